This design comes from an exercise in tuning for small area on the open sky130 flow, not from production work.
At most, simulation tests tie the RTL to the original design; equivalence was not proved.
Order is by start time. A run may have started before the one above it ended, and the first run may already hold edits.
Some runs may be left out. An edit can pass the tests and still lose a function that they never use.
The RTL of run 3 was laid out without a check of its function.
The flow treats the clock pin as an ideal source, which a real chip does not have.
Power figures rest on the tool's default switching activity, not on a simulated workload.

$ cat design/flow/run.sh
#!/bin/bash
# synth_recipe.tcl (not shown) runs the flow's synth.tcl, then flattens the netlist and writes it again
# the make line also repeats each setting of config.mk as NAME=value (left out here)
make -C /OpenROAD-flow-scripts/flow DESIGN_CONFIG=/design/flow/config.mk WORK_HOME=/design/flow/orfs CLKGATE_MAP_FILE= SYNTH_SCRIPT=/design/flow/synth_recipe.tcl finish
$ cat design/flow/config.mk
export PLATFORM = sky130hd
export DESIGN_NAME = uart_top
export DESIGN_NICKNAME = uart_top
export VERILOG_FILES = /design/flow/design.v
export SDC_FILE = /design/flow/constraint.sdc
export NUM_CORES = 4
export LEC_CHECK = 0
export CAP_MARGIN = 20
export CORE_MARGIN = 2
export CORE_UTILIZATION = 40
export SLEW_MARGIN = 20
$ cat design/flow/constraint.sdc
create_clock -name core_clock -period 10.0 [get_ports {clk}]
set_input_delay 2.0000 -clock core_clock [delete_from_list [all_inputs] [get_ports {clk}]]
set_output_delay 2.0000 -clock core_clock [all_outputs]
set_load 0.01 [all_outputs]
$ cat design/flow/design.v
module baud_generate_tx(clock, reset, tx_sel, baud_tx_out);
input clock;
input reset;
input [1:0]tx_sel;
output reg baud_tx_out;
wire baud_tick_115200bps, baud_tick_38400bps, baud_tick_19200bps, baud_tick_9600bps;
integer count1;
integer count2;
integer count3;
integer count4;
always@(posedge clock, negedge reset)
if(!reset)
count1<=0;
else if(count1<86)
count1<=count1+1;
else
count1<=1;
assign baud_tick_115200bps=(count1<44)?1:0;
always@(posedge clock, negedge reset)
if(!reset)
count2<=0;
else if(count2<260)
count2<=count2+1;
else
count2<=1;
assign baud_tick_38400bps =(count2<131)?1:0;
always@(posedge clock, negedge reset)
if(!reset)
count3<=0;
else if(count3<520)
count3<=count3+1;
else
count3<=1;
assign baud_tick_19200bps =(count3<261)?1:0;
always@(posedge clock, negedge reset)
if(!reset)
count4<=0;
else if(count4<1042)
count4<=count4+1;
else
count4<=1;
assign baud_tick_9600bps =(count4<522)?1:0;
always@(tx_sel, baud_tick_115200bps, baud_tick_38400bps, baud_tick_19200bps, baud_tick_9600bps)
begin
case(tx_sel)
2'b00 : baud_tx_out = baud_tick_115200bps;
2'b01 : baud_tx_out = baud_tick_38400bps;
2'b10 : baud_tx_out = baud_tick_19200bps;
2'b11 : baud_tx_out = baud_tick_9600bps;
endcase
end
endmodule
module baud_generate_rx(clock, reset, rx_sel, baud_rx_out);
input clock;
input reset;
input [1:0]rx_sel;
output reg baud_rx_out;
wire baud_tick_115200bps, baud_tick_38400bps, baud_tick_19200bps, baud_tick_9600bps;
integer count1;
integer count2;
integer count3;
integer count4;
always@(posedge clock, negedge reset)
if(!reset)
count1<=0;
else if(count1<68)
count1<=count1+1;
else
count1<=1;
assign baud_tick_115200bps=(count1<35)?1:0;
always@(posedge clock, negedge reset)
if(!reset)
count2<=0;
else if(count2<208)
count2<=count2+1;
else
count2<=1;
assign baud_tick_38400bps =(count2<105)?1:0;
always@(posedge clock, negedge reset)
if(!reset)
count3<=0;
else if(count3<416)
count3<=count3+1;
else
count3<=1;
assign baud_tick_19200bps =(count3<209)?1:0;
always@(posedge clock, negedge reset)
if(!reset)
count4<=0;
else if(count4<832)
count4<=count4+1;
else
count4<=1;
assign baud_tick_9600bps =(count4<417)?1:0;
always@(rx_sel, baud_tick_115200bps, baud_tick_38400bps, baud_tick_19200bps, baud_tick_9600bps)
begin
case(rx_sel)
2'b00 : baud_rx_out = baud_tick_115200bps;
2'b01 : baud_rx_out = baud_tick_38400bps;
2'b10 : baud_rx_out = baud_tick_19200bps;
2'b11 : baud_rx_out = baud_tick_9600bps;
endcase
end
endmodule
module uart_transmitter(tx_start,clock_tx,reset_tx,tick_tx,data_out_tx,data_in_tx);
input [7:0]data_in_tx;
input clock_tx,reset_tx;
input tick_tx;
input tx_start;
output data_out_tx;
wire w_shift_tx,w_load_tx,w_data_bit_tx,w_parity_bit_tx;
wire [1:0] w_select_tx;
fsm_tx  f1(.clock_tx(clock_tx),.reset_tx(reset_tx),.tick_tx(tick_tx),.tx_start(tx_start),.shift_tx(w_shift_tx),
            .load_tx(w_load_tx),.select_tx(w_select_tx));
piso_tx  p1(.clock_tx(clock_tx),.reset_tx(reset_tx),.tick_tx(tick_tx),.data_in_tx(data_in_tx),.data_out_tx(w_data_bit_tx),
            .load_tx(w_load_tx),.shift_tx(w_shift_tx));
mux_tx  m1(.data_bit_tx(w_data_bit_tx),.parity_bit_tx(w_parity_bit_tx),.data_output_tx(data_out_tx),
            .select_tx(w_select_tx));
parity_generator_tx  pg1(.clock_tx(clock_tx),.reset_tx(reset_tx),.tick_tx(tick_tx),
            .parity_out_tx(w_parity_bit_tx),.data_in_tx(data_in_tx),.load_tx(w_load_tx));
endmodule
module piso_tx(clock_tx,reset_tx,tick_tx,data_in_tx,data_out_tx,load_tx,shift_tx);
input [7:0]data_in_tx;
input clock_tx,reset_tx,tick_tx;
input load_tx,shift_tx;
output data_out_tx;
reg [7:0]temp_tx;
always @(posedge clock_tx, negedge reset_tx)
begin
if(!reset_tx)
temp_tx <= 8'b0;
else if(tick_tx)
begin
if(load_tx)
temp_tx <= data_in_tx;
else if(shift_tx)
temp_tx <= {1'b0, temp_tx[7:1]};
end
end
assign data_out_tx = temp_tx[0];
endmodule
module mux_tx(data_bit_tx,parity_bit_tx,data_output_tx,select_tx);
input [1:0]select_tx;
input data_bit_tx,parity_bit_tx;
output reg data_output_tx;
always @(select_tx,data_bit_tx,parity_bit_tx)
begin
case(select_tx)
2'b00 : data_output_tx = 1'b0;
2'b01 : data_output_tx = data_bit_tx;
2'b10 : data_output_tx = parity_bit_tx;
2'b11 : data_output_tx = 1'b1;
default : data_output_tx = 1'b1;
endcase
end
endmodule
module parity_generator_tx(clock_tx,reset_tx,tick_tx,parity_out_tx,data_in_tx,load_tx);
input clock_tx,reset_tx,tick_tx;
input [7:0]data_in_tx;
input load_tx;
output parity_out_tx;
reg [7:0]temp_parity_tx;
always @(posedge clock_tx, negedge reset_tx)
begin
if(!reset_tx)
temp_parity_tx <= 8'b0;
else if(tick_tx && load_tx)
temp_parity_tx <= data_in_tx;
end
assign parity_out_tx = ^(temp_parity_tx);
endmodule
module fsm_tx(clock_tx,reset_tx,tick_tx,tx_start,shift_tx,load_tx,select_tx);
input clock_tx,reset_tx,tick_tx;
input tx_start;
output reg [1:0]select_tx;
output reg shift_tx,load_tx;
parameter  [2:0] IDLE_TX = 3'b000, START_BIT_TX = 3'b001, DATA_BIT_TX = 3'b010, PARITY_BIT_TX = 3'b011,
                     STOP_BIT_TX = 3'b100;
reg [2:0] state_tx,next_state_tx;
integer count_tx;
reg go_tx;
always @(posedge clock_tx, negedge reset_tx)
begin
if(!reset_tx)
count_tx <= 1;
else if(tick_tx)
begin
if(go_tx)
count_tx <= count_tx + 1;
else
count_tx <= 1;
end
end
always @(state_tx,tx_start,count_tx)
begin
go_tx = 0;
case(state_tx)
IDLE_TX : next_state_tx = tx_start ? START_BIT_TX : IDLE_TX;
START_BIT_TX : next_state_tx = DATA_BIT_TX;
DATA_BIT_TX : begin
    go_tx = (count_tx == 8) ? 0 : 1;
    next_state_tx = (count_tx == 8) ? PARITY_BIT_TX : DATA_BIT_TX;
end
PARITY_BIT_TX : next_state_tx = STOP_BIT_TX;
STOP_BIT_TX : next_state_tx = IDLE_TX;
default : next_state_tx = IDLE_TX;
endcase 
end
always @(posedge clock_tx, negedge reset_tx)
begin
    if(!reset_tx)
    state_tx <= IDLE_TX;
    else if(tick_tx)
    state_tx <= next_state_tx;
end
always @(state_tx)
begin
if(state_tx == IDLE_TX)
begin
    select_tx = 2'b11;
    shift_tx = 0;
    load_tx = 0;
end
else if(state_tx == START_BIT_TX)
begin
    select_tx = 2'b00;
    shift_tx = 0;
    load_tx = 1;
end
else if(state_tx == DATA_BIT_TX)
begin
    select_tx = 2'b01;
    shift_tx = 1;
    load_tx = 0;
end
else if(state_tx == PARITY_BIT_TX)
begin
    select_tx = 2'b10;
    shift_tx = 0;
    load_tx = 0;
end
else if(state_tx == STOP_BIT_TX)
begin
    select_tx = 2'b11;
    shift_tx = 0;
    load_tx = 0;
end
else
begin
    select_tx = 2'b11;
    shift_tx = 0;
    load_tx = 0;
end
end
endmodule
module uart_receiver(rx_in,rx_clock,rx_reset,rx_tick,rx_parity_bit_error,stop_bit_error,data_out_rx);
input rx_in,rx_clock,rx_reset,rx_tick;
output rx_parity_bit_error,stop_bit_error;
output [7:0]data_out_rx;
wire w_start_detect, w_parity_load, w_shift_rx, w_check_stop, w_parity_mismatch;
wire [7:0]w_data;
fsm_rx  f2(.start_detect_rx(w_start_detect),.parity_mismatch_rx(w_parity_mismatch),.rx_clock(rx_clock),.rx_tick(rx_tick),
    .rx_reset(rx_reset),.parity_load_rx(w_parity_load),.rx_shift(w_shift_rx),.check_stop_rx(w_check_stop));
sipo_rx  sp2(.rx_data_in(rx_in),.rx_clock(rx_clock),.rx_reset(rx_reset),.rx_tick(rx_tick),.rx_shift(w_shift_rx),.rx_out(w_data));
start_bit_detector  sbd2(.rx_data_in(rx_in),.start_detect_rx(w_start_detect));
stop_bit_detector  stopbd2(.rx_data_in(rx_in),.rx_clock(rx_clock),.rx_reset(rx_reset),.rx_tick(rx_tick),
    .check_stop_rx(w_check_stop),.stop_bit_error(stop_bit_error));
parity_checker  pc2(.rx_data_in(rx_in),.rx_clock(rx_clock),.rx_reset(rx_reset),.rx_tick(rx_tick),
    .parity_load_rx(w_parity_load),.data_in_sipo(w_data),.parity_mismatch_rx(w_parity_mismatch),
    .rx_parity_bit_error(rx_parity_bit_error));
assign data_out_rx = (stop_bit_error == 0) ? w_data : 8'b0;
endmodule
module sipo_rx(rx_data_in,rx_clock,rx_reset,rx_tick,rx_shift,rx_out);
input rx_clock,rx_reset,rx_tick;
input rx_shift;
input rx_data_in;
output [7:0]rx_out;
reg [7:0]temp_rx;
reg [7:0]hold_rx;
always @(posedge rx_clock, negedge rx_reset)
begin
if(!rx_reset)
temp_rx <= 8'b0;
else if(rx_tick && rx_shift)
temp_rx <= {rx_data_in,temp_rx[7:1]};
end
always @(posedge rx_clock, negedge rx_reset)
begin
if(!rx_reset)
hold_rx <= 8'b0;
else if(!rx_shift)
hold_rx <= temp_rx;
end
assign rx_out = (!rx_shift) ? temp_rx : hold_rx;
endmodule
module start_bit_detector(rx_data_in,start_detect_rx);
input rx_data_in;
output reg start_detect_rx;
always @(rx_data_in)
begin
if(rx_data_in == 0)
start_detect_rx = 1;
else 
start_detect_rx = 0;
end
endmodule
module stop_bit_detector(rx_data_in,rx_clock,rx_reset,rx_tick,check_stop_rx,stop_bit_error);
input rx_data_in, check_stop_rx;
input rx_clock,rx_reset,rx_tick;
output reg stop_bit_error;
always @(posedge rx_clock, negedge rx_reset)
begin
if(!rx_reset)
stop_bit_error <= 0;
else if(rx_tick && check_stop_rx)
begin
    if(rx_data_in==1)
    stop_bit_error <= 0;
    else
    stop_bit_error <= 1;
end
end
endmodule
module parity_checker(rx_data_in,rx_clock,rx_reset,rx_tick,parity_load_rx,data_in_sipo,parity_mismatch_rx,rx_parity_bit_error);
input rx_data_in,parity_load_rx;
input rx_clock,rx_reset,rx_tick;
input [7:0] data_in_sipo;
output parity_mismatch_rx;
output reg rx_parity_bit_error;
assign parity_mismatch_rx = (rx_data_in != ^data_in_sipo);
always @(posedge rx_clock, negedge rx_reset)
begin
if(!rx_reset)
rx_parity_bit_error <= 0;
else if(rx_tick && parity_load_rx == 1)
begin
    if(rx_data_in == ^data_in_sipo)
    rx_parity_bit_error <= 0;
    else
    rx_parity_bit_error <= 1;
end
end
endmodule
module fsm_rx(start_detect_rx,parity_mismatch_rx,rx_clock,rx_reset,rx_tick,parity_load_rx,rx_shift,check_stop_rx);
input rx_clock,rx_reset,rx_tick;
input start_detect_rx, parity_mismatch_rx;
output reg check_stop_rx, rx_shift, parity_load_rx;
parameter [1:0] IDLE_RX = 2'b00, DATA_RX = 2'b01, PARITY_BIT_RX = 2'b10, STOP_RX = 2'b11;
reg [1:0] state_rx, next_state_rx;
integer count_rx;
reg go_rx;
always @(posedge rx_clock, negedge rx_reset)  begin
if(!rx_reset)
count_rx <= 1;
else if(rx_tick)
begin
if(go_rx == 1)
count_rx <= count_rx + 1;
else
count_rx <= 1;
end
end
always @(state_rx, start_detect_rx, parity_mismatch_rx,count_rx)
begin
go_rx = 0;
case(state_rx)
IDLE_RX : next_state_rx = (start_detect_rx) ? DATA_RX : IDLE_RX;
DATA_RX : begin
    go_rx = (count_rx == 8) ? 0 : 1;
    next_state_rx = (count_rx == 8) ? PARITY_BIT_RX : DATA_RX;
end
PARITY_BIT_RX : next_state_rx = (parity_mismatch_rx == 1) ? IDLE_RX : STOP_RX;
STOP_RX : next_state_rx = IDLE_RX;
default :  next_state_rx = IDLE_RX;
endcase
end
always @(posedge rx_clock, negedge rx_reset)
begin
if(!rx_reset)
state_rx <= IDLE_RX;
else if(rx_tick)
state_rx <= next_state_rx;
end
always @(state_rx)
begin
if(state_rx == IDLE_RX)
begin
rx_shift = 0;
parity_load_rx = 0;
check_stop_rx = 0;
end
else if(state_rx == DATA_RX)
begin
rx_shift = 1;
parity_load_rx = 0;
check_stop_rx = 0;
end
else if(state_rx == PARITY_BIT_RX)
begin
rx_shift = 0;
parity_load_rx = 1;
check_stop_rx = 0;
end
else if(state_rx == STOP_RX)
begin
rx_shift = 0;
parity_load_rx = 0;
check_stop_rx = 1;
end
else
begin
rx_shift = 0;
parity_load_rx = 0;
check_stop_rx = 0;
end
end
endmodule
module uart_top(
    input        clk,
    input        rst_n,
    input  [1:0] tx_sel,
    input  [1:0] rx_sel,
    input        tx_start,
    input  [7:0] tx_data,
    output       tx_out,
    input        rx_in,
    output [7:0] rx_data,
    output       rx_parity_error,
    output       rx_stop_error
);
wire baud_tx, baud_rx;
reg  baud_tx_q, baud_rx_q;
baud_generate_tx bg_tx(.clock(clk), .reset(rst_n), .tx_sel(tx_sel), .baud_tx_out(baud_tx));
baud_generate_rx bg_rx(.clock(clk), .reset(rst_n), .rx_sel(rx_sel), .baud_rx_out(baud_rx));
always @(posedge clk, negedge rst_n)
begin
if(!rst_n)
begin
    baud_tx_q <= 1'b1;
    baud_rx_q <= 1'b1;
end
else
begin
    baud_tx_q <= baud_tx;
    baud_rx_q <= baud_rx;
end
end
wire tick_tx = baud_tx & ~baud_tx_q;
wire tick_rx = baud_rx & ~baud_rx_q;
uart_transmitter tx(.tx_start(tx_start), .clock_tx(clk), .reset_tx(rst_n), .tick_tx(tick_tx),
    .data_out_tx(tx_out), .data_in_tx(tx_data));
uart_receiver rx(.rx_in(rx_in), .rx_clock(clk), .rx_reset(rst_n), .rx_tick(tick_rx),
    .rx_parity_bit_error(rx_parity_error), .stop_bit_error(rx_stop_error), .data_out_rx(rx_data));
endmodule
==> notes.md, run 1 <==
Shortest period the worst path allows: 4.554 ns. Synthesis produced 1933 cells. After clock tree synthesis, the clock-pin slew on the worst setup and hold paths is 0.06 ns.

The clock passes through at most 3 buffers. The hold buffer count at cts was 0; the power per unit of standard cell area was 173.4 mW/mm^2. Net switching is 25.26% of the power. Synthesis inferred 361 register bits. The core region is 0.04528 sq mm. The post-layout worst setup margin was 5.446 ns. The area overhead of the layout relative to synthesis is 13.10%. The tools report the cell-internal power as 2686 uW.

For the post-route non-filler standard cell count, the log shows 2592. For the final routed database, the setup TNS stands at 0 ns. The area share of the largest cell type after synthesis is 48.77%. Cell with the most instances after synthesis: dfrtp_1. The predominant post-synthesis flop cell was dfrtp_1.

From left edge to right edge, the die measures 218.0 um. The antenna violation net count after detailed routing was 0; the cell area after technology mapping was 0.01832 sq mm. The element type at the critical path end is an output pin.

The leakage power summed over all cells came out at 0.008982 uW. Type of the worst min-delay path: reg2reg. The initial core utilization came out at 40.45%. The number of gates resized after CTS was 0. The residual DRC count came out at 0.

IR analysis of the VDD net gives a maximum drop of 0.0001430 V. In the global route stage, met1 resource usage came out at 21.57%. The post-placement cell count is 2516, and the number of inserted diodes is 0. Full die area: 0.04752 sq mm.

In this run the vertical extent of the chip is 218.0 um. The core utilization of the finished layout was 45.75%. Across all layers, the routed design uses 13750 vias.

The tools report the maximum level of the CTS H-tree as 2. Layer with the highest usage after global routing: met2. For the number of nets in the synthesized netlist, the log shows 1965. The number of rows in the core area was 78.

Required time at the worst-slack endpoint: 8.00 ns. Of the total power, registers draw 44.6%. For the half-perimeter wire length after placement, the log shows 23820 um.

The tools report the number of antenna violations at the first check in global routing as 0. Per report_power, the clock group accounts for 43.7% of the total. The total iterations of the first detailed-routing run came out at 5.

The worst setup path is launched from a flop. The analysis attributes to net switching a power of 907.5 uW. The design draws 3593 uW.

Number of top-level pins: 27. The count of buffers added on input and output ports is 26. OpenSTA, run right after detailed placement, puts the worst setup slack at 5.288 ns. The logs give 26.47% for the met2 capacity usage during global routing and 2.55 ns for the data arrival time at the worst-slack endpoint. The layout cell share with drive strength beyond 1 was 7.781%. Final cycle utilization of the critical path: 45.54%.

The root buffer cell chosen for the clock tree is clkbuf_16. The number of global-route vias before repair was 13650; the Yosys warning count was 12. TritonCTS created 42 clock buffers.

The final net count was 1992. In the post-synthesis netlist, the biggest area contributors are dfrtp_1, nor2_1, xor2_1, xnor2_1, nand3_1. Yosys mapped a number of flops with a built-in enable equal to 0.

After detailed routing, the number of vias per cell comes to 5.304. Entering global routing, the biggest net connects 180 pins. The global-route wire length before repair was 64710 um. Setup repair after global routing left no endpoint under its margin.

In the synthesized netlist, the cells that appear most often are dfrtp_1, nor2_1, xor2_1. For the worst-skew pair, the clock arrives at the later sink with an insertion delay of 0.57 ns. Of the total power, combinational logic draws 11.6%. The tree built by TritonCTS fans out to 361 sinks. Pin slew with the least headroom to its limit: 1.020 ns.

The logs give 0.02702 ns for the worst clock skew and 0 for the total count of max-transition violations in the final report. The weighted congestion at the end of routability-driven global placement is 0.7684, and the setup violation total in the final timing report is 0. The run gives 4332 as the filler cell count. The run gives 64 as the unique cell type count in the Yosys netlist. Path type of the worst setup path: reg2out. The tools report the total count of hold-check failures in the final report as 0. The tightest slew margin relative to the limit was 31.41%; the average footprint of a synthesized cell was 9.476 sq um. Setup fix buffers added after clock tree synthesis: 0.

The max-capacitance violation count is 0. Global routing finished with a remaining overflow of 0. Static timing analysis puts the maximum clock frequency at 0.2196 GHz. The final routed wire length divided by cell count came out at 14.19 um.

The maximum fanout along the worst path was 14. TritonCTS built the clock tree. The run finished with no timing, DRC or antenna violations. The cell taking the most area after synthesis was dfrtp_1.

The met3 capacity usage during global routing is 2.329%, and the total routing usage reported by global routing is 15.96%. After synthesis, flip-flops and latches occupy 49.34% of the total area. In the synthesized netlist the async set-or-reset flop fraction comes to 100.0%. The detailed router finished its first iteration with 841 violations. Wires add up to 36770 um.
## kinds of logic (layout without fill, tap and decap cells)
kind of cell	count (synthesis)	after routing	share of synthesized area [%]
AND/OR/NAND/NOR	896	896	24.17
multiplexers	40	40	2.432
AO/OA/AOI/OAI	275	275	9.447
flip-flops	361	361	49.34
adder cells (fa/ha/maj)	16	16	1.093
XOR/XNOR	233	233	11.14
buffers and inverters	112	171	2.370
## final cells by class
| class | instances | area (sq um) | area share (%) |
|---|---|---|---|
| Tap cell | 600 | 750.7 | 3.624 |
| Timing Repair Buffer | 44 | 412.9 | 1.993 |
| Multi-Input combinational cell | 1460 | 8901 | 42.96 |
| Sequential cell | 361 | 9039 | 43.63 |
| Clock inverter | 25 | 286.5 | 1.383 |
| Inverter | 51 | 191.4 | 0.9240 |
| Clock buffer | 51 | 1136 | 5.484 |
## critical path: stages (launching register included)
cell,delay [ns]
dfrtp_1,0.40
nand2b_1,0.55
mux2_2,0.42
and2_1,0.16
clkdlybuf4s50_1,0.48
## power by group through the flow
| stage | Combinational (uW) | Clock [uW] | Sequential [uW] |
|---|---|---|---|
| floorplan | 313 | 0 | 1600 |
| detailed placement | 426 | 0 | 1630 |
| global placement | 414 | 0 | 1630 |
| CTS | 428 | 1620 | 1600 |
| finish | 418 | 1570 | 1600 |
| global route | 471 | 1680 | 1620 |
## metrics by stage
step | cell area, sq um | hold WS [ns]
2_1_floorplan | 18320 | 0.4460
3_3_place_gp | 19280 | 0.4687
3_5_place_dp | 19290 | 0.4760
4_1_cts | 20710 | 0.4819
5_1_grt | 20720 | 0.5079
6_report | 20720 | 0.4803
## placed cells by master, fill, tap and decap left out, types with 11 or more instances in the layout
cell type and count:
o31ai_1 41, ha_1 16, and3_1 49, o21ai_0 101, nand3_1 119, and2_1 17, nand2_1 126, a21oi_1 48
clkinv_2 13, or3_1 23, nand4_1 71, buf_4 17, nor3_1 35, nand2b_1 17, inv_1 51, nor2_1 313
nor4_1 59, xnor2_1 100, nor2b_1 16, mux2_2 36, xor2_1 133, clkbuf_16 43, clkdlybuf4s50_1 25, and4_1 26
o41ai_1 11, dfrtp_1 357, a31oi_1 19
## layer usage
metal  vias up  share of wire, %  routed length, um
met1      6714                49              17920
met3        45               2.8               1016
li1       6859                 -                  -
met5         -                 0                  0
met2       130                47              17130
met4         0               1.9                703
## registers in the layout (all words and copies together), names as in the netlist
register / count
bg_rx.count1: 32
tx.pg1.temp_parity_tx: 8
rx.f2.count_rx: 32
tx.p1.temp_tx: 8
bg_tx.count2: 32
tx.f1.count_tx: 32
tx.f1.state_tx: 3
baud_rx_q: 1
bg_rx.count2: 32
bg_tx.count1: 32
bg_rx.count3: 32
rx.pc2.rx_parity_bit_error: 1
bg_tx.count4: 32
rx.stopbd2.stop_bit_error: 1
rx.sp2.temp_rx: 8
bg_tx.count3: 32
baud_tx_q: 1
bg_rx.count4: 32
rx.sp2.hold_rx: 8
rx.f2.state_rx: 2
## path summary, 6_finish.rpt
path                               startpoint                       end  slack (ns)  cells past startpoint
setup / recovery            rx.f2.state_rx[1]                rx_data[2]        5.45                      4
hold / removal             tx.f1.count_tx[31]        tx.f1.count_tx[31]        0.48                      1
setup reg to reg              bg_tx.count4[8]  tx.pg1.temp_parity_tx[3]        6.16                      7
hold reg to reg            tx.f1.count_tx[31]        tx.f1.count_tx[31]        0.48                      1
max in group asynchronous               rst_n          bg_rx.count1[23]        6.70                      3
min in group asynchronous               rst_n         tx.f1.count_tx[6]        1.41                      1
==> run 2: changes to the inputs <==
==> design/flow/design.v (replaced) <==
module baud_generate_tx(clock, reset, tx_sel, baud_tx_out);
input clock;
input reset;
input [1:0] tx_sel;
output baud_tx_out;
reg [5:0] a0; reg       b0;    
reg [7:0] a1; reg [1:0] b1;    
reg [9:0] a3; reg       b3;    
wire w0 = a0[5] & a0[3] & a0[1] & a0[0];
wire w1 = a1[7] & a1[1];
wire w3 = a3[9] & a3[3] & a3[0];
always @(posedge clock, negedge reset)
if (!reset) begin
    a0 <= 6'd0; b0 <= 1'b0;
    a1 <= 8'd0; b1 <= 2'd0;
    a3 <= 10'd0; b3 <= 1'b0;
end else begin
    a0 <= w0 ? 6'd1 : a0 + 6'd1;
    b0 <= b0 ^ w0;
    a1 <= w1 ? 8'd1 : a1 + 8'd1;
    b1 <= b1 + {1'b0, w1};
    a3 <= w3 ? 10'd1 : a3 + 10'd1;
    b3 <= b3 ^ w3;
end
reg lv;
always @(*)
case (tx_sel)
2'b00: lv = b0;
2'b01: lv = b1[0];
2'b10: lv = b1[1];
default: lv = b3;
endcase
assign baud_tx_out = ~lv;
endmodule
module baud_generate_rx(clock, reset, rx_sel, baud_rx_out);
input clock;
input reset;
input [1:0] rx_sel;
output baud_rx_out;
reg [5:0] a0; reg       b0;    
reg [6:0] a1; reg [2:0] b1;    
wire w0 = a0[5] & a0[1];
wire w1 = a1[6] & a1[5] & a1[3];
always @(posedge clock, negedge reset)
if (!reset) begin
    a0 <= 6'd0; b0 <= 1'b0;
    a1 <= 7'd0; b1 <= 3'd0;
end else begin
    a0 <= w0 ? 6'd1 : a0 + 6'd1;
    b0 <= b0 ^ w0;
    a1 <= w1 ? 7'd1 : a1 + 7'd1;
    b1 <= b1 + {2'b0, w1};
end
reg lv;
always @(*)
case (rx_sel)
2'b00: lv = b0;
2'b01: lv = b1[0];
2'b10: lv = b1[1];
default: lv = b1[2];
endcase
assign baud_rx_out = ~lv;
endmodule
module uart_transmitter(tx_start,clock_tx,reset_tx,tick_tx,data_out_tx,data_in_tx);
input [7:0] data_in_tx;
input clock_tx, reset_tx;
input tick_tx;
input tx_start;
output data_out_tx;
reg st;
reg [9:0] s;
wire empty = (s == 10'd0);
always @(posedge clock_tx, negedge reset_tx)
if (!reset_tx) begin
    st <= 1'b0;
    s <= 10'd0;
end else if (tick_tx) begin
    st <= ~st & empty & tx_start;
    s <= st ? {1'b1, ^data_in_tx, data_in_tx} : {1'b0, s[9:1]};
end
assign data_out_tx = ~st & (s[0] | empty);
endmodule
module uart_receiver(rx_in,rx_clock,rx_reset,rx_tick,rx_parity_bit_error,stop_bit_error,data_out_rx);
input rx_in, rx_clock, rx_reset, rx_tick;
output reg rx_parity_bit_error, stop_bit_error;
output [7:0] data_out_rx;
localparam IDLE = 2'd0, DATA = 2'd1, PARITY = 2'd2, STOP = 2'd3;
reg [1:0] state;
reg [7:0] x;
reg [7:0] w;
wire mismatch = rx_in ^ (^w);
always @(posedge rx_clock)
if (state == IDLE)
    x <= 8'h80;
else if (rx_tick)
    x <= {rx_in, x[7:1]};
always @(posedge rx_clock, negedge rx_reset)
if (!rx_reset) begin
    state <= IDLE;
    w <= 8'd0;
    rx_parity_bit_error <= 1'b0;
    stop_bit_error <= 1'b0;
end else if (rx_tick) begin
    case (state)
    IDLE: if (!rx_in) state <= DATA;
    DATA: if (x[0]) begin
        w <= {rx_in, x[7:1]};
        state <= PARITY;
    end
    PARITY: begin
        rx_parity_bit_error <= mismatch;
        state <= mismatch ? IDLE : STOP;
    end
    STOP: begin
        stop_bit_error <= ~rx_in;
        state <= IDLE;
    end
    endcase
end
assign data_out_rx = stop_bit_error ? 8'd0 : w;
endmodule
module uart_top(
    input        clk,
    input        rst_n,
    input  [1:0] tx_sel,
    input  [1:0] rx_sel,
    input        tx_start,
    input  [7:0] tx_data,
    output       tx_out,
    input        rx_in,
    output [7:0] rx_data,
    output       rx_parity_error,
    output       rx_stop_error
);
wire baud_tx, baud_rx;
reg  baud_tx_q, baud_rx_q;
baud_generate_tx bg_tx(.clock(clk), .reset(rst_n), .tx_sel(tx_sel), .baud_tx_out(baud_tx));
baud_generate_rx bg_rx(.clock(clk), .reset(rst_n), .rx_sel(rx_sel), .baud_rx_out(baud_rx));
always @(posedge clk, negedge rst_n)
if (!rst_n) begin
    baud_tx_q <= 1'b1;
    baud_rx_q <= 1'b1;
end else begin
    baud_tx_q <= baud_tx;
    baud_rx_q <= baud_rx;
end
wire tick_tx = baud_tx & ~baud_tx_q;
wire tick_rx = baud_rx & ~baud_rx_q;
uart_transmitter tx(.tx_start(tx_start), .clock_tx(clk), .reset_tx(rst_n), .tick_tx(tick_tx),
    .data_out_tx(tx_out), .data_in_tx(tx_data));
uart_receiver rx(.rx_in(rx_in), .rx_clock(clk), .rx_reset(rst_n), .rx_tick(tick_rx),
    .rx_parity_bit_error(rx_parity_error), .stop_bit_error(rx_stop_error), .data_out_rx(rx_data));
endmodule
==> run 2 against run 1 <==
Final area down 81%. Critical path depth up 1. Sequential cell count down 283. Clock power down 87%. Wire length down 85%. Worst hold slack worse by 0.010 ns. Maximum frequency up 6.2%. Global-route usage down 2.6 points. Combinational power down 84%. First-iteration DRC count down 90%. Critical endpoint is now tx_out. Largest power group unchanged.
==> notes.md, run 2 <==
The length in cells of the worst reg-to-reg path came out at 5 (-2). The cell sitting at the root of the clock tree is a clkbuf_8. The unique cell type count in the Yosys netlist is 40 (-38%), and the Yosys warning count is 5 (-7). The biggest cell delay along the critical path was 0.54 ns (about the same); the cell area after technology mapping was 0.003480 sq mm (-81%). The setup violation total in the final timing report is 0 (unchanged). The startpoint identified for the worst hold timing path is bg_rx.b0. The number of global-route vias before repair was 2242 (-84%); the share of the yosys chip area belonging to registers was 55.02% (+5.7 points). The flow ran to the end and the layout has no timing, DRC or antenna violations. For the final net count, the log shows 370 (-81%). Sorting the synthesized cells by area gives the leading types as dfrtp_1, dfxtp_1, xnor2_1, mux2i_1, nor2_1. The total vias in the final route came out at 2270 (-83%). For the full die area, the log shows 0.009461 sq mm (-80%). The core region area is 0.008593 sq mm (-81%).

For the post-placement setup slack, the log shows 5.340 ns (+0.05206 ns). The area growth from synthesis to layout is 15.32%. The number of top-level pins was 27 (unchanged); the maximum count of clock buffers along a single path was 2 (-1).

The post-placement cell count was 443 (-82%). The overall die width is 97.27 um (-55%). Upper clock frequency limit: 0.2333 GHz (+6.2%).

Among all stages on the critical path, the largest delay is contributed by clkdlybuf4s50_1. The category of the worst setup path launch point is a flop. The maximum level of the CTS H-tree is 3 (+1), and the register-to-register setup slack is 7.48 ns (+1.32 ns). The met2 capacity usage during global routing came out at 20.51% (-6.0 points). Setup repair after global routing left no endpoint under its margin. The logs give 4.101% (+1.8 points) for the met3 capacity usage during global routing and 0 ns (unchanged) for the sum of negative setup slack. The required time at the worst-slack endpoint is 8.00 ns (about the same), and the worst vdd rail ir drop is 0.00007661 V (-46%). The final routed wire length divided by cell count was 12.34 um (-13%); the half-perimeter wire length after placement was 3785 um (-84%). The tools report the worst clock skew as 0.01068 ns (-0.01634 ns). In this run the critical register-to-register path is captured at rx.w[6]. The layer flagged by global routing as most heavily used is met2.

The setup fix buffers added after clock tree synthesis is 0 (unchanged), and the number of buffers inserted by port buffering is 26 (unchanged). The logs give 42.53% (+11 points) for the tightest slew margin relative to the limit and 0.35 ns (-0.22 ns) for the clock latency reported for the late side of the worst-skew pair. The die span in y works out to 97.27 um (-55%). The logs give 0 (unchanged) for the sum of overflow across all layers after global routing and 0 (unchanged) for the residual DRC count. The antenna violation net count after detailed routing came out at 0 (unchanged). The most common library cell in the layout ignoring fill and taps was dfrtp_1. The CTS sink count was 78 (-78%). The worst register-to-register path begins at bg_rx.b1[2].

The path type of the worst setup path was reg2out. The leakage power summed over all cells is 0.001777 uW (-80%). The top cell types in the final layout, fill and taps aside, are dfrtp_1, nor2_1, clkdlybuf4s50_1, nand2_1, xnor2_1. The area share of the largest cell type after synthesis is 48.90% (+0.13 points), and the power per unit of standard cell area is 156.0 mW/mm^2 (-10%). The via count normalized by instance count is 4.946 (-6.8%), and the cell depth of the worst hold path is 1 (unchanged). The element type at the critical path end is an output pin. The final cycle utilization of the critical path came out at 42.87% (-2.7 points). The data arrival time at the worst-slack endpoint came out at 2.29 ns (-0.26 ns). The layout cell share with drive strength beyond 1 works out to 9.687% (+1.9 points). The shortest period the worst path allows came out at 4.287 ns (-0.2677 ns). The tightest min-delay check is of the reg2reg type.

The worst hold path endpoint is bg_rx.b0. The number of rows in the core area is 34 (-56%), and the global-route wire length before repair is 10190 um (-84%). The maximum number of pins on one net before global-route repair is 71 (-61%). The buffering stage count on the worst path with inverters included was 1 (unchanged).

In this design, the critical path's most frequently occurring cell is nor2_1. The post-place instance area is 0.003846 sq mm (-80%), and the max-capacitance violation count is 0 (unchanged). The maximum fanout along the worst path came out at 3 (-11).

The number of antenna violations at the first check in global routing was 0 (unchanged). The number of buffers inserted during clock tree synthesis came out at 9 (-79%). Walking the worst path, the cells encountered are or4_1 > nor4_1 > nor2_1 > nor2_1 > clkdlybuf4s50_1. The weighted congestion at the end of routability-driven global placement is 0.7706 (+0.29%).

The largest registers in the layout are bg_tx.a3: 10 flops, tx.s: 10 flops. For the met1 layer usage reported by global route, the log shows 17.38% (-4.2 points). The cell taking the most area after synthesis is dfrtp_1.

The most common cell in the synthesized netlist is dfrtp_1. The tools report the post-layout worst setup margin as 5.713 ns (+0.2677 ns). The predominant post-synthesis flop cell was dfrtp_1. Filler cell count: 833 (-81%).

The number of nets in the synthesized netlist was 340 (-83%). By count the netlist is led by dfrtp_1, nor2_1, nand2_1. The logs give 316 (-84%) for the number of instances in the synthesized netlist and 0 (unchanged) for the number of inserted diodes. The total routing usage reported by global routing was 13.34% (-2.6 points). The area of all placed cells without fillers was 0.004013 sq mm (-81%).

The run gives 0 (unchanged) as the hold buffer count at cts. The number of gates given a new drive strength after cts came out at 0 (unchanged). The post-route non-filler standard cell count was 459 (-82%); the total count of hold-check failures in the final report was 0 (unchanged). The clock transition at the registers of the reported paths came out at 0.08 ns (+0.02 ns).

The kind of cell with the highest combined delay along the critical path is simple AND/OR/NAND/NOR gates. The initial core utilization was 40.49% (+0.041 points); the final routed wirelength across all metal layers was 5662 um (-85%). TritonCTS built the clock tree. The flop and latch count out of synthesis was 78 (-78%); the number of DRC markers after the initial detailed-route iteration was 86 (-90%). The total iterations of the first detailed-routing run is 4 (-1). Average footprint of a synthesized cell: 11.01 sq um (+16%). The tools report the total count of max-transition violations in the final report as 0 (unchanged). Count of flip-flops with a built-in enable after synthesis: 0 (unchanged).

The pin slew with the least headroom to its limit is 0.8621 ns (-0.1574 ns). Fraction of registers with async set/reset: 89.74% (-10 points).
run 2: changes by cell type in the layout (fill, tap and decap cells not counted), moves of 44 or more:
cell,change
nor4_1,-58
nand2_1,-105
nor2_1,-276
nand4_1,-67
dfrtp_1,-289
o21ai_0,-85
inv_1,-44
xnor2_1,-82
and3_1,-46
xor2_1,-119
nand3_1,-106
run 2: power by group:
group	internal (uW)	switching (uW)
clock network	89.2	113
logic	33.6	32.5
registers	333	25.0
run 2: layer usage:
layer  share of wire [%]  vias up
met5                   0        -
met3                 4.5        9
met1                  49     1090
li1                    -     1138
met4                 2.0        0
met2                  44       33
run 2: worst max-delay path by stage:
stage,depth (start not counted),from,slack (ns),end
3_5_place_dp,6,rx_sel[1],5.34,rx.w[6]
2_1_floorplan,5,rx_sel[1],6.49,rx.w[7]
6_report,5,tx.s[5],5.71,tx_out
3_3_place_gp,6,rx_sel[1],5.41,rx.w[3]
5_1_grt,5,tx.s[5],5.56,tx_out
4_1_cts,5,tx.s[5],5.68,tx_out
run 2: worst reg2reg max path, stage by stage, from the launching register on:
cell	delay [ns]
dfrtp_1	0.40
mux4_2	0.52
nor2_2	0.53
inv_2	0.16
nor3_4	0.43
mux2_2	0.39
run 2: final cells by class:
class | count | area [sq um] | share of cell area (%)
sequential | 78 | 1914 | 47.71
multi-input combinational | 222 | 1504 | 37.48
timing repair buffer | 27 | 262.8 | 6.548
tap | 108 | 135.1 | 3.368
clock buffer | 10 | 127.6 | 3.181
clock inverter | 6 | 38.79 | 0.9666
inverter | 8 | 30.03 | 0.7484
run 2: logic make-up (layout without fill, tap and decap cells):
logic type | after synthesis | count (layout) | synth area share (%)
adder cells (fa/ha/maj) | 8 | 8 | 2.877
AO/OA/AOI/OAI | 44 | 44 | 7.264
buffers and inverters | 16 | 51 | 1.762
flip-flops | 78 | 78 | 55.02
XOR/XNOR | 33 | 33 | 8.702
multiplexers | 27 | 27 | 8.846
AND/OR/NAND/NOR | 110 | 110 | 15.53
run 2: through the flow:
stage	hold slack [ns]	power [uW]	utilization [%]
after floorplan	0.4330	397.6	-
after global placement	0.4582	429.8	44.76
after detailed placement	0.4618	431.4	44.76
after CTS	0.4755	637.1	46.69
after global routing	0.4797	660.0	46.69
final	0.4701	626.0	46.69
==> run 3: changes to the inputs <==
--- a/design/flow/design.v
+++ b/design/flow/design.v
@@ -4,22 +4,31 @@
 input [1:0] tx_sel;
 output baud_tx_out;
-reg [5:0] a0; reg       b0;    
-reg [7:0] a1; reg [1:0] b1;    
-reg [9:0] a3; reg       b3;    
-wire w0 = a0[5] & a0[3] & a0[1] & a0[0];
-wire w1 = a1[7] & a1[1];
-wire w3 = a3[9] & a3[3] & a3[0];
+reg [5:0] a0;
+wire a0_w = a0[5] & a0[2] & a0[1] & a0[0];
+wire a0_f = ~(a0[4] ^ a0[5]) ^ a0_w;
+reg [7:0] a1;
+wire a1_w = a1[7] & ~a1[4] & a1[3] & ~a1[2] & ~a1[0];
+wire a1_f = ~(a1[0] ^ a1[4] ^ a1[5] ^ a1[7]) ^ a1_w;
+reg [9:0] a3;
+wire a3_w = ~a3[9] & a3[6] & a3[5] & ~a3[4] & a3[2] & a3[1] & ~a3[0];
+wire a3_f = ~(a3[2] ^ a3[9]) ^ a3_w;
+reg b0;
+reg [1:0] b1;
+reg b3;
 always @(posedge clock, negedge reset)
 if (!reset) begin
-    a0 <= 6'd0; b0 <= 1'b0;
-    a1 <= 8'd0; b1 <= 2'd0;
-    a3 <= 10'd0; b3 <= 1'b0;
+    a0 <= 6'd23;
+    a1 <= 8'd40;
+    a3 <= 10'd750;
+    b0 <= 1'b0;
+    b1 <= 2'd0;
+    b3 <= 1'b0;
 end else begin
-    a0 <= w0 ? 6'd1 : a0 + 6'd1;
-    b0 <= b0 ^ w0;
-    a1 <= w1 ? 8'd1 : a1 + 8'd1;
-    b1 <= b1 + {1'b0, w1};
-    a3 <= w3 ? 10'd1 : a3 + 10'd1;
-    b3 <= b3 ^ w3;
+    a0 <= {a0[4:0], a0_f};
+    a1 <= {a1[6:0], a1_f};
+    a3 <= {a3[8:0], a3_f};
+    b0 <= b0 ^ a0_w;
+    b1 <= b1 + {1'b0, a1_w};
+    b3 <= b3 ^ a3_w;
 end
 reg lv;
@@ -38,17 +47,23 @@
 input [1:0] rx_sel;
 output baud_rx_out;
-reg [5:0] a0; reg       b0;    
-reg [6:0] a1; reg [2:0] b1;    
-wire w0 = a0[5] & a0[1];
-wire w1 = a1[6] & a1[5] & a1[3];
+reg [5:0] a0;
+wire a0_w = a0[5] & a0[1] & a0[0];
+wire a0_f = ~(a0[4] ^ a0[5]) ^ a0_w;
+reg [6:0] a1;
+wire a1_w = a1[6] & ~a1[4] & a1[3] & a1[2] & ~a1[1] & a1[0];
+wire a1_f = ~(a1[0] ^ a1[6]) ^ a1_w;
+reg b0;
+reg [2:0] b1;
 always @(posedge clock, negedge reset)
 if (!reset) begin
-    a0 <= 6'd0; b0 <= 1'b0;
-    a1 <= 7'd0; b1 <= 3'd0;
+    a0 <= 6'd27;
+    a1 <= 7'd13;
+    b0 <= 1'b0;
+    b1 <= 3'd0;
 end else begin
-    a0 <= w0 ? 6'd1 : a0 + 6'd1;
-    b0 <= b0 ^ w0;
-    a1 <= w1 ? 7'd1 : a1 + 7'd1;
-    b1 <= b1 + {2'b0, w1};
+    a0 <= {a0[4:0], a0_f};
+    a1 <= {a1[5:0], a1_f};
+    b0 <= b0 ^ a0_w;
+    b1 <= b1 + {2'b0, a1_w};
 end
 reg lv;
==> design/flow/flow/run.sh (new file) <==
#!/bin/bash
# Standard ORFS layout (standard.sh), with two knobs changed:
#  - the port buffers that buffer_ports inserts use the smallest buffer cell;
#  - clock tree synthesis uses small clock buffers and no dummy loads.
set -euo pipefail
CTS="-sink_clustering_enable -repair_clock_nets -dont_use_dummy_load -buf_list sky130_fd_sc_hd__clkbuf_4 -root_buf sky130_fd_sc_hd__clkbuf_4 -sink_clustering_size 30 -sink_clustering_max_diameter 100"
bash standard.sh synth > log_synth.txt 2>&1
bash standard.sh "BUFFER_PORTS_ARGS=-buffer_cell sky130_fd_sc_hd__buf_1" "CTS_ARGS=$CTS" finish > log_layout.txt 2>&1
==> design/flow/standard.sh (new file) <==
#!/bin/bash
# synth_recipe.tcl (not shown) runs the flow's synth.tcl, then flattens the netlist and writes it again
# the make line also repeats each setting of config.mk as NAME=value (left out here)
make -C /OpenROAD-flow-scripts/flow DESIGN_CONFIG=/design/flow/config.mk WORK_HOME=/design/flow/orfs CLKGATE_MAP_FILE= SYNTH_SCRIPT=/design/flow/synth_recipe.tcl "${@:-finish}"
removed: design/flow/run.sh
==> run 3 against run 2 <==
Sequential share of layout area up 11 points. Still clean. Synthesized cell count is 31% lower. Combinational power increased by 120%. Largest power group unchanged.
==> notes.md, run 3 <==
The flow ran to the end and the layout has no timing, DRC or antenna violations. The upper clock frequency limit was 0.2550 GHz (+9.3%). The via count normalized by instance count works out to 4.702 (-4.9%). The number of rows in the core area came out at 31 (-8.8%). For the share of the yosys chip area belonging to registers, the log shows 63.52% (+8.5 points). By count the netlist is led by dfrtp_1, dfstp_2, nor2_1.

For this design, the slowest cell found on the critical path is or4_1. The data arrival time at the worst-slack endpoint is 1.92 ns (-0.37 ns), and the final cycle utilization of the critical path is 39.22% (-3.7 points). The type of the worst min-delay path is reg2reg.

Final routed wirelength across all metal layers: 4548 um (-20%). Setup repair after global routing left no endpoint under its margin. Final routed wire length divided by cell count: 13.03 um (+5.6%). The cell sitting at the root of the clock tree is a clkbuf_4. The length in cells of the worst reg-to-reg path is 5 (unchanged), and the area share of the largest cell type after synthesis is 39.34% (-9.6 points). The layout cell share with drive strength beyond 1 was 20.40% (+11 points); the pin slew with the least headroom to its limit was 0.8486 ns (-0.01349 ns).

The run gives 1731 (-23%) as the number of global-route vias before repair. The total routing usage reported by global routing was 12.89% (-0.45 points). Category of the worst setup path launch point: a flop. Max-capacitance violation count: 0 (unchanged). The overall die width was 91.37 um (-6.1%).

The total count of max-transition violations in the final report is 0 (unchanged). The die span in y works out to 91.37 um (-6.1%). The shortest period the worst path allows is 3.922 ns (-0.3651 ns). For the worst vdd rail ir drop, the log shows 0.0001303 V (+70%).

Initial core utilization: 41.65% (+1.2 points). The tools report the required time at the worst-slack endpoint as 8.00 ns (about the same). The number of inserted diodes is 0 (unchanged), and the half-perimeter wire length after placement is 3095 um (-18%).

The XOR/XNOR share of the synthesized area is 7.623% (-1.1 points), and the final net count is 271 (-27%). The biggest area contributor in the post-synthesis netlist is dfrtp_1. Post-synthesis share of cell area spent on full adders, half adders and majority gates: 1.230% (-1.6 points). The tools report the core region area as 0.007331 sq mm (-15%). The run gives 0 (unchanged) as the antenna violation net count after detailed routing. For the clock latency reported for the late side of the worst-skew pair, the log shows 0.41 ns (+0.06 ns). STA classifies the critical path endpoint as an output pin. The run gives 45.25% (-1.4 points) as the core utilization of the finished layout.

The full die area came out at 0.008348 sq mm (-12%). The unique cell type count in the Yosys netlist came out at 40 (unchanged). The most used flip-flop cell after synthesis is dfrtp_1. TritonCTS built the clock tree.

The number of buffers inserted by port buffering was 26 (unchanged). Counting stages on the worst path, the most repeated cell is nor2_1. Maximum level of the CTS H-tree: 3 (unchanged). The biggest cell delay along the critical path works out to 0.54 ns (about the same). dfrtp_1 is the most common cell in the netlist.

The average footprint of a synthesized cell is 13.94 sq um (+27%), and the multiplexer share of the synthesized area is 12.42% (+3.6 points). The maximum count of clock buffers along a single path came out at 2 (unchanged). For the number of top-level pins, the log shows 27 (unchanged).

For the CTS sink count, the log shows 78 (unchanged). The fraction of registers with async set/reset is 89.74% (unchanged), and the total vias in the final route is 1641 (-28%). The power per unit of standard cell area was 200.7 mW/mm^2 (+29%); the worst clock skew was 0.04219 ns (+0.03151 ns). The simple-gate area share of the yosys netlist works out to 9.754% (-5.8 points). Total count of hold-check failures in the final report: 0 (unchanged).

Sum of overflow across all layers after global routing: 0 (unchanged). The largest registers in the layout are bg_tx.a3: 10 flops, tx.s: 10 flops. The maximum fanout along the worst path came out at 3 (unchanged). For the sum of negative setup slack, the log shows 0 ns (unchanged). By area, the combinational part of the netlist is dominated by multiplexers. The number of antenna violations at the first check in global routing came out at 0 (unchanged). Leaving out fill and tap cells, the most frequent cell in the layout is dfrtp_1. The logs give 0 (unchanged) for the hold buffer count at cts and 0 (unchanged) for the number of gates given a new drive strength after cts. The maximum number of pins on one net before global-route repair was 71 (unchanged). The tightest slew margin relative to the limit is 43.43% (+0.90 points), and the global-route wire length before repair is 8349 um (-18%). The run gives 0 (unchanged) as the setup fix buffers added after clock tree synthesis. The top cell types in the final layout, fill and taps aside, are dfrtp_1, buf_1, nor2_1, dfstp_2, mux2i_1. The tools report the leakage power summed over all cells as 0.001450 uW (-18%). The residual DRC count is 0 (unchanged). By area the synthesized netlist is led by dfrtp_1, dfstp_2, mux2i_1, dfxtp_1, xnor2_1.

The run gives 0.7393 (-4.1%) as the weighted congestion at the end of routability-driven global placement. The Yosys warning count is 5 (unchanged). By startpoint and endpoint, the worst setup path is classified as reg2out. The compound-cell area share of the yosys netlist was 3.852% (-3.4 points).

The critical path goes through or4_1 > nor4_2 > nor2_1 > nor2_1 > buf_1. Total iterations of the first detailed-routing run: 4 (unchanged). The run gives 219 (-31%) as the number of instances in the synthesized netlist. The setup violation total in the final timing report is 0 (unchanged).

The number of nets in the synthesized netlist is 238 (-30%). The area growth from synthesis to layout is 8.648%. The cell depth of the worst hold path is 0 (-1).

The count of flip-flops with a built-in enable after synthesis came out at 0 (unchanged). The flop and latch count out of synthesis was 78 (unchanged); the number of DRC markers after the initial detailed-route iteration was 32 (-63%). The cell area after technology mapping was 0.003053 sq mm (-12%); the clock transition at the registers of the reported paths was 0.12 ns (+0.04 ns).

The number of buffers inserted during clock tree synthesis is 9 (unchanged).
-- run 3: changes by cell type in the layout (fill, tap and decap cells not counted), sizes merged, moves of 16 or more --
cell / change
buf: +26
clkdlybuf4s50: -25
dfrtp: -20
dfstp: +20
nand2: -17
nor2: -16
-- run 3: cell type report --
| class | count | area, sq um |
|---|---|---|
| sequential | 78 | 1939 |
| timing repair buffer | 28 | 113.9 |
| tap | 99 | 123.9 |
| clock buffer | 9 | 67.56 |
| inverter | 2 | 7.507 |
| multi-input combinational | 133 | 1065 |
| fill | 664 | 4014 |
-- run 3: final timing paths --
path	startpoint	endpoint	slack [ns]
min in group asynchronous	rst_n	bg_tx.a0[5]	1.76
worst max register to register	baud_rx_q	rx.w[5]	7.96
worst min register to register	bg_tx.a1[6]	bg_tx.a1[7]	0.35
worst min-delay path	bg_tx.a1[6]	bg_tx.a1[7]	0.35
max in group asynchronous	rst_n	rx.w[2]	7.63
worst max-delay path	tx.s[5]	tx_out	6.08
-- run 3: cell families after synthesis --
group           count (synthesis)
flops                          78
simple gates                   53
mux                            32
xor+xnor                       25
compound gates                 20
buf+inv                         8
fa+ha+maj                       3
-- run 3: through the flow --
stage	setup WS, ns	total power [uW]	area (sq um)	hold slack, ns	instances
2_1_floorplan	6.640	499.6	3053	0.3312	219
3_3_place_gp	6.326	543.5	3249	0.3338	340
3_5_place_dp	6.279	545.3	3249	0.3379	340
4_1_cts	6.017	678.3	3317	0.3530	349
5_1_grt	5.887	714.6	3317	0.3559	349
6_report	6.078	665.8	3317	0.3481	349
-- run 3: layer usage --
metal  global-route usage, %  vias up  part of all wire, %
li1                        -      811                    -
met1                   16.76      799                   48
met2                   18.77       25                   46
met3                   6.307        6                  4.8
met4                   4.419        0                  1.3
met5                       0        -                    0
-- run 3: critical path: cells and delay by family (launching register included) --
kind / cells / cell delay (ns)
flip-flops: 1 / 0.40
AND/OR/NAND/NOR: 4 / 0.97
buffers and inverters: 1 / 0.17
-- run 3: power by group --
group / internal [uW] / switching (uW)
Combinational: 79.2 / 63.9
Clock: 41.9 / 86.2
Sequential: 354 / 40.0
Total: 476 / 190
==> run 4: changes to the inputs <==
--- a/design/flow/design.v
+++ b/design/flow/design.v
@@ -1,33 +1,26 @@
-module baud_generate_tx(clock, reset, tx_sel, baud_tx_out);
+module baud_generate_tx(clock, reset, tx_sel, baud_tx_out, l260, l520);
 input clock;
 input reset;
 input [1:0] tx_sel;
 output baud_tx_out;
+input l260, l520;
 reg [5:0] a0;
 wire a0_w = a0[5] & a0[2] & a0[1] & a0[0];
 wire a0_f = ~(a0[4] ^ a0[5]) ^ a0_w;
-reg [7:0] a1;
-wire a1_w = a1[7] & ~a1[4] & a1[3] & ~a1[2] & ~a1[0];
-wire a1_f = ~(a1[0] ^ a1[4] ^ a1[5] ^ a1[7]) ^ a1_w;
+reg b0;
 reg [9:0] a3;
 wire a3_w = ~a3[9] & a3[6] & a3[5] & ~a3[4] & a3[2] & a3[1] & ~a3[0];
 wire a3_f = ~(a3[2] ^ a3[9]) ^ a3_w;
-reg b0;
-reg [1:0] b1;
 reg b3;
 always @(posedge clock, negedge reset)
 if (!reset) begin
     a0 <= 6'd23;
-    a1 <= 8'd40;
+    b0 <= 1'b0;
     a3 <= 10'd750;
-    b0 <= 1'b0;
-    b1 <= 2'd0;
     b3 <= 1'b0;
 end else begin
     a0 <= {a0[4:0], a0_f};
-    a1 <= {a1[6:0], a1_f};
+    b0 <= b0 ^ a0_w;
     a3 <= {a3[8:0], a3_f};
-    b0 <= b0 ^ a0_w;
-    b1 <= b1 + {1'b0, a1_w};
     b3 <= b3 ^ a3_w;
 end
@@ -35,43 +28,66 @@
 always @(*)
 case (tx_sel)
-2'b00: lv = b0;
-2'b01: lv = b1[0];
-2'b10: lv = b1[1];
-default: lv = b3;
+2'b00: lv = ~b0;
+2'b01: lv = l260;
+2'b10: lv = l520;
+default: lv = ~b3;
 endcase
-assign baud_tx_out = ~lv;
+assign baud_tx_out = lv;
 endmodule
-module baud_generate_rx(clock, reset, rx_sel, baud_rx_out);
+module baud_generate_rx(clock, reset, rx_sel, baud_rx_out, l260, l520);
 input clock;
 input reset;
 input [1:0] rx_sel;
 output baud_rx_out;
+output reg l260, l520;
 reg [5:0] a0;
 wire a0_w = a0[5] & a0[1] & a0[0];
 wire a0_f = ~(a0[4] ^ a0[5]) ^ a0_w;
-reg [6:0] a1;
-wire a1_w = a1[6] & ~a1[4] & a1[3] & a1[2] & ~a1[1] & a1[0];
-wire a1_f = ~(a1[0] ^ a1[6]) ^ a1_w;
 reg b0;
-reg [2:0] b1;
+reg [4:0] s;
+wire s_w = ~s[4] & s[3] & s[2] & s[0];
+wire s_f = ~(s[1] ^ s[4]) ^ s_w;
+reg [4:0] qb;
+reg [2:0] q5;
 always @(posedge clock, negedge reset)
 if (!reset) begin
     a0 <= 6'd27;
-    a1 <= 7'd13;
     b0 <= 1'b0;
-    b1 <= 3'd0;
+    s <= 5'd29;
+    qb <= 5'd0;
+    q5 <= 3'd0;
 end else begin
     a0 <= {a0[4:0], a0_f};
-    a1 <= {a1[5:0], a1_f};
     b0 <= b0 ^ a0_w;
-    b1 <= b1 + {2'b0, a1_w};
+    s <= {s[3:0], s_f};
+    qb <= qb + {4'd0, s_w};
+    if (s_w) q5 <= (q5 == 3'd4) ? 3'd0 : q5 + 3'd1;
 end
+always @(*)
+case ({q5, qb[1:0]})
+{3'd0, 2'd0}: {l520, l260} = 2'b11;    
+{3'd1, 2'd1}: {l520, l260} = 2'b11;    
+{3'd2, 2'd2}: {l520, l260} = 2'b11;    
+{3'd3, 2'd3}: {l520, l260} = 2'b11;    
+{3'd4, 2'd0}: {l520, l260} = 2'b11;    
+{3'd0, 2'd1}: {l520, l260} = 2'b10;    
+{3'd1, 2'd2}: {l520, l260} = 2'b10;    
+{3'd2, 2'd3}: {l520, l260} = 2'b10;    
+{3'd3, 2'd0}: {l520, l260} = 2'b10;    
+{3'd4, 2'd1}: {l520, l260} = 2'b10;    
+{3'd0, 2'd2}: {l520, l260} = 2'b01;    
+{3'd1, 2'd3}: {l520, l260} = 2'b01;    
+{3'd2, 2'd0}: {l520, l260} = 2'b01;    
+{3'd3, 2'd1}: {l520, l260} = 2'b01;    
+{3'd4, 2'd2}: {l520, l260} = 2'b01;    
+default:      {l520, l260} = 2'b00;    
+endcase
 reg lv;
 always @(*)
 case (rx_sel)
 2'b00: lv = b0;
-2'b01: lv = b1[0];
-2'b10: lv = b1[1];
-default: lv = b1[2];
+2'b01: lv = qb[2];
+2'b10: lv = qb[3];
+default: lv = qb[4];
 endcase
 assign baud_rx_out = ~lv;
@@ -149,7 +165,10 @@
 );
 wire baud_tx, baud_rx;
+wire l260, l520;
 reg  baud_tx_q, baud_rx_q;
-baud_generate_tx bg_tx(.clock(clk), .reset(rst_n), .tx_sel(tx_sel), .baud_tx_out(baud_tx));
-baud_generate_rx bg_rx(.clock(clk), .reset(rst_n), .rx_sel(rx_sel), .baud_rx_out(baud_rx));
+baud_generate_tx bg_tx(.clock(clk), .reset(rst_n), .tx_sel(tx_sel), .baud_tx_out(baud_tx),
+    .l260(l260), .l520(l520));
+baud_generate_rx bg_rx(.clock(clk), .reset(rst_n), .rx_sel(rx_sel), .baud_rx_out(baud_rx),
+    .l260(l260), .l520(l520));
 always @(posedge clk, negedge rst_n)
 if (!rst_n) begin
==> design/flow/flow/run.sh (replaced) <==
#!/bin/bash
# Standard ORFS layout (standard.sh), with two knobs changed:
#  - the port buffers that buffer_ports inserts use the smallest buffer cell;
#  - clock tree synthesis uses one size of clock buffer and no dummy loads.
set -euo pipefail
CTS="-sink_clustering_enable -repair_clock_nets -dont_use_dummy_load -buf_list sky130_fd_sc_hd__clkbuf_8 -root_buf sky130_fd_sc_hd__clkbuf_8 -sink_clustering_size 50 -sink_clustering_max_diameter 200"
bash standard.sh synth > log_synth.txt 2>&1
bash standard.sh "BUFFER_PORTS_ARGS=-buffer_cell sky130_fd_sc_hd__buf_1" "CTS_ARGS=$CTS" finish > log_layout.txt 2>&1
==> run 4 against run 3 <==
Sequential share of layout area down 5.0 points. Global-route usage down 0.71 points. Clock skew down 0.013 ns. Cell count up 2.0%. Critical path type is now in2reg. Critical endpoint is now rx.w[5]. Largest cell class unchanged. Largest power group unchanged. Highest routed layer unchanged.
==> notes.md, run 4 <==
TritonCTS built the clock tree. The flop and latch count out of synthesis was 71 (-9.0%); the die span in y was 89.83 um (-1.7%). The number of nets in the synthesized netlist was 245 (+2.9%); the hold buffer count at cts was 0 (unchanged).

The weighted congestion at the end of routability-driven global placement was 0.7421 (+0.38%); the upper clock frequency limit was 0.2737 GHz (+7.3%). Via count normalized by instance count: 4.809 (+2.3%). The run finished with no timing, DRC or antenna violations.

dfrtp_1 is the most common cell in the netlist. Hold path startpoint: bg_tx.a3[1]. The worst register-to-register path begins at bg_rx.qb[2]. For the number of antenna violations at the first check in global routing, the log shows 0 (unchanged). Setup repair after global routing left no endpoint under its margin.

Walking the worst path, the cells encountered are buf_1 > mux4_2 > nor2_4 > inv_2 > nor3_4 > mux2_2. The post-placement setup slack is 6.004 ns (-0.2747 ns), and the setup fix buffers added after clock tree synthesis is 0 (unchanged). The required time at the worst-slack endpoint came out at 10.21 ns (+2.21 ns).

The tools report the antenna violation net count after detailed routing as 0 (unchanged). Initial core utilization: 41.06% (-0.58 points). The tightest slew margin relative to the limit came out at 49.11% (+5.7 points).

Worst vdd rail ir drop: 0.00006675 V (-49%). The worst clock skew came out at 0.02890 ns (-0.01329 ns). The tools report the unique cell type count in the Yosys netlist as 36 (-10%). The clock transition at the registers of the reported paths is 0.08 ns (-0.04 ns), and the Yosys warning count is 5 (unchanged).

The library cell contributing the largest single delay on the critical path was mux4_2. The run gives 7.72 ns (-0.24 ns) as the register-to-register setup slack. Total iterations of the first detailed-routing run: 4 (unchanged).

The largest registers in the layout are bg_tx.a3: 10 flops, tx.s: 10 flops. The critical path is of the in2reg type. Final cycle utilization of the critical path: 36.54% (-2.7 points). The count of flip-flops with a built-in enable after synthesis came out at 0 (unchanged).

The commonest cells after synthesis are dfrtp_1, mux2_2, dfstp_2. The logs give 0 (unchanged) for the number of inserted diodes and 0 (unchanged) for the setup violation total in the final timing report. The tools report the number of instances in the synthesized netlist as 224 (+2.3%).

The predominant post-synthesis flop cell was dfrtp_1. The global-route wire length before repair is 7872 um (-5.7%). Area overhead of the layout relative to synthesis: 11.93%.

The final routed wire length divided by cell count came out at 12.24 um (-6.1%). The number of gates given a new drive strength after cts is 0 (unchanged). The tools report the number of top-level pins as 27 (unchanged). The run gives 0.34 ns (-0.07 ns) as the clock latency reported for the late side of the worst-skew pair. The total vias in the final route was 1712 (+4.3%); the final net count was 280 (+3.3%). The element type at the critical path end was a flop.

For the share of the yosys chip area belonging to registers, the log shows 59.83% (-3.7 points). The CTS sink count was 71 (-9.0%); the overall die width was 89.83 um (-1.7%). The tools report the sum of overflow across all layers after global routing as 0 (unchanged). After synthesis, the cell types taking the most area are dfrtp_1, dfstp_2, mux2_2, dfxtp_1, xnor2_1.

Layout cell share with drive strength beyond 1: 26.46% (+6.1 points). The tools report the data arrival time at the worst-slack endpoint as 3.86 ns (+1.94 ns). For the max-capacitance violation count, the log shows 0 (unchanged). The run gives 2 (unchanged) as the maximum count of clock buffers along a single path. The shortest period the worst path allows was 3.654 ns (-0.2673 ns).

Tracing the worst setup path back leads to its startpoint at rx_sel[1]. The tightest min-delay check is of the reg2reg type. Pin slew with the least headroom to its limit: 0.7634 ns (-0.08519 ns).

The worst setup path is launched from an input pin. The total count of hold-check failures in the final report is 0 (unchanged), and the power per unit of standard cell area is 180.5 mW/mm^2 (-10%). The post-layout worst setup margin is 6.346 ns (+0.2673 ns).

Of all cell types, the one taking the most synthesized area is dfrtp_1. The cell area after technology mapping was 0.002947 sq mm (-3.5%). The logs give 12.18% (-0.71 points) for the total routing usage reported by global routing and 0 (unchanged) for the total count of max-transition violations in the final report. Leaving out fill and tap cells, the most frequent cell in the layout is dfrtp_1. The run gives 0.003174 sq mm (-2.3%) as the post-place instance area. The sum of negative setup slack is 0 ns (unchanged), and the full die area is 0.008069 sq mm (-3.3%). The run gives 31 (unchanged) as the number of rows in the core area. In the layout the commonest cells are dfrtp_1, mux2_2, buf_1, dfstp_2, xnor2_1. The number of buffers inserted by port buffering is 26 (unchanged).

The tools report the half-perimeter wire length after placement as 2927 um (-5.4%). CTS placed an instance of clkbuf_8 at the clock tree root. The number of DRC markers after the initial detailed-route iteration is 48 (+50%). The area share of the largest cell type after synthesis was 35.67% (-3.7 points).

The maximum level of the CTS H-tree was 3 (unchanged); the fraction of registers with async set/reset was 88.73% (-1.0 points). The average footprint of a synthesized cell is 13.15 sq um (-5.6%), and the area of all placed cells without fillers is 0.003298 sq mm (-0.57%). The maximum fanout along the worst path is 13 (+10).

Biggest cell delay along the critical path: 0.55 ns (about the same). For the residual DRC count, the log shows 0 (unchanged). The number of buffers inserted during clock tree synthesis came out at 9 (unchanged). The logs give 1712 (-1.1%) for the number of global-route vias before repair and 64 (-9.9%) for the maximum number of pins on one net before global-route repair. The final routed wirelength across all metal layers is 4356 um (-4.2%), and the leakage power summed over all cells is 0.001390 uW (-4.1%). The core region area came out at 0.007176 sq mm (-2.1%).
run 4: cell count changes after synthesis, moves of 3 or more:
cell,before,now
nand3_1,3,8
mux2_2,4,30
o21ai_0,1,9
nor4_1,1,5
o21ai_1,5,0
a21oi_1,9,2
nand2_1,4,11
dfrtp_1,48,42
inv_1,2,5
mux2i_1,18,8
mux2_4,8,0
nor2_1,22,14
run 4: cell type report:
cell class              count  area [sq um]
inverters                   6         22.52
clock buffers               9         123.9
repair buffers             28         113.9
fillers                   666          3877
well taps                  99         123.9
flip-flops and latches     71          1763
multi-input cells         143          1151
run 4: critical path: cells and delay by family:
kind / cells / cell delay [ns]
buf+inv: 2 / 0.19
mux: 2 / 0.93
simple gates: 2 / 0.74
run 4: metal layers:
layer	GRT usage [%]	vias up	part of all wire (%)
met2	19.13	28	47
met5	0	-	0
met1	15.71	834	48
met4	3.077	0	0.78
li1	-	846	-
met3	5.113	4	4.3
run 4: path summary, 6_finish.rpt:
path | endpoint | cells past startpoint
max in group asynchronous | bg_tx.a3[0] | 2
min in group asynchronous | bg_tx.a0[3] | 2
worst min-delay path | bg_tx.a3[2] | 0
worst max register to register | rx.w[5] | 5
worst min register to register | bg_tx.a3[2] | 0
worst max-delay path | rx.w[5] | 6
run 4: power breakdown:
group | internal [uW] | switching, uW | leakage, uW
registers | 313 | 26.9 | 0.000816
clock network | 80.1 | 86.5 | 0.0000647
logic | 49.8 | 39.1 | 0.000510
run 4: logic make-up (layout without fill, tap and decap cells):
family	after synthesis	in the layout	share of synthesized area (%)
xor gates and xnor gates	24	24	7.601
muxes	39	39	14.95
and+or+nand+nor	57	57	10.36
adders and majority gates	5	5	2.123
AOI/OAI and AO/OA	18	18	3.779
buffers and inverters	10	43	1.359
DFF	71	71	59.83
run 4: metrics by stage:
| stage | instances | util, % | hold slack (ns) | power [uW] |
|---|---|---|---|---|
| 3_5_place_dp | 347 | 44.24 | 0.3418 | 434.6 |
| 4_1_cts | 356 | 45.96 | 0.3534 | 606.4 |
| 2_1_floorplan | 224 | - | 0.3330 | 406.5 |
| 5_1_grt | 356 | 45.96 | 0.3553 | 634.9 |
| 6_report | 356 | 45.96 | 0.3528 | 595.3 |
| 3_3_place_gp | 347 | 44.24 | 0.3369 | 433.6 |
==> run 5: changes to the inputs <==
==> design/flow/flow/run.sh (replaced) <==
#!/bin/bash
# Standard ORFS layout (standard.sh), with two knobs changed:
#  - the port buffers that buffer_ports inserts use the smallest buffer cell;
#  - clock tree synthesis uses one size of clock buffer and no dummy loads.
set -euo pipefail
CTS="-sink_clustering_enable -repair_clock_nets -dont_use_dummy_load -buf_list sky130_fd_sc_hd__clkbuf_16 -root_buf sky130_fd_sc_hd__clkbuf_16 -sink_clustering_size 100 -sink_clustering_max_diameter 500"
bash standard.sh synth > log_synth.txt 2>&1
bash standard.sh "BUFFER_PORTS_ARGS=-buffer_cell sky130_fd_sc_hd__buf_1" "CTS_ARGS=$CTS" finish > log_layout.txt 2>&1
==> run 5 against run 4 <==
Cell count stayed put. Global-route usage is 0.33 points higher. Worst hold slack about the same. Largest power group unchanged. Clock skew is 0.010 ns lower. Count of clock-buffer cells in the layout unchanged. Critical path type unchanged. Non-clock buffer count is the same. Final area increased by 3.1%. Clock power is 53% higher. Still clean on timing, DRC and antenna. Utilization increased by 1.4 points. First-iteration DRC count up 4.2%. Via count fell by 0.47%. Maximum frequency fell by 0.75%.
==> notes.md, run 5 <==
The worst register-to-register path ends at rx.w[0]. The full die area is 0.008069 sq mm (unchanged), and the shortest period the worst path allows is 3.682 ns (+0.02760 ns). For the number of antenna violations at the first check in global routing, the log shows 0 (unchanged). The final cycle utilization of the critical path came out at 36.82% (+0.28 points). For the register-to-register setup slack, the log shows 7.71 ns (about the same). The number of inserted diodes was 0 (unchanged). In the post-synthesis netlist, the biggest area contributors are dfrtp_1, dfstp_2, mux2_2, dfxtp_1, xnor2_1.

The count of flip-flops with a built-in enable after synthesis came out at 0 (unchanged). The run gives 1733 (+1.2%) as the number of global-route vias before repair. Length in cells of the worst reg-to-reg path: 5 (unchanged). The power per unit of standard cell area is 201.3 mW/mm^2 (+12%).

The tools report the max-capacitance violation count as 0 (unchanged). The layout cell share with drive strength beyond 1 is 26.46% (unchanged), and the core region area is 0.007176 sq mm (unchanged). The library cell used most frequently in the layout, excluding fill and tap cells, is dfrtp_1. The number of top-level pins was 27 (unchanged). Among all flip-flop cells after synthesis, the most frequent one is dfrtp_1. The setup fix buffers added after clock tree synthesis was 0 (unchanged); the maximum level of the CTS H-tree was 3 (unchanged). The run gives 4401 um (+1.0%) as the final routed wirelength across all metal layers.

The logs give 2927 um (unchanged) for the half-perimeter wire length after placement and 10.20 ns (about the same) for the required time at the worst-slack endpoint. The number of nets in the synthesized netlist is 245 (unchanged). The path with the worst hold slack has its endpoint at bg_rx.a0[3]. The hold buffer count at cts is 0 (unchanged), and the data arrival time at the worst-slack endpoint is 3.88 ns (+0.02 ns).

The global-route wire length before repair is 7962 um (+1.1%). Antenna violation net count after detailed routing: 0 (unchanged). The upper clock frequency limit was 0.2716 GHz (-0.75%).

The post-place instance area was 0.003174 sq mm (unchanged). The total vias in the final route was 1704 (-0.47%). The worst clock skew was 0.01862 ns (-0.01028 ns); the leakage power summed over all cells was 0.001437 uW (+3.3%). The clock transition at the registers of the reported paths was 0.05 ns (-0.03 ns). The largest registers in the layout are bg_tx.a3: 10 flops, tx.s: 10 flops. The flop and latch count out of synthesis came out at 71 (unchanged).

Category of the worst setup path launch point: an input pin. Fraction of registers with async set/reset: 88.73% (unchanged). The initial core utilization came out at 41.06% (unchanged).

The run finished with no timing, DRC or antenna violations. The total count of max-transition violations in the final report was 0 (unchanged); the worst hold-check slack was 0.3531 ns (+0.0002370 ns). The tools report the total count of hold-check failures in the final report as 0 (unchanged).

Area overhead of the layout relative to synthesis: 15.37%. For the post-route non-filler standard cell count, the log shows 356 (unchanged). In the layout the commonest cells are dfrtp_1, mux2_2, buf_1, dfstp_2, xnor2_1. The total power of the final layout is 684.3 uW (+15%), and the clock latency reported for the late side of the worst-skew pair is 0.32 ns (-0.02 ns). The number of buffers inserted by port buffering works out to 26 (unchanged). For the unique cell type count in the Yosys netlist, the log shows 36 (unchanged). TritonCTS built the clock tree. Summed over all instances, the cell type with the most area after synthesis is dfrtp_1.

The area share of the largest cell type after synthesis is 35.67% (unchanged), and the maximum fanout along the worst path is 13 (unchanged). The worst setup path is captured at a flop. The run gives 48.64% (-0.46 points) as the tightest slew margin relative to the limit. The tools report the total routing usage reported by global routing as 12.50% (+0.33 points). Cell area after technology mapping: 0.002947 sq mm (unchanged). The number of DRC markers after the initial detailed-route iteration is 50 (+4.2%). For the area of all placed cells without fillers, the log shows 0.003400 sq mm (+3.1%). The logs give 0.7421 (unchanged) for the weighted congestion at the end of routability-driven global placement and 0 (unchanged) for the number of gates given a new drive strength after cts. The run gives 31 (unchanged) as the number of rows in the core area.

The share of the yosys chip area belonging to registers is 59.83% (unchanged), and the number of instances in the synthesized netlist is 224 (unchanged). The reg-to-reg critical path startpoint is bg_rx.qb[2]. The worst setup path is of the in2reg kind.

In the post-synthesis netlist, the cell with the most instances is dfrtp_1. The die span in y is 89.83 um (unchanged). Via count normalized by instance count: 4.787 (-0.47%). The number of buffers inserted during clock tree synthesis was 9 (unchanged). The filler cell count was 651 (-2.3%); the post-placement cell count was 347 (unchanged). Setup violation total in the final timing report: 0 (unchanged).

The logs give 71 (unchanged) for the CTS sink count and 0.00008138 V (+22%) for the worst vdd rail ir drop. The cell depth of the worst hold path came out at 0 (unchanged). The type of the worst min-delay path is reg2reg. The tools report the maximum number of pins on one net before global-route repair as 64 (unchanged). The sum of negative setup slack was 0 ns (unchanged); the Yosys warning count was 5 (unchanged).

The sum of overflow across all layers after global routing was 0 (unchanged). In this run the worst setup path begins at rx_sel[1]. The final routed wire length divided by cell count was 12.36 um (+1.0%).

The residual DRC count was 0 (unchanged). The average footprint of a synthesized cell was 13.15 sq um (unchanged). The pin slew with the least headroom to its limit is 0.7703 ns (+0.006919 ns), and the maximum count of clock buffers along a single path is 2 (unchanged). The overall die width was 89.83 um (unchanged). The root buffer cell chosen for the clock tree is clkbuf_16.

The hold path startpoint is bg_rx.a0[2]. After synthesis, the most frequently instantiated cells are dfrtp_1, mux2_2, dfstp_2. The tools report the total iterations of the first detailed-routing run as 4 (unchanged).

Final net count: 280 (unchanged). Setup repair after global routing left no endpoint under its margin.
[run 5: cell families after synthesis]
kind of cell | synth area share (%)
adders and majority gates | 2.123
and+or+nand+nor | 10.36
AOI/OAI and AO/OA | 3.779
xor gates and xnor gates | 7.601
buffers and inverters | 1.359
DFF | 59.83
muxes | 14.95
[run 5: final cells by class]
class	count	area (sq um)	area share, %
flip-flops and latches	71	1763	51.86
multi-input cells	143	1151	33.86
clock buffers	9	225.2	6.625
well taps	99	123.9	3.644
repair buffers	28	113.9	3.349
inverters	6	22.52	0.6625
[run 5: routing by layer]
metal  part of all wire, %  global-route usage (%)  wire length (um)
met3                   3.6                   5.113               160
met2                    47                   19.57              2050
met1                    49                   15.83              2143
met4                   1.0                   4.231                45
met5                     0                       0                 0
[run 5: critical path, stage by stage]
cell,delay [ns]
buf_1,0.09
mux4_2,0.55
nor2_4,0.34
inv_2,0.10
nor3_4,0.40
mux2_2,0.39
[run 5: worst max-delay path by stage]
stage	endpoint	slack [ns]	cells after the start
2_1_floorplan	rx.w[7]	6.50	5
3_3_place_gp	rx.w[7]	6.01	6
3_5_place_dp	rx.w[3]	6.00	6
4_1_cts	rx.w[0]	6.32	6
5_1_grt	rx.w[0]	6.23	6
6_report	rx.w[0]	6.32	6
[run 5: through the flow]
step	setup slack, ns	utilization (%)
2_1_floorplan	6.498	-
6_report	6.318	47.38
4_1_cts	6.317	47.38
3_3_place_gp	6.007	44.24
3_5_place_dp	6.004	44.24
5_1_grt	6.235	47.38
[run 5: where the power goes]
| group | internal, uW | switching [uW] |
|---|---|---|
| logic | 49.8 | 38.8 |
| registers | 313 | 27.3 |
| clock network | 157 | 98.0 |
| total | 520 | 164 |
==> run 6: changes to the inputs <==
==> design/flow/flow/run.sh (replaced) <==
#!/bin/bash
# The standard ORFS layout (standard.sh), with three changes:
#  - synthesis: the standard script (synth_recipe.tcl) with only the ABC script
#    replaced by an area-oriented one (flow/area.abc); registers are mapped
#    before ABC, so they are the standard synthesis's, by name and cell;
#  - the port buffers that buffer_ports inserts use the smallest buffer cell;
#  - before clock tree synthesis, flow/clock_buffers.tcl drives the registers'
#    clock pins through four clkbuf_8 buffers, one per quarter of the
#    registers by placement, all fed by the clock port; CTS then leaves it.
# Each make run's full output goes to a log_*.txt file here.
set -euo pipefail
W=$PWD
cat > $W/flow_synth.tcl <<EOT
proc abc {args} {
  set i [lsearch \$args -script]
  if {\$i >= 0} { lset args [expr {\$i + 1}] $W/flow/area.abc }
  yosys abc {*}\$args
}
source $W/synth_recipe.tcl
EOT
export NBUF=4 BUFCELL=sky130_fd_sc_hd__clkbuf_8
bash standard.sh SYNTH_SCRIPT=$W/flow_synth.tcl synth > log_synth.txt 2>&1
bash standard.sh SYNTH_SCRIPT=$W/flow_synth.tcl "BUFFER_PORTS_ARGS=-buffer_cell sky130_fd_sc_hd__buf_1" \
  "PRE_CTS_TCL=$W/flow/clock_buffers.tcl" finish > log_layout.txt 2>&1
==> design/flow/flow/area.abc (new file) <==
strash
balance; rewrite; refactor; balance; rewrite; rewrite -z; balance; refactor -z; rewrite -z; balance
dch -f
map -a
mfs2
strash
dch -f
map -a
topo
==> design/flow/flow/clock_buffers.tcl (new file) <==
# Drive the registers' clock pins through NBUF clock buffers of type BUFCELL,
# each serving the pins of one group of registers, grouped by placement.
set nbuf $::env(NBUF)
set cell $::env(BUFCELL)
set pins {}
foreach p [get_pins -of_objects [get_nets clk]] {
  set inst [$p instance]
  if {$inst eq ""} continue
  set db [sta::sta_to_db_inst $inst]
  set loc [$db getLocation]
  lappend pins [list [get_full_name $p] [lindex $loc 0] [lindex $loc 1]]
}
set n [llength $pins]
# split into columns by x, then each column by y
set ncol [expr {$nbuf >= 2 ? 2 : 1}]
if {$nbuf == 1} {set ncol 1}
set nrow [expr {$nbuf / $ncol}]
set byx [lsort -integer -index 1 $pins]
set per [expr {($n + $ncol - 1) / $ncol}]
set k 0
for {set c 0} {$c < $ncol} {incr c} {
  set col [lrange $byx [expr {$c*$per}] [expr {($c+1)*$per-1}]]
  set col [lsort -integer -index 2 $col]
  set m [llength $col]
  set per2 [expr {($m + $nrow - 1) / $nrow}]
  for {set r 0} {$r < $nrow} {incr r} {
    set g [lrange $col [expr {$r*$per2}] [expr {($r+1)*$per2-1}]]
    if {[llength $g] == 0} continue
    set sx 0; set sy 0; set names {}
    foreach e $g { lappend names [lindex $e 0]; incr sx [lindex $e 1]; incr sy [lindex $e 2] }
    set dbu [[ord::get_db_block] getDbUnitsPerMicron]
    set x [expr {double($sx) / [llength $g] / $dbu}]
    set y [expr {double($sy) / [llength $g] / $dbu}]
    insert_buffer -buffer_cell $cell -net clk -load_pins [get_pins $names] -location [list $x $y] -buffer_name clkbuf_g$k -net_name clknet_g$k
    incr k
  }
}
==> run 6 against run 5 <==
Combinational power rose by 110%. Sequential power rose by 12%. Cell count rose by 13%. Wire length rose by 4.8%. Clock power fell by 58%. Final area fell by 8.4%. Worst hold slack improved by 0.0082 ns. Highest routed layer unchanged. Register-to-register slack got worse by 0.08 ns. First-iteration DRC count fell by 6.0%. Via count rose by 10%. Critical path type unchanged. Synthesized cell count rose by 23%. Sequential share of layout area rose by 4.8 points.
==> notes.md, run 6 <==
The worst clock skew was 0.005460 ns (-0.01316 ns). The required time at the worst-slack endpoint was 10.02 ns (-0.18 ns). The pin slew with the least headroom to its limit is 0.7461 ns (-0.02424 ns). The antenna violation net count after detailed routing was 0 (unchanged). The setup fix buffers added after clock tree synthesis was 0 (unchanged); the clock latency reported for the late side of the worst-skew pair was 0.16 ns (-0.16 ns). Startpoint of the worst setup timing path: rx_sel[1].

The signal on the critical path passes through buf_1 > clkinv_1 > o21ai_0 > o32a_2 > nand2_1 > clkinv_1 > o311ai_0 > nor3_2 > o21ai_0. The tightest slew margin relative to the limit is 50.26% (+1.6 points). The hold path startpoint is bg_rx.a0[3]. The element type at the critical path end is a flop.

The setup violation total in the final timing report was 0 (unchanged); the data arrival time at the worst-slack endpoint was 3.96 ns (+0.08 ns). The logs give 0 (unchanged) for the number of antenna violations at the first check in global routing and 0.002828 sq mm (-4.0%) for the cell area after technology mapping. Met1 layer usage reported by global route: 18.32% (+2.5 points). The run finished with no timing, DRC or antenna violations.

The upper clock frequency limit came out at 0.2542 GHz (-6.4%). Sorting the synthesized cells by how often they occur yields nor2_1, dfrtp_1, o21ai_0. The largest registers in the layout are bg_tx.a3: 10 flops, tx.s: 10 flops.

The via count normalized by instance count is 4.667 (-2.5%). The total count of max-transition violations in the final report came out at 0 (unchanged). Setup repair after global routing left no endpoint under its margin. The critical path is of the in2reg type.

The area share of the largest cell type after synthesis came out at 37.17% (+1.5 points). In this run the critical register-to-register path is launched from bg_rx.q5[0]. The layer flagged by global routing as most heavily used is met2. From synthesis to final layout, the design area changed by 10.13%.

The logs give 30 (-3.2%) for the number of rows in the core area and 4611 um (+4.8%) for the final routed wirelength across all metal layers. The global-route wire length before repair was 7900 um (-0.78%); the number of buffers inserted by port buffering was 26 (unchanged). For this run, the leading register cell type out of synthesis is dfrtp_1. The final routed wire length divided by cell count is 11.47 um (-7.2%), and the Yosys warning count is 5 (unchanged). The full die area is 0.007758 sq mm (-3.8%). The fraction of registers with async set/reset was 88.73% (unchanged). The total count of hold-check failures in the final report was 0 (unchanged).

The min-delay analysis places its worst path in the category reg2reg. The total vias in the final route is 1876 (+10%), and the leakage power summed over all cells is 0.001281 uW (-11%). The number of nets in the synthesized netlist was 296 (+21%).

Switching share of total power: 32.96% (+9.0 points). The final cycle utilization of the critical path is 39.34% (+2.5 points). The post-route non-filler standard cell count is 402 (+13%), and the die span in y is 88.08 um (-1.9%). On the critical path, the stage with the largest delay is an instance of nor3_2. The max-capacitance violation count was 0 (unchanged). The number of DRC markers after the initial detailed-route iteration is 47 (-6.0%), and the share of the yosys chip area belonging to registers is 62.35% (+2.5 points). The post-placement cell count is 398 (+15%).

For the unique cell type count in the Yosys netlist, the log shows 25 (-31%). Number of top-level pins: 27 (unchanged). The initial core utilization is 41.39% (+0.33 points), and the overall die width is 88.08 um (-1.9%). The sum of overflow across all layers after global routing was 0 (unchanged); the total iterations of the first detailed-routing run was 4 (unchanged).

Hold buffer count at cts: 0 (unchanged). The switching power is 222.7 uW (+36%). The power share of the sequential group is 56.5% (+6.7 points). The count of flip-flops with a built-in enable after synthesis was 0 (unchanged); the maximum fanout along the worst path was 16 (+3). The part of the power in the clock network is 15.8% (-22 points), and the number of instances in the synthesized netlist is 275 (+23%). Core utilization of the finished layout: 45.59% (-1.8 points).

The cell taking the most area after synthesis is dfrtp_1. The run gives 0.7954 (+7.2%) as the weighted congestion at the end of routability-driven global placement. The met3 capacity usage during global routing is 0.9425% (-4.2 points). Biggest cell delay along the critical path: 0.60 ns (+0.05 ns).

The number of gates given a new drive strength after cts came out at 0 (unchanged). The half-perimeter wire length after placement was 3261 um (+11%); the core region area was 0.006832 sq mm (-4.8%). The tools report the part of the power in combinational logic as 27.8% (+15 points). The cell-internal power was 453.1 uW (-13%). Yosys attributes the largest share of cell area to dfrtp_1, dfstp_2, o21ai_0, nor2_1, dfxtp_1. The sum of negative setup slack is 0 ns (unchanged), and the total routing usage reported by global routing is 12.28% (-0.22 points). Maximum number of pins on one net before global-route repair: 64 (unchanged).

Cell with the most instances after synthesis: nor2_1. The flop and latch count out of synthesis was 71 (unchanged); the layout cell share with drive strength beyond 1 was 9.804% (-17 points). The power per unit of standard cell area came out at 217.0 mW/mm^2 (+7.8%).

The library cell used most frequently in the layout, excluding fill and tap cells, is nor2_1. The number of inserted diodes came out at 0 (unchanged). The tools report the number of global-route vias before repair as 1760 (+1.6%). The shortest period the worst path allows is 3.934 ns (+0.2518 ns). Residual DRC count: 0 (unchanged).

The met2 capacity usage during global routing was 20.45% (+0.88 points); the clock transition at the registers of the reported paths was 0.11 ns (+0.06 ns). The tools report the worst vdd rail ir drop as 0.0001433 V (+76%). The average footprint of a synthesized cell is 10.28 sq um (-22%). In the layout the commonest cells are nor2_1, dfrtp_1, o21ai_0, clkinv_1, nand2_1. Category of the worst setup path launch point: an input pin.

Final net count: 329 (+18%).
-- run 6: cell type report, without the clock buffers --
type / count / area, sq um
fill: 656 / 3717
tap: 96 / 120.1
inverter: 30 / 112.6
sequential: 71 / 1763
multi-input combinational: 174 / 957.2
timing repair buffer: 27 / 106.4
-- run 6: worst max-delay path: cells and delay by family --
kind | cells | cell delay (ns)
and+or+nand+nor | 2 | 0.75
buffers and inverters | 3 | 0.43
AOI/OAI and AO/OA | 4 | 0.77
-- run 6: routing by layer --
layer,share of wire (%),wire length (um)
met5,0,0
met4,1.4,63
met3,3.4,155
met2,43,1973
met1,52,2418
-- run 6: path summary, 6_finish.rpt --
kind                               end  slack [ns]  cells past startpoint
min                        bg_rx.a0[4]        0.36                      0
max                            rx.w[0]        6.07                      9
min reg2reg                bg_rx.a0[4]        0.36                      0
min in group asynchronous  bg_tx.a0[3]        1.98                      2
max in group asynchronous   bg_rx.s[1]        7.54                      2
max reg2reg                    tx.s[2]        7.63                     11
-- run 6: power by group through the flow --
stage / clock network [uW] / logic, uW / registers [uW]
after floorplan: 0 / 139 / 377
after global placement: 0 / 189 / 386
after detailed placement: 0 / 190 / 386
after CTS: 79.6 / 191 / 387
after global routing: 123 / 217 / 389
final: 107 / 188 / 382
-- run 6: stage by stage --
step	hold slack, ns	setup WS, ns	cell area (sq um)	total power (uW)
floorplan	0.3330	6.101	2828	516.1
global placement	0.3389	5.604	3054	575.4
detailed placement	0.3399	5.867	3059	575.8
CTS	0.3382	5.862	3114	658.2
global route	0.3712	5.693	3114	728.4
finish	0.3613	6.066	3114	675.8
-- run 6: cells by family (layout without fill, tap and decap cells) --
kind of cell	Yosys count	count (layout)	share of synthesized area (%)
adders and majority gates	5	5	2.212
AOI/OAI and AO/OA	55	55	10.71
buffers and inverters	30	61	3.982
and+or+nand+nor	89	89	13.01
xor gates and xnor gates	25	25	7.743
DFF	71	71	62.35
==> run 7: changes to the inputs <==
--- a/design/flow/design.v
+++ b/design/flow/design.v
@@ -6,16 +6,16 @@
 input l260, l520;
 reg [5:0] a0;
-wire a0_w = a0[5] & a0[2] & a0[1] & a0[0];
-wire a0_f = ~(a0[4] ^ a0[5]) ^ a0_w;
+wire a0_w = ~a0[5] & ~a0[2] & ~a0[1] & ~a0[0];
+wire a0_f = (a0[4] ^ a0[5]) ^ a0_w;
 reg b0;
 reg [9:0] a3;
-wire a3_w = ~a3[9] & a3[6] & a3[5] & ~a3[4] & a3[2] & a3[1] & ~a3[0];
-wire a3_f = ~(a3[2] ^ a3[9]) ^ a3_w;
+wire a3_w = a3[9] & ~a3[6] & ~a3[5] & a3[4] & ~a3[2] & ~a3[1] & a3[0];
+wire a3_f = (a3[2] ^ a3[9]) ^ a3_w;
 reg b3;
 always @(posedge clock, negedge reset)
 if (!reset) begin
-    a0 <= 6'd23;
+    a0 <= 6'd40;
     b0 <= 1'b0;
-    a3 <= 10'd750;
+    a3 <= 10'd273;
     b3 <= 1'b0;
 end else begin
@@ -42,17 +42,17 @@
 output reg l260, l520;
 reg [5:0] a0;
-wire a0_w = a0[5] & a0[1] & a0[0];
-wire a0_f = ~(a0[4] ^ a0[5]) ^ a0_w;
+wire a0_w = ~a0[5] & ~a0[1] & ~a0[0];
+wire a0_f = (a0[4] ^ a0[5]) ^ a0_w;
 reg b0;
 reg [4:0] s;
-wire s_w = ~s[4] & s[3] & s[2] & s[0];
-wire s_f = ~(s[1] ^ s[4]) ^ s_w;
+wire s_w = s[4] & ~s[3] & ~s[2] & ~s[0];
+wire s_f = (s[1] ^ s[4]) ^ s_w;
 reg [4:0] qb;
 reg [2:0] q5;
 always @(posedge clock, negedge reset)
 if (!reset) begin
-    a0 <= 6'd27;
+    a0 <= 6'd36;
     b0 <= 1'b0;
-    s <= 5'd29;
+    s <= 5'd2;
     qb <= 5'd0;
     q5 <= 3'd0;
@@ -99,16 +99,19 @@
 input tx_start;
 output data_out_tx;
-reg st;
+reg f;
 reg [9:0] s;
-wire empty = (s == 10'd0);
+wire top0 = (s[9:2] == 8'd0);
+wire empty = top0 & ~s[1] & ~s[0];
+wire stop = top0 & ~s[1] & s[0];
+wire st = f & empty;
 always @(posedge clock_tx, negedge reset_tx)
 if (!reset_tx) begin
-    st <= 1'b0;
+    f <= 1'b0;
     s <= 10'd0;
 end else if (tick_tx) begin
-    st <= ~st & empty & tx_start;
-    s <= st ? {1'b1, ^data_in_tx, data_in_tx} : {1'b0, s[9:1]};
+    f <= empty ? (~f & tx_start) : (~stop & (f ^ s[0]));
+    s <= {st, s[9:1]} | ({10{st}} & {2'b0, data_in_tx});   
 end
-assign data_out_tx = ~st & (s[0] | empty);
+assign data_out_tx = ~st & (s[0] | (top0 & (~s[1] | f)));
 endmodule
 module uart_receiver(rx_in,rx_clock,rx_reset,rx_tick,rx_parity_bit_error,stop_bit_error,data_out_rx);
@@ -120,5 +123,6 @@
 reg [7:0] x;
 reg [7:0] w;
-wire mismatch = rx_in ^ (^w);
+reg p;    
+wire mismatch = rx_in ^ p;
 always @(posedge rx_clock)
 if (state == IDLE)
@@ -126,4 +130,7 @@
 else if (rx_tick)
     x <= {rx_in, x[7:1]};
+always @(posedge rx_clock)
+if (rx_tick)
+    p <= (state != IDLE) & (p ^ rx_in);
 always @(posedge rx_clock, negedge rx_reset)
 if (!rx_reset) begin
@@ -166,5 +173,5 @@
 wire baud_tx, baud_rx;
 wire l260, l520;
-reg  baud_tx_q, baud_rx_q;
+reg  baud_tx_n, baud_rx_n;
 baud_generate_tx bg_tx(.clock(clk), .reset(rst_n), .tx_sel(tx_sel), .baud_tx_out(baud_tx),
     .l260(l260), .l520(l520));
@@ -173,12 +180,12 @@
 always @(posedge clk, negedge rst_n)
 if (!rst_n) begin
-    baud_tx_q <= 1'b1;
-    baud_rx_q <= 1'b1;
+    baud_tx_n <= 1'b0;
+    baud_rx_n <= 1'b0;
 end else begin
-    baud_tx_q <= baud_tx;
-    baud_rx_q <= baud_rx;
+    baud_tx_n <= ~baud_tx;
+    baud_rx_n <= ~baud_rx;
 end
-wire tick_tx = baud_tx & ~baud_tx_q;
-wire tick_rx = baud_rx & ~baud_rx_q;
+wire tick_tx = baud_tx & baud_tx_n;
+wire tick_rx = baud_rx & baud_rx_n;
 uart_transmitter tx(.tx_start(tx_start), .clock_tx(clk), .reset_tx(rst_n), .tick_tx(tick_tx),
     .data_out_tx(tx_out), .data_in_tx(tx_data));
==> design/flow/flow/area.abc (replaced) <==
strash
balance; rewrite; refactor; balance; rewrite; rewrite -z; balance; refactor -z; rewrite -z; balance
balance; rewrite; refactor; balance; rewrite; rewrite -z; balance; refactor -z; rewrite -z; balance
dch -f
map -a
mfs2
strash
dch -f
map -a
topo
==> run 7 against run 6 <==
Still clean on timing, DRC and antenna. Cell count shrank 8.0%. Critical path depth down 2. Final area down 4.3%. Wire length decreased by 4.5%. Die area fell by 3.6%. Total power shrank 13%. Worst setup slack lost 0.24 ns. First-iteration DRC count is 110% higher. Sequential cell count grew 1. Critical path type is now reg2out.
==> notes.md, run 7 <==
Filler cell count: 655 (-0.15%). For the residual DRC count, the log shows 0 (unchanged). The worst setup path is captured at an output pin. The tools report the post-placement cell count as 366 (-8.0%). The run gives 0 (unchanged) as the hold buffer count at cts. The run gives 27 (unchanged) as the number of top-level pins. Number of global-route vias before repair: 1824 (+3.6%). The clock transition at the registers of the reported paths is 0.10 ns (about the same), and the number of buffers inserted by port buffering is 26 (unchanged).

The max-capacitance violation count was 0 (unchanged). Setup repair after global routing left no endpoint under its margin. The library cells used most frequently in the layout, excluding fill and tap cells, are dfrtp_1, nand2_1, a21oi_1, nor2_1, clkinv_1.

For the cell-internal power, the log shows 409.6 uW (-9.6%). For the upper clock frequency limit, the log shows 0.2398 GHz (-5.7%). The met2 capacity usage during global routing was 21.40% (+0.94 points); the power per unit of standard cell area was 196.7 mW/mm^2 (-9.4%).

Maximum fanout along the worst path: 10 (-6). The leakage power summed over all cells is 0.001264 uW (-1.3%), and the register-to-register setup slack is 7.53 ns (-0.10 ns). The tools report the number of nets in the synthesized netlist as 280 (-5.4%). The tools report the post-place instance area as 0.002927 sq mm (-4.3%). The average footprint of a synthesized cell was 10.50 sq um (+2.1%); the number of rows in the core area was 30 (unchanged). The met3 capacity usage during global routing came out at 1.333% (+0.39 points).

The sum of negative setup slack is 0 ns (unchanged), and the final routed wire length divided by cell count is 11.90 um (+3.7%). The area share of the largest cell type after synthesis is 50.60% (+13 points), and the full die area is 0.007476 sq mm (-3.6%). The layout cell share with drive strength beyond 1 is 6.207% (-3.6 points), and the unique cell type count in the Yosys netlist is 24 (-4.0%). The predominant post-synthesis flop cell was dfrtp_1. In the final layout, the registers with the most flip-flops are bg_tx.a3: 10 flops, tx.s: 10 flops. The sum of overflow across all layers after global routing was 0 (unchanged); the clock latency reported for the late side of the worst-skew pair was 0.16 ns (about the same). The category of the worst setup path launch point is a flop. The via count normalized by instance count was 4.803 (+2.9%).

The core region area is 0.006681 sq mm (-2.2%). dfrtp_1 is the most common cell in the netlist. The overall die width is 86.47 um (-1.8%), and the total iterations of the first detailed-routing run is 4 (unchanged). The number of antenna violations at the first check in global routing is 0 (unchanged).

The library cell used most frequently in the layout, excluding fill and tap cells, is dfrtp_1. The final net count was 313 (-4.9%); the flop and latch count out of synthesis was 72 (+1.4%). The flow ran to the end and the layout has no timing, DRC or antenna violations. The maximum number of pins on one net before global-route repair is 64 (unchanged). The path type of the worst setup path was reg2out.

Layer with the highest usage after global routing: met2. The number of gates given a new drive strength after cts was 0 (unchanged). The global-route wire length before repair is 7921 um (+0.27%), and the total vias in the final route is 1777 (-5.3%). The share of the yosys chip area belonging to registers is 65.32% (+3.0 points). The tools report the weighted congestion at the end of routability-driven global placement as 0.7967 (+0.16%).

Sorting the synthesized cells by how often they occur yields dfrtp_1, nand2_1, a21oi_1. The shortest period the worst path allows is 4.170 ns (+0.2367 ns), and the final routed wirelength across all metal layers is 4402 um (-4.5%). The count of flip-flops with a built-in enable after synthesis is 1 (+1), and the worst clock skew is 0.004741 ns (-0.0007198 ns).

Data arrival time at the worst-slack endpoint: 2.17 ns (-1.79 ns). The die span in y was 86.47 um (-1.8%). By area the synthesized netlist is led by dfrtp_1, dfstp_2, a21oi_1, dfxtp_1, nand2_1. The fraction of registers with async set/reset is 87.50% (-1.2 points).

The required time at the worst-slack endpoint is 8.00 ns (-2.02 ns), and the setup fix buffers added after clock tree synthesis is 0 (unchanged). Number of instances in the synthesized netlist: 259 (-5.8%). The tools report the part of the power in combinational logic as 20.8% (-7.0 points).

The run gives 0 (unchanged) as the total count of max-transition violations in the final report. The cell taking the most area after synthesis was dfrtp_1. The worst hold-check slack is 0.3633 ns (+0.001990 ns). The tools report the part of the power in the clock network as 18.1% (+2.3 points). The worst hold path belongs to the class reg2reg. The worst vdd rail ir drop is 0.00009445 V (-34%), and the tightest slew margin relative to the limit is 34.77% (-15 points).

The logs give 101 (+110%) for the number of DRC markers after the initial detailed-route iteration and 12.50% (+0.22 points) for the total routing usage reported by global routing. The total count of hold-check failures in the final report was 0 (unchanged). The setup violation total in the final timing report is 0 (unchanged). The tools report the cell area after technology mapping as 0.002720 sq mm (-3.8%).

Switching power: 176.9 uW (-21%). The logs give 586.5 uW (-13%) for the total power of the final layout and 40.71% (-0.68 points) for the initial core utilization. The post-route non-filler standard cell count is 370 (-8.0%). The area of all placed cells without fillers came out at 0.002982 sq mm (-4.3%). The final cycle utilization of the critical path was 41.70% (+2.4 points).

The Yosys warning count came out at 5 (unchanged). The met1 layer usage reported by global route came out at 17.99% (-0.33 points). Switching share of total power: 30.17% (-2.8 points).

The pin slew with the least headroom to its limit was 0.9709 ns (+0.2248 ns); the area overhead of the layout relative to synthesis was 9.614%. The antenna violation net count after detailed routing was 0 (unchanged). The number of inserted diodes came out at 0 (unchanged). The logs give 3019 um (-7.4%) for the half-perimeter wire length after placement and 61.1% (+4.6 points) for the power share of the sequential group.
[run 7: cell types whose count changed in the layout (fill, tap and decap cells not counted), moves of 5 or more]
cell     delta
a21oi_1    +24
dfrtp_1    +13
dfstp_2    -13
nand2_1     +9
nor2_1     -14
nor3_1      +5
o21ai_0    -19
xor2_1     -11
[run 7: metal layers]
metal | wire [um] | share of wire (%) | vias to the layer above
met5 | 0 | 0 | -
met2 | 2013 | 46 | 17
met4 | 47 | 1.1 | 0
met1 | 2217 | 50 | 840
li1 | - | - | 917
met3 | 124 | 2.8 | 3
[run 7: kinds of logic after synthesis]
kind of cell | synth area share (%)
simple gates | 12.88
flops | 65.32
compound gates | 11.50
buf+inv | 3.726
xor+xnor | 3.864
fa+ha+maj | 2.300
mux | 0.4140
[run 7: metrics by stage]
step / utilization [%] / setup WS (ns)
2_1_floorplan: - / 6.415
3_3_place_gp: 43.80 / 5.970
3_5_place_dp: 43.80 / 5.948
4_1_cts: 44.63 / 5.973
5_1_grt: 44.63 / 5.499
6_report: 44.63 / 5.830
[run 7: final cells by class, without the clock buffers]
| type | instances | area [sq um] | area share [%] |
|---|---|---|---|
| tap | 80 | 100.1 | 3.357 |
| sequential | 72 | 1777 | 59.59 |
| multi-input combinational | 160 | 842.1 | 28.24 |
| timing repair buffer | 27 | 106.4 | 3.567 |
| inverter | 27 | 101.3 | 3.399 |
[run 7: power by group through the flow]
stage	combinational (uW)	sequential (uW)	clock (uW)
2_1_floorplan	82.8	358	0
3_5_place_dp	124	364	0
5_1_grt	144	364	121
3_3_place_gp	122	364	0
6_report	122	358	106
4_1_cts	124	364	80.2
[run 7: critical path, stage by stage, from the launching register on]
cell and delay, ns:
dfrtp_1 0.41, nor3_1 0.20, nand4_1 0.14, nor2_1 0.16, clkinv_1 0.10, nor3_1 0.75, nor2_1 0.08, buf_1 0.16
[run 7: path summary, 6_finish.rpt]
kind	startpoint	endpoint	cells past startpoint
min reg2reg	bg_tx.a3[7]	bg_tx.a3[8]	0
min	bg_tx.a3[7]	bg_tx.a3[8]	0
max reg2reg	bg_rx.q5[0]	tx.s[9]	9
min in group asynchronous	rst_n	rx.w[5]	2
max	tx.s[3]	tx_out	7
max in group asynchronous	rst_n	bg_rx.qb[1]	2
==> run 8: changes to the inputs <==
--- a/design/flow/design.v
+++ b/design/flow/design.v
@@ -121,13 +121,13 @@
 localparam IDLE = 2'd0, DATA = 2'd1, PARITY = 2'd2, STOP = 2'd3;
 reg [1:0] state;
-reg [7:0] x;
-reg [7:0] w;
-reg p;    
+reg [7:0] xn;
+reg [7:0] wn;
+reg p;
 wire mismatch = rx_in ^ p;
 always @(posedge rx_clock)
 if (state == IDLE)
-    x <= 8'h80;
+    xn <= 8'h7f;
 else if (rx_tick)
-    x <= {rx_in, x[7:1]};
+    xn <= {~rx_in, xn[7:1]};
 always @(posedge rx_clock)
 if (rx_tick)
@@ -136,5 +136,5 @@
 if (!rx_reset) begin
     state <= IDLE;
-    w <= 8'd0;
+    wn <= 8'hff;
     rx_parity_bit_error <= 1'b0;
     stop_bit_error <= 1'b0;
@@ -142,6 +142,6 @@
     case (state)
     IDLE: if (!rx_in) state <= DATA;
-    DATA: if (x[0]) begin
-        w <= {rx_in, x[7:1]};
+    DATA: if (!xn[0]) begin
+        wn <= {~rx_in, xn[7:1]};
         state <= PARITY;
     end
@@ -156,5 +156,5 @@
     endcase
 end
-assign data_out_rx = stop_bit_error ? 8'd0 : w;
+assign data_out_rx = ~(wn | {8{stop_bit_error}});
 endmodule
 module uart_top(
==> design/flow/flow/area.abc (replaced) <==
strash
balance; rewrite; refactor; balance; rewrite; rewrite -z; balance; refactor -z; rewrite -z; balance
dch -f
map -a
mfs2 -W 20 -M 5000
strash
dch -f
map -a
mfs2 -W 20 -M 5000
strash
dch -f
map -a
topo
==> run 8 against run 7 <==
Final area is 0.13% lower. Via count is 1.7% lower. Wire length is 1.3% lower. Clock skew is 0.0022 ns higher. Worst hold slack worse by 0.0014 ns. Sequential power is 8.4% higher. Cell count is 2.7% lower. Sequential cell count stayed put. Synthesized cell count is 3.5% lower. Sequential share of layout area is 0.41 points higher.
==> notes.md, run 8 <==
Final routed wirelength across all metal layers: 4344 um (-1.3%). The main combinational cell family by area after synthesis was compound AO/OA/AOI/OAI gates. The tools report the setup violation total in the final timing report as 0 (unchanged). Number of instances in the synthesized netlist: 250 (-3.5%). Ranked by instance count, the synthesized netlist is headed by dfrtp_1, nor2_1, a21oi_1. The die span in y was 86.20 um (-0.31%); the number of inserted diodes was 0 (unchanged).

The run gives 1746 (-1.7%) as the total vias in the final route. Setup repair after global routing left no endpoint under its margin. The overall die width was 86.20 um (-0.31%). The pin slew with the least headroom to its limit works out to 0.8402 ns (-0.1307 ns). The total power of the final layout came out at 624.7 uW (+6.5%). The cell taking the most area after synthesis is dfrtp_1. The count of flip-flops with a built-in enable after synthesis came out at 1 (unchanged).

In the layout the commonest cells are dfrtp_1, nor2_1, a21oi_1, clkinv_1, buf_1. For the initial core utilization, the log shows 41.84% (+1.1 points). The area of all placed cells without fillers was 0.002978 sq mm (-0.13%); the number of buffers inserted by port buffering was 26 (unchanged). The maximum number of pins on one net before global-route repair is 64 (unchanged), and the power per unit of standard cell area is 209.8 mW/mm^2 (+6.6%). The compound-cell area share of the yosys netlist is 13.15% (+1.6 points), and the via count normalized by instance count is 4.850 (+0.98%). The worst setup path is launched from an input pin.

The logs give 12.40% (-0.10 points) for the total routing usage reported by global routing and 5 (unchanged) for the Yosys warning count. The cell area after technology mapping is 0.002703 sq mm (-0.64%). The number of rows in the core area was 29 (-3.3%); the final routed wire length divided by cell count was 12.07 um (+1.4%). For the final net count, the log shows 306 (-2.2%).

The logs give 0 (unchanged) for the setup fix buffers added after clock tree synthesis and 0 (unchanged) for the number of antenna violations at the first check in global routing. In the post-synthesis netlist, the biggest area contributors are dfrtp_1, dfstp_2, a21oi_1, dfxtp_1, nor2_1. In this run the worst hold path is classified as reg2reg.

Final cycle utilization of the critical path: 42.92% (+1.2 points). The unique cell type count in the Yosys netlist was 28 (+17%); the required time at the worst-slack endpoint was 10.10 ns (+2.10 ns). For the sum of negative setup slack, the log shows 0 ns (unchanged). The largest registers in the layout are bg_tx.a3: 10 flops, tx.s: 10 flops. The flop and latch count out of synthesis came out at 72 (unchanged). The register-to-register setup slack is 7.25 ns (-0.28 ns), and the XOR/XNOR share of the synthesized area is 3.565% (-0.30 points). The logs give 0.2330 GHz (-2.8%) for the upper clock frequency limit and 7748 um (-2.2%) for the global-route wire length before repair. The sum of overflow across all layers after global routing was 0 (unchanged). Path type of the worst setup path: in2reg. The layout cell share with drive strength beyond 1 works out to 9.894% (+3.7 points).

The half-perimeter wire length after placement is 3048 um (+0.94%), and the number of global-route vias before repair is 1681 (-7.8%). The maximum fanout along the worst path works out to 21 (+11). Area share of the largest cell type after synthesis: 43.52% (-7.1 points). Number of nets in the synthesized netlist: 271 (-3.2%). The max-capacitance violation count is 0 (unchanged), and the total count of hold-check failures in the final report is 0 (unchanged). For the number of DRC markers after the initial detailed-route iteration, the log shows 95 (-5.9%). The logs give 27 (unchanged) for the number of top-level pins and 0.3620 ns (-0.001351 ns) for the worst hold-check slack. The shortest period the worst path allows works out to 4.292 ns (+0.1215 ns). The run gives 0.002920 sq mm (-0.21%) as the post-place instance area.

The clock transition at the registers of the reported paths is 0.11 ns (about the same). The post-synthesis share of cell area spent on full adders, half adders and majority gates came out at 2.315% (+0.015 points). Leaving out fill and tap cells, the most frequent cell in the layout is dfrtp_1. The run gives 0.00007587 V (-20%) as the worst vdd rail ir drop. The core region area was 0.006459 sq mm (-3.3%); the average footprint of a synthesized cell was 10.81 sq um (+2.9%). The tools report the tightest slew margin relative to the limit as 43.78% (+9.0 points). The data arrival time at the worst-slack endpoint was 4.40 ns (+2.23 ns); the simple-gate area share of the yosys netlist was 10.69% (-2.2 points). The flow ran to the end and the layout has no timing, DRC or antenna violations. In the post-synthesis netlist, the cell with the most instances is dfrtp_1.

The multiplexer share of the synthesized area was 0.4167% (+0.0027 points). Total count of max-transition violations in the final report: 0 (unchanged). The logs give 0 (unchanged) for the antenna violation net count after detailed routing and 0.006935 ns (+0.002194 ns) for the worst clock skew.

The fraction of registers with async set/reset was 87.50% (unchanged); the total iterations of the first detailed-routing run was 4 (unchanged). The residual DRC count was 0 (unchanged); the clock latency reported for the late side of the worst-skew pair was 0.16 ns (about the same). The logs give 66.11% (+0.79 points) for the share of the yosys chip area belonging to registers and 0 (unchanged) for the hold buffer count at cts.

The full die area is 0.007430 sq mm (-0.62%), and the weighted congestion at the end of routability-driven global placement is 0.7888 (-0.99%). The run gives 0 (unchanged) as the number of gates given a new drive strength after cts. The element type at the critical path end is a flop.

Compared with the post-synthesis result, the final layout area differs by 10.19%. Leakage power summed over all cells: 0.001276 uW (+0.93%). The predominant post-synthesis flop cell was dfrtp_1.
-- run 8: changes by cell type in the layout (fill, tap and decap cells not counted), sizes merged, moves of 2 or more --
cell,change
nand2,-21
dfrtp,-8
dfstp,+8
o21ai,+7
nor2,+5
a211oi,-2
buf,+2
o211ai,-2
xnor2,-2
-- run 8: final timing paths --
kind,startpoint,end,depth (start not counted)
max,rx_sel[0],rx.wn[6],8
min,bg_tx.a3[3],bg_tx.a3[4],0
max reg2reg,bg_rx.qb[3],rx.wn[6],6
min reg2reg,bg_tx.a3[3],bg_tx.a3[4],0
max in group asynchronous,rst_n,tx.s[9],2
min in group asynchronous,rst_n,rx.rx_parity_bit_error,2
-- run 8: stage by stage --
stage / cells / setup slack, ns / util, %
floorplan: 250 / 5.778 / -
global placement: 356 / 5.222 / 45.21
detailed placement: 356 / 5.145 / 45.21
CTS: 360 / 5.138 / 46.07
global route: 360 / 5.404 / 46.11
finish: 360 / 5.708 / 46.11
-- run 8: layout make-up, without the clock buffers --
type / instances / area, sq um
fillers: 629 / 3481
inverters: 27 / 101.3
multi-input cells: 151 / 817.0
flip-flops and latches: 72 / 1787
well taps: 77 / 96.34
repair buffers: 29 / 121.4
-- run 8: kinds of logic after synthesis --
kind of cell	count (synthesis)
flops	72
simple gates	68
compound gates	66
buf+inv	27
xor+xnor	11
fa+ha+maj	5
mux	1
-- run 8: routing by layer --
| layer | GRT usage, % | share of wire (%) | vias to the layer above | routed length [um] |
|---|---|---|---|---|
| li1 | - | - | 909 | - |
| met1 | 19.13 | 51 | 814 | 2219 |
| met2 | 19.80 | 44 | 18 | 1933 |
| met3 | 1.238 | 3.0 | 5 | 132 |
| met4 | 1.420 | 1.4 | 0 | 59 |
| met5 | 0 | 0 | - | 0 |
-- run 8: worst max-delay path, stage by stage --
cell	delay (ns)
buf_1	0.12
clkinv_1	0.10
nor2_1	0.09
o32ai_1	0.12
nor2_2	0.52
o21ai_0	0.32
nor2_1	0.71
mux2_2	0.41
-- run 8: where the power goes --
group | switching, uW | internal, uW
Clock | 68.5 | 37.2
Sequential | 36.2 | 352
Combinational | 81.9 | 49.3
Total | 187 | 438
==> run 9: changes to the inputs <==
--- a/design/flow/flow/area.abc
+++ b/design/flow/flow/area.abc
@@ -1,3 +1,4 @@
 strash
+balance; rewrite; refactor; balance; rewrite; rewrite -z; balance; refactor -z; rewrite -z; balance
 balance; rewrite; refactor; balance; rewrite; rewrite -z; balance; refactor -z; rewrite -z; balance
 dch -f
==> run 9 against run 8 <==
Maximum frequency up 5.6%. Sequential power increased by 2%. Global-route usage down 0.19 points. Sequential cell count is the same. Cell count is the same. Critical endpoint is now tx_out.
==> notes.md, run 9 <==
Leaving out fill and tap cells, the most frequent cells in the layout are dfrtp_1, o21ai_0, nand2_1, nor2_1. The total count of hold-check failures in the final report came out at 0 (unchanged). The upper clock frequency limit came out at 0.2461 GHz (+5.6%). After synthesis, the most frequently instantiated cells are dfrtp_1, o21ai_0, nand2_1. Setup violation total in the final timing report: 0 (unchanged).

The residual DRC count is 0 (unchanged), and the total count of max-transition violations in the final report is 0 (unchanged). The type of the worst min-delay path was reg2reg. The tools report the half-perimeter wire length after placement as 2981 um (-2.2%). For the antenna violation net count after detailed routing, the log shows 0 (unchanged). Post-placement setup slack: 5.843 ns (+0.6975 ns). In the final layout, the registers with the most flip-flops are bg_tx.a3: 10 flops, tx.s: 10 flops. Cell with the most instances after synthesis: dfrtp_1. Setup repair after global routing left no endpoint under its margin. The cell taking the most area after synthesis is dfrtp_1. The category of the worst setup path launch point is a flop. The initial core utilization was 41.96% (+0.12 points). The core region area was 0.006422 sq mm (-0.56%); the buffering stage count on the worst path with inverters included was 3 (+1). The number of rows in the core area came out at 29 (unchanged). Sorting the synthesized cells by area gives the leading types as dfrtp_1, dfstp_2, dfxtp_1, o21ai_0, a21oi_1.

For the total vias in the final route, the log shows 1759 (+0.74%). Share of the yosys chip area belonging to registers: 66.30% (+0.18 points). The average footprint of a synthesized cell works out to 10.74 sq um (-0.68%). The final routed wire length divided by cell count came out at 12.18 um (+0.90%).

The maximum fanout along the worst path works out to 8 (-62%). The sum of negative setup slack was 0 ns (unchanged); the register-to-register setup slack was 7.68 ns (+0.43 ns). The tools report the number of inserted diodes as 0 (unchanged). Broken down by cell family, the worst path's largest delay share belongs to simple AND/OR/NAND/NOR gates. The tools report the reg-to-reg critical path startpoint as bg_rx.q5[0]. The flop and latch count out of synthesis is 72 (unchanged), and the sum of overflow across all layers after global routing is 0 (unchanged). The final net count came out at 306 (unchanged).

The data arrival time at the worst-slack endpoint is 2.06 ns (-2.34 ns), and the area share of the largest cell type after synthesis is 43.64% (+0.12 points). The number of buffers inserted by port buffering works out to 26 (unchanged). The cell area after technology mapping was 0.002695 sq mm (-0.28%); the die span in y was 86.09 um (-0.13%).

The worst vdd rail ir drop was 0.00008872 V (+17%); the count of flip-flops with a built-in enable after synthesis was 1 (unchanged). Cell depth of the worst hold path: 0 (unchanged). The worst setup path is captured at an output pin. The tools report the total iterations of the first detailed-routing run as 4 (unchanged). The pin slew with the least headroom to its limit was 0.7562 ns (-0.08406 ns).

The layout cell share with drive strength beyond 1 is 9.187% (-0.71 points), and the number of DRC markers after the initial detailed-route iteration is 99 (+4.2%). The hold buffer count at cts came out at 0 (unchanged). The global-route wire length before repair came out at 7603 um (-1.9%). The flow ran to the end and the layout has no timing, DRC or antenna violations.

The tools report the filler cell count as 604 (-4.0%). The unique cell type count in the Yosys netlist was 25 (-11%). The post-layout worst setup margin came out at 5.937 ns (+0.2284 ns). Predominant post-synthesis flop cell: dfrtp_1. The worst clock skew is 0.008463 ns (+0.001528 ns), and the length in cells of the worst reg-to-reg path is 7 (+1). The most common library cell in the layout ignoring fill and taps is dfrtp_1. The required time at the worst-slack endpoint came out at 8.00 ns (-2.10 ns). For the number of global-route vias before repair, the log shows 1672 (-0.54%). The final routed wirelength across all metal layers came out at 4383 um (+0.90%). The biggest cell delay along the critical path is 0.40 ns (-0.31 ns), and the setup fix buffers added after clock tree synthesis is 0 (unchanged). The tools report the reg-to-reg endpoint as tx.s[9]. The combined flip-flop and latch cell area came out at 0.001787 sq mm (unchanged). For the weighted congestion at the end of routability-driven global placement, the log shows 0.7587 (-3.8%).

The via count normalized by instance count was 4.886 (+0.74%). The max-capacitance violation count was 0 (unchanged); the clock latency reported for the late side of the worst-skew pair was 0.16 ns (about the same). The number of nets in the synthesized netlist came out at 272 (+0.37%). The number of gates given a new drive strength after cts came out at 0 (unchanged). The maximum number of pins on one net before global-route repair was 64 (unchanged); the leakage power summed over all cells was 0.001270 uW (-0.42%). The shortest period the worst path allows works out to 4.063 ns (-0.2284 ns). The number of instances in the synthesized netlist was 251 (+0.40%).

In this run the most critical hold path is launched from bg_tx.a3[7]. The worst setup path is of the reg2out kind. The critical path goes through nor4_1 > nand2_1 > nor2_1 > clkinv_1 > nor3_1 > buf_2 > a21oi_1 > buf_1.

The overall die width was 86.09 um (-0.13%); the power per unit of standard cell area was 225.7 mW/mm^2 (+7.6%). The number of antenna violations at the first check in global routing is 0 (unchanged), and the number of top-level pins is 27 (unchanged). The total routing usage reported by global routing came out at 12.21% (-0.19 points).

The clock transition at the registers of the reported paths came out at 0.11 ns (about the same). The slowest stage of the critical path belongs to the cell dfrtp_1. The fraction of registers with async set/reset works out to 87.50% (unchanged). The tightest slew margin relative to the limit came out at 49.59% (+5.8 points).

The area overhead of the layout relative to synthesis works out to 9.749%. The footprint of the multi-input gates was 818.3 sq um (+0.15%); the final cycle utilization of the critical path was 40.63% (-2.3 points). Worst hold path endpoint: bg_tx.a3[8]. The Yosys warning count was 5 (unchanged).

The full die area was 0.007411 sq mm (-0.26%).
[run 9: cell count changes after synthesis, sizes merged, moves of 3 or more]
cell	delta
clkinv	-3
a21oi	-8
nor2	-8
nand2	+15
o21ai	+9
[run 9: power breakdown]
part / switching, uW / internal [uW] / total, uW / leakage, uW
sequential: 40.1 / 355 / 395 / 0.000854
clock: 69.2 / 37.3 / 106 / 0.0000288
combinational: 104 / 62.1 / 166 / 0.000388
[run 9: metrics by stage]
step	hold WS, ns	area, sq um	power (uW)	instances	util, %
finish	0.3631	2958	667.6	360	46.05
global placement	0.3364	2898	563.1	355	45.12
detailed placement	0.3418	2898	566.9	355	45.12
global route	0.3731	2958	719.1	360	46.05
CTS	0.3418	2953	648.3	359	45.98
floorplan	0.3312	2695	509.1	251	-
[run 9: worst max-delay path by stage]
stage             from     end  slack, ns  cells past startpoint
2_1_floorplan  tx.s[7]  tx_out       6.24                      6
3_3_place_gp   tx.s[7]  tx_out       5.92                      7
3_5_place_dp   tx.s[3]  tx_out       5.84                      7
4_1_cts        tx.s[3]  tx_out       5.83                      7
5_1_grt        tx.s[7]  tx_out       5.73                      8
6_report       tx.s[7]  tx_out       5.94                      8
[run 9: area by class of cell, without the clock buffers]
type	instances	share of cell area (%)
repair buffers	28	3.765
inverters	24	3.046
flip-flops and latches	72	60.41
well taps	77	3.257
multi-input cells	155	27.66
[run 9: worst register-to-register path, delay by kind of cell (launching register included)]
family                   cells  cell delay [ns]
flip-flops                   1             0.38
buffers and inverters        1             0.15
AND/OR/NAND/NOR              2             0.57
adder cells (fa/ha/maj)      1             0.31
multiplexers                 1             0.40
AO/OA/AOI/OAI                2             0.42
[run 9: metal layers]
metal | global-route usage, % | wire [um]
met1 | 18.50 | 2254
met2 | 19.87 | 1965
met4 | 1.154 | 19
met3 | 1.155 | 144
met5 | 0 | 0
[run 9: kinds of logic after synthesis]
kind of cell | after synthesis | synth area share, %
AOI/OAI and AO/OA | 63 | 12.35
xor gates and xnor gates | 11 | 3.575
adders and majority gates | 5 | 2.321
buffers and inverters | 24 | 3.343
DFF | 72 | 66.30
muxes | 1 | 0.4178
and+or+nand+nor | 75 | 11.70
==> run 10: changes to the inputs <==
--- a/design/flow/flow/run.sh
+++ b/design/flow/flow/run.sh
@@ -8,4 +8,7 @@
 #    clock pins through four clkbuf_8 buffers, one per quarter of the
 #    registers by placement, all fed by the clock port; CTS then leaves it.
+#    At the end of the CTS step, flow/clock_inverters.tcl turns this into a
+#    two-level inverter tree: the clock port drives one inv_4, which drives
+#    four inv_6, one per quarter (each in place of its clkbuf_8).
 # Each make run's full output goes to a log_*.txt file here.
 set -euo pipefail
@@ -19,6 +22,6 @@
 source $W/synth_recipe.tcl
 EOT
-export NBUF=4 BUFCELL=sky130_fd_sc_hd__clkbuf_8
+export NBUF=4 BUFCELL=sky130_fd_sc_hd__clkbuf_8 LEAFINV=sky130_fd_sc_hd__inv_6 ROOTINV=sky130_fd_sc_hd__inv_4
 bash standard.sh SYNTH_SCRIPT=$W/flow_synth.tcl synth > log_synth.txt 2>&1
 bash standard.sh SYNTH_SCRIPT=$W/flow_synth.tcl "BUFFER_PORTS_ARGS=-buffer_cell sky130_fd_sc_hd__buf_1" \
-  "PRE_CTS_TCL=$W/flow/clock_buffers.tcl" finish > log_layout.txt 2>&1
+  "PRE_CTS_TCL=$W/flow/clock_buffers.tcl" "POST_CTS_TCL=$W/flow/clock_inverters.tcl" finish > log_layout.txt 2>&1
==> design/flow/flow/clock_inverters.tcl (new file) <==
# Turn the clock buffers clkbuf_g* into inverters of type LEAFINV, fed by one
# root inverter of type ROOTINV that the clock port drives.
set block [ord::get_db_block]
set db [ord::get_db]
set leafM [$db findMaster $::env(LEAFINV)]
set rootM [$db findMaster $::env(ROOTINV)]
set clkNet [$block findNet clk]
set rootNet [odb::dbNet_create $block clknet_root]
$rootNet setSigType CLOCK
set sx 0; set sy 0; set k 0
foreach inst [$block getInsts] {
  set name [$inst getName]
  if {![string match clkbuf_g* $name]} continue
  set loc [$inst getLocation]
  set out [[$inst findITerm X] getNet]
  $out setSigType CLOCK
  odb::dbInst_destroy $inst
  set inv [odb::dbInst_create $block $leafM clkinv_g$k]
  $inv setLocation [lindex $loc 0] [lindex $loc 1]
  $inv setPlacementStatus PLACED
  [$inv findITerm A] connect $rootNet
  [$inv findITerm Y] connect $out
  incr sx [lindex $loc 0]; incr sy [lindex $loc 1]; incr k
}
set root [odb::dbInst_create $block $rootM clkinv_root]
$root setLocation [expr {$sx / $k}] [expr {$sy / $k}]
$root setPlacementStatus PLACED
[$root findITerm A] connect $clkNet
[$root findITerm Y] connect $rootNet
detailed_placement
check_placement -verbose
puts "post_inv: $k leaf inverters and a root inverter"
==> run 10 against run 9 <==
Die area unchanged. First-iteration DRC count decreased by 6.1%. Sequential share of layout area increased by 0.28 points. Combinational power about the same. Clock skew about the same. Sequential power about the same. Utilization decreased by 0.21 points. Register-to-register slack about the same. Critical path depth unchanged. Cell count increased by 0.28%. Worst hold slack improved by 0.0017 ns.
==> notes.md, run 10 <==
The flow ran to the end and the layout has no timing, DRC or antenna violations. Number of buffers inserted by port buffering: 26 (unchanged). The total routing usage reported by global routing is 12.27% (+0.061 points), and the post-placement setup slack is 5.843 ns (unchanged).

The run gives 93 (-6.1%) as the number of DRC markers after the initial detailed-route iteration. The number of antenna violations at the first check in global routing was 0 (unchanged). The length in cells of the worst reg-to-reg path came out at 7 (unchanged).

The tools report the leakage power summed over all cells as 0.001264 uW (-0.49%). The antenna violation net count after detailed routing was 0 (unchanged); the part of the power in combinational logic was 24.9% (about the same). The clock transition at the registers of the reported paths is 0.11 ns (about the same), and the post-synthesis share of cell area spent on full adders, half adders and majority gates is 2.321% (unchanged).

The clock latency reported for the late side of the worst-skew pair is 0.19 ns (+0.03 ns), and the tightest slew margin relative to the limit is 49.77% (+0.18 points). The worst vdd rail ir drop is 0.00007921 V (-11%), and the unique cell type count in the Yosys netlist is 25 (unchanged). The cell-internal power is 429.7 uW (-5.4%), and the via count normalized by instance count is 4.864 (-0.45%). The count of flip-flops with a built-in enable after synthesis is 1 (unchanged), and the post-route non-filler standard cell count is 361 (+0.28%). The largest registers in the layout are bg_tx.a3: 10 flops, tx.s: 10 flops. The simple-gate area share of the yosys netlist was 11.70% (unchanged); the initial core utilization was 41.96% (unchanged). The total vias in the final route is 1756 (-0.17%), and the total count of hold-check failures in the final report is 0 (unchanged).

The global-route wire length before repair is 7672 um (+0.91%). Among all flip-flop cells after synthesis, the most frequent one is dfrtp_1. The reg-to-reg critical path startpoint was bg_rx.q5[0].

The element type at the critical path end was an output pin. Type of the worst min-delay path: reg2reg. The run gives 0.7587 (unchanged) as the weighted congestion at the end of routability-driven global placement. For the core utilization of the finished layout, the log shows 45.84% (-0.21 points). After synthesis, the largest family of logic cells by area is compound AO/OA/AOI/OAI gates.

The run gives 0.001787 sq mm (unchanged) as the combined flip-flop and latch cell area. The overall die width was 86.09 um (unchanged). The die span in y works out to 86.09 um (unchanged). The library cell used most frequently in the layout, excluding fill and tap cells, is dfrtp_1. The part of the power in the clock network was 15.8% (about the same). The flop and latch count out of synthesis works out to 72 (unchanged).

The commonest cells after synthesis are dfrtp_1, o21ai_0, nand2_1. The XOR/XNOR share of the synthesized area works out to 3.575% (unchanged). The maximum number of pins on one net before global-route repair is 64 (unchanged), and the cell area after technology mapping is 0.002695 sq mm (unchanged).

The final cycle utilization of the critical path works out to 40.96% (+0.32 points). The filler cell count is 605 (+0.17%). Number of inserted diodes: 0 (unchanged). STA classifies the critical path startpoint as a flop. Final routed wirelength across all metal layers: 4407 um (+0.55%).

The critical path is of the reg2out type. The switching share of total power was 35.46% (+3.5 points); the area share of the largest cell type after synthesis was 43.64% (unchanged). By area the synthesized netlist is led by dfrtp_1, dfstp_2, dfxtp_1, o21ai_0, a21oi_1. The cell taking the most area after synthesis was dfrtp_1.

The fraction of registers with async set/reset is 87.50% (unchanged). The run gives 2.10 ns (+0.04 ns) as the data arrival time at the worst-slack endpoint. The run gives 0 (unchanged) as the residual DRC count.

Setup repair after global routing left no endpoint under its margin. The number of rows in the core area came out at 29 (unchanged). The path with the worst hold slack has its endpoint at bg_tx.a3[8]. The post-layout worst setup margin was 5.904 ns (-0.03236 ns); the power per unit of standard cell area was 226.1 mW/mm^2 (+0.18%).

The top cell types in the final layout, fill and taps aside, are dfrtp_1, o21ai_0, nand2_1, nor2_1. The final net count is 307 (+0.33%), and the footprint of the multi-input gates is 818.3 sq um (unchanged). The setup violation total in the final timing report is 0 (unchanged), and the Yosys warning count is 5 (unchanged). The run gives 7.68 ns (about the same) as the register-to-register setup slack. The tools report the total iterations of the first detailed-routing run as 4 (unchanged). For the half-perimeter wire length after placement, the log shows 2981 um (unchanged). The hold path startpoint is bg_tx.a3[7]. The sum of negative setup slack is 0 ns (unchanged). The cell depth of the worst hold path came out at 0 (unchanged).

The number of top-level pins came out at 27 (unchanged). The logs give 8.00 ns (about the same) for the required time at the worst-slack endpoint and 236.0 uW (+11%) for the switching power. The number of instances in the synthesized netlist was 251 (unchanged); the pin slew with the least headroom to its limit was 0.7535 ns (-0.002697 ns). The power share of the sequential group is 59.3% (about the same).

The worst clock skew came out at 0.008197 ns (-0.0002653 ns). In this run the critical register-to-register path is captured at tx.s[9]. The final routed wire length divided by cell count was 12.21 um (+0.27%). For the sum of overflow across all layers after global routing, the log shows 0 (unchanged). The compound-cell area share of the yosys netlist is 12.35% (unchanged), and the number of global-route vias before repair is 1672 (unchanged).

The multiplexer share of the synthesized area is 0.4178% (unchanged). For the full die area, the log shows 0.007411 sq mm (unchanged). Average footprint of a synthesized cell: 10.74 sq um (unchanged). The maximum fanout along the worst path was 8 (unchanged). The upper clock frequency limit came out at 0.2442 GHz (-0.79%).

The max-capacitance violation count was 0 (unchanged); the shortest period the worst path allows was 4.096 ns (+0.03236 ns). The area overhead of the layout relative to synthesis came out at 9.238%. The tools report the post-placement cell count as 355 (unchanged).

The run gives 0 (unchanged) as the total count of max-transition violations in the final report. dfrtp_1 is the most common cell in the netlist. The layout cell share with drive strength beyond 1 was 9.507% (+0.32 points). The number of nets in the synthesized netlist was 272 (unchanged). The logs give 0.006422 sq mm (unchanged) for the core region area and 66.30% (unchanged) for the share of the yosys chip area belonging to registers.
-- run 10: changes by cell type in the layout (fill, tap and decap cells not counted), sizes merged --
cell,before,now
clkbuf,5,1
inv,0,5
-- run 10: how the worst max path moves through the flow --
stage	slack, ns	endpoint	start
2_1_floorplan	6.24	tx_out	tx.s[7]
3_3_place_gp	5.92	tx_out	tx.s[7]
3_5_place_dp	5.84	tx_out	tx.s[3]
5_1_grt	5.68	tx_out	tx.s[7]
6_report	5.90	tx_out	tx.s[7]
-- run 10: cell type report --
class	count	share of cell area [%]
multi-input combinational	155	27.79
timing repair buffer	28	3.782
inverter	29	4.462
tap	77	3.272
sequential	72	60.69
-- run 10: per-layer routing --
metal / vias up / global-route usage, % / part of all wire, %
met1: 816 / 18.63 / 52
li1: 913 / - / -
met4: 0 / 1.443 / 1.3
met2: 22 / 19.66 / 44
met5: - / 0 / 0
met3: 5 / 1.347 / 3.6
-- run 10: power groups by stage --
stage | clock (uW) | sequential, uW | combinational, uW
2_1_floorplan | 0 | 393 | 116
3_3_place_gp | 0 | 399 | 164
3_5_place_dp | 0 | 400 | 167
5_1_grt | 121 | 403 | 195
6_report | 105 | 395 | 166
-- run 10: kinds of logic after synthesis --
logic type | after synthesis
DFF | 72
muxes | 1
adders and majority gates | 5
buffers and inverters | 24
and+or+nand+nor | 75
xor gates and xnor gates | 11
AOI/OAI and AO/OA | 63
-- run 10: critical path: stages, from the launching register on --
cell and delay, ns:
dfrtp_1 0.41, nor4_1 0.39, nand2_1 0.10, nor2_1 0.22, clkinv_1 0.09, nor3_1 0.25, buf_2 0.25, a21oi_1 0.06
buf_1 0.12
-- run 10: stage by stage --
stage | hold slack (ns) | total power, uW | cell area [sq um]
after floorplan | 0.3312 | 509.1 | 2695
after global placement | 0.3364 | 563.1 | 2898
after detailed placement | 0.3418 | 566.9 | 2898
after global routing | 0.3749 | 718.7 | 2944
final | 0.3648 | 665.7 | 2944

-- what the ideal ports hide --
How much do the figures lean on ideal ports? The routed layouts below were timed once more, with nothing changed but the port constraints.
Step 1, drivers: a clkbuf_16 drives clk and a buf_2 each remaining input, both assumed.
Step 2 moves the port delays by t, midway between the first and last clock arrival at a register: inputs arrive t later, outputs are due t later. That takes back most of the time a late clock gives input paths.
Slacks: no drivers / after step 1 / after step 2; pairs: no drivers / after step 1.
| run | shift t [ns] | slack for setup (ns) | hold WS [ns] | worst setup path at the end |
|---|---|---|---|---|
| run 1 | 0.615 | 5.446 / 5.391 / 5.304 | 0.480 / 0.480 / 0.480 | input to register |
| run 2 | 0.373 | 5.713 / 5.684 / 5.354 | 0.470 / 0.470 / 0.470 | input to register |
| run 3 | 0.413 | 6.078 / 6.051 / 6.256 | 0.348 / 0.348 / 0.348 | input to register |
| run 4 | 0.348 | 6.346 / 6.346 / 5.999 | 0.353 / 0.353 / 0.353 | input to register |
| run 5 | 0.346 | 6.318 / 6.324 / 5.978 | 0.353 / 0.353 / 0.353 | input to register |
| run 6 | 0.215 | 6.066 / 6.100 / 5.885 | 0.361 / 0.361 / 0.361 | input to register |
| run 7 | 0.213 | 5.830 / 5.775 / 5.989 | 0.363 / 0.363 / 0.363 | register to output |
| run 8 | 0.215 | 5.708 / 5.741 / 5.526 | 0.362 / 0.362 / 0.362 | input to register |
| run 9 | 0.213 | 5.937 / 5.883 / 6.041 | 0.363 / 0.363 / 0.363 | input to register |
| run 10 | 0.223 | 5.904 / 5.871 / 6.029 | 0.365 / 0.365 / 0.365 | input to register |
After both steps every run listed still meets setup and hold. The setup slack of run 2, which loses most, moves by -0.029 ns with the drivers and by -0.359 ns with both steps.
